This is an optimization exercise on Yosys and OpenROAD, whose aim is small area, not a production implementation.
At most, simulation tests tie the RTL to the original design; equivalence was not proved.
Runs are listed by start time; runs that overlapped did not see each other's results, and the first one shown may already differ from the original design.
Not every run is shown, and edits may drop behaviour that the tests do not exercise.
No functional check of the RTL was part of runs 1, 2 and 5.
The clock cells of runs 4 to 10 come from the design's own scripts or RTL, not from TritonCTS.
The flow treats the clock pin as an ideal source. Dropping or thinning the clock tree relies on that and would not hold on a real chip.

[flow/design.v]
module seven_seg_controller (
    input clk,
    input reset,
    input avs_address,
    input avs_write,
    input [15:0] avs_writedata,
    output avs_waitrequest,
    output reg sr_data,
    output reg sr_clk,
    output reg sr_latch
);
    assign avs_waitrequest = 1'b0;
    localparam [5:0] ST_LOAD = 6'd31;
    localparam [5:0] ST_IDLE = 6'd6;
    reg [15:0] display_data;
    reg [1:0]  digit_sel;
    reg [23:0] cnt;
    reg [17:0] refresh_counter;
    reg        load_req;
    reg [3:0]  f_code;      
    reg [1:0]  f_digit;     
    reg [5:0]  st;
    wire wr      = avs_write & ~avs_address;
    wire debug   = &display_data;
    wire tick    = &cnt[11:0];
    wire refresh = ~debug & (load_req | (&refresh_counter));
    wire shifting = st[5];
    wire is_load  = ~st[5] & st[4];
    wire is_idle  = ~st[5] & st[2] & st[1] & ~st[0];
    wire is_hold  = ~st[5] & ~st[4] & ~(st[2] & (st[1] | st[0]));   
    wire [3:0] cur_code = display_data[digit_sel*4 +: 4];
    reg [7:0] seg;
    always @(*) begin
        case (f_code)
            4'd0: seg = 8'hC0;
            4'd1: seg = 8'hF9;
            4'd2: seg = 8'hA4;
            4'd3: seg = 8'hB0;
            4'd4: seg = 8'h99;
            4'd5: seg = 8'h92;
            4'd6: seg = 8'h82;
            4'd7: seg = 8'hF8;
            4'd8: seg = 8'h80;
            4'd9: seg = 8'h90;
            default: seg = 8'hFF;
        endcase
    end
    wire [3:0] bi = st[4:1];
    wire frame_bit = bi[3] ? (bi[2] & (bi[1:0] == f_digit)) : seg[~bi[2:0]];
    always @(posedge clk or posedge reset) begin
        if (reset) begin
            display_data    <= 16'h0000;
            digit_sel       <= 2'd0;
            cnt             <= 24'd0;
            refresh_counter <= 18'd0;
            load_req        <= 1'b0;
            st              <= ST_IDLE;
            sr_data         <= 1'b0;
            sr_clk          <= 1'b0;
            sr_latch        <= 1'b0;
        end else begin
            cnt <= cnt + 1'b1;
            if (wr)
                display_data <= avs_writedata;
            load_req <= ~refresh & (wr | load_req);
            if (debug) begin
                sr_data  <= 1'b0;
                sr_clk   <= 1'b0;
                sr_latch <= cnt[23];
                st       <= ST_IDLE;
            end else begin
                if (load_req)
                    refresh_counter <= 18'd0;
                else
                    refresh_counter <= refresh_counter + 1'b1;
                if (refresh)
                    digit_sel <= digit_sel + 1'b1;
                if (tick && !is_idle)
                    st <= st + 1'b1;
                else if (refresh)
                    st <= ST_LOAD;
                if (tick) begin
                    sr_clk   <= shifting & st[0];
                    sr_latch <= is_hold;
                    if (shifting)
                        sr_data <= frame_bit;
                    else if (is_idle)
                        sr_data <= 1'b0;
                end
            end
        end
    end
    always @(posedge clk) begin
        if (tick && is_load && !debug) begin
            f_code  <= cur_code;
            f_digit <= digit_sel;
        end
    end
endmodule
[flow/run.sh]
#!/bin/bash
# synth_recipe.tcl (not shown) runs the flow's synth.tcl, then flattens the netlist and writes it again
# the make line also repeats each setting of config.mk as NAME=value (left out here)
make -C /OpenROAD-flow-scripts/flow DESIGN_CONFIG=/design/flow/config.mk WORK_HOME=/design/flow/orfs CLKGATE_MAP_FILE= SYNTH_SCRIPT=/design/flow/synth_recipe.tcl finish
[flow/config.mk]
export PLATFORM = sky130hd
export DESIGN_NAME = seven_seg_controller
export DESIGN_NICKNAME = seven_seg_controller
export VERILOG_FILES = /design/flow/design.v
export SDC_FILE = /design/flow/constraint.sdc
export NUM_CORES = 4
export LEC_CHECK = 0
export ABC_AREA = 1
export CAP_MARGIN = 20
export CORE_MARGIN = 2
export CORE_UTILIZATION = 40
export SLEW_MARGIN = 20
[flow/constraint.sdc]
create_clock -name core_clock -period 10.0 [get_ports {clk}]
set_input_delay 2.0000 -clock core_clock [delete_from_list [all_inputs] [get_ports {clk}]]
set_output_delay 2.0000 -clock core_clock [all_outputs]
set_load 0.01 [all_outputs]
==> reports/summary.txt, run 1 <==
antenna violations before repair = 0
sequential fraction of the synthesis area = 46.3%
number of buffers and inverters on the critical path = 1
highest clock rate = 307 MHz
port buffer count = 22
total of warnings raised by yosys = 1
setup repair after global routing missed its margin = no
number of endpoints with negative hold slack in the final report = 0
row cnt = 38
initial standard-cell utilization of the core = 41.1%
type of origin of the critical path = flop
area grow syn2layout = 12.4%
endpoints failing setup = 0
master of the slowest instance on the critical path = sky130_fd_sc_hd__clkdlybuf4s50_1
critical path peak fanout = 2
clock latency at the later pin of the worst-skew pair = 0.36 ns
Crit path max-delay family = buffers and inverters
number of global-route vias before repair = 3352
Die Ht = 110 um
CTS tree = done
number of iterations in the first detailed-routing pass = 4
Iter 0 DRT Violations = 165
core box area = 10900 um2
list of cells traversed by the critical path = clkdlybuf4s50_1
post-detail-place hpwl = 6320 um
category of the worst setup path capture point = output pin
clock slew seen by the registers of the worst setup and hold paths = 0.08 ns
Antenna Nets Post-Route = 0
part of the cycle the worst path needs = 32.6%
crit path kind = reg -> out
post-CTS setup repair buffer count = 0
total I/O pin count = 24
WP data required = 8.00 ns
Filler Cell Count = 1078
status = timing/DRC/antenna clean
H-tree lvl count = 3
max incr delay on CP = 0.54 ns
DRC violation count after routing = 0
fraction of layout instances using a drive strength above 1 = 12.5%
average size of a mapped cell = 8.48 um2
die area = 12100 um2
Total Negative Setup Slacks = 0 ns
total congestion overflow after global routing = 0
maximum capacitance violations = 0
wire length per cell = 12.1 um
die width = 110 um
number of buffers created by CTS = 9
post-synthesis cell count = 528
antenna diode count = 0
number of hold buffers added after CTS = 0
CTS sink count = 83
via count = 3430
largest clock skew in the final design = 0.0144 ns
combined area of all synthesized cells = 4480 um2
transition at the pin with the smallest max-transition slack = 0.874 ns
total detailed-routing wirelength = 8430 um
final critical-path required period = 3.26 ns
global routing usage summed across all routing layers = 16.0%
worst slew margin relative to its limit = 41.7%
number of nets in the layout = 583
worst-case clock buffer depth = 2
Resized cells post-CTS = 0
Tightest Hold Check Type = reg -> reg
number of pins with negative max-slew slack in the final report = 0
routability-driven placement congestion ratio = 0.836
pin count of the biggest net entering global routing = 71
clock root cell = sky130_fd_sc_hd__clkbuf_8
CP Data Arrival Time = 1.26 ns
first-pass GRT wire length = 15200 um
DR vias/cell = 4.91
post-synthesis register bit count = 83
Distinct cells, synth = 49
-- per-stage QoR --
step / instances / instance area (um2) / util, % / hold WS [ns] / setup WS (ns)
floorplan: 528 / 4480 / - / 0.423 / 6.24
global placement: 683 / 4840 / 44.4 / 0.436 / 6.44
detailed placement: 683 / 4840 / 44.4 / 0.451 / 6.41
CTS: 699 / 5030 / 46.2 / 0.464 / 6.70
global route: 699 / 5030 / 46.2 / 0.477 / 6.67
finish: 699 / 5030 / 46.2 / 0.457 / 6.74
-- layer usage --
metal	share of wire, %	vias to the layer above	GRT usage, %
met4	1.3	0	5.97
met1	50	1610	21.6
met5	0	-	0
li1	-	1761	-
met3	2.9	13	3.62
met2	46	46	24.9
-- cell usage after synthesis, drive strengths merged --
cell type / instances / area (um2)
nand2: 132 / 571
dfrtp: 68 / 1700
nor2: 67 / 319
inv: 57 / 214
nand3: 38 / 230
o21ai: 25 / 125
a21oi: 17 / 88.8
nor3: 17 / 101
xor2: 15 / 131
nand4: 12 / 75.1
mux2: 10 / 113
xnor2: 10 / 87.6
ha: 9 / 113
buf: 7 / 43.8
dfxtp: 7 / 140
edfxtp: 6 / 180
nand3b: 4 / 30.0
nor4: 3 / 18.8
or2: 3 / 18.8
and2: 2 / 12.5
clkbuf: 2 / 7.51
clkinv: 2 / 13.8
dfstp: 2 / 52.6
o2111ai: 2 / 17.5
o22ai: 2 / 12.5
o31ai: 2 / 15.0
a211oi: 1 / 7.51
a31oi: 1 / 6.26
and3: 1 / 6.26
conb: 1 / 3.75
nor3b: 1 / 7.51
o211ai: 1 / 7.51
o21a: 1 / 7.51
-- final timing paths --
check | startpoint | cells past startpoint | endpoint | slack (ns)
setup / recovery | sr_clk$_DFFE_PP0P_ | 1 | sr_clk | 6.74
hold / removal | cnt[0]$_DFF_PP0_ | 1 | cnt[0]$_DFF_PP0_ | 0.46
setup reg to reg | display_data[7]$_DFFE_PP0P_ | 12 | seg[3]$_DFF_P_ | 7.88
hold reg to reg | cnt[0]$_DFF_PP0_ | 1 | cnt[0]$_DFF_PP0_ | 0.46
max in group asynchronous | reset | 3 | display_data[13]$_DFFE_PP0P_ | 7.21
min in group asynchronous | reset | 3 | cnt[7]$_DFF_PP0_ | 2.22
-- cell usage in the layout (no fill, tap or decap), types with 5 or more instances in the layout --
cell                              instances
sky130_fd_sc_hd__edfxtp_1                 6
sky130_fd_sc_hd__nor3_1                  15
sky130_fd_sc_hd__nand4_1                 12
sky130_fd_sc_hd__clkbuf_8                10
sky130_fd_sc_hd__dfrtp_1                 68
sky130_fd_sc_hd__nand2_1                118
sky130_fd_sc_hd__mux2_2                  10
sky130_fd_sc_hd__o21ai_0                 21
sky130_fd_sc_hd__inv_2                    6
sky130_fd_sc_hd__a21oi_1                 16
sky130_fd_sc_hd__nand2_4                  8
sky130_fd_sc_hd__inv_1                   51
sky130_fd_sc_hd__ha_1                     9
sky130_fd_sc_hd__nor2_2                   5
sky130_fd_sc_hd__nor2_1                  57
sky130_fd_sc_hd__dfxtp_1                  7
sky130_fd_sc_hd__nand3_1                 33
sky130_fd_sc_hd__xor2_1                  15
sky130_fd_sc_hd__nand2_2                  6
sky130_fd_sc_hd__clkdlybuf4s50_1         22
sky130_fd_sc_hd__xnor2_1                 10
-- flip-flops by register name (all words and copies together), names as in the netlist --
register         flops
sr_data              1
f_code               4
sr_clk               1
display_data        16
f_digit              2
refresh_counter     18
st                   6
digit_sel            2
seg                  7
cnt                 24
load_req             1
sr_latch             1
-- kinds of logic (layout without fill, tap and decap cells) --
logic type               after synthesis  in the layout  synth area share (%)
other                                  1              1                0.0837
flip-flops                            83             83                  46.3
AO/OA/AOI/OAI                         52             52                  6.42
buffers and inverters                 68             99                  6.23
adder cells (fa/ha/maj)                9              9                  2.51
multiplexers                          10             10                  2.51
AND/OR/NAND/NOR                      280            280                  31.0
XOR/XNOR                              25             25                  4.89
-- final cells by class --
class                           instances  area (um2)  area share, %
Clock buffer                           12         145           2.88
Clock inverter                          4        51.3           1.02
Inverter                               59         228           4.52
Multi-Input combinational cell        377        2130           42.2
Sequential cell                        83        2070           41.2
Tap cell                              140         175           3.48
Timing Repair Buffer                   24         235           4.67
Power of run 1 is not shown: the default activity estimate is doubtful for this run.
==> run 2: changes to the inputs <==
--- a/flow/config.mk
+++ b/flow/config.mk
@@ -5,7 +5,6 @@
 export SDC_FILE = /design/flow/constraint.sdc
 export NUM_CORES = 4
 export LEC_CHECK = 0
-export ABC_AREA = 1
 export CAP_MARGIN = 20
 export CORE_MARGIN = 2
 export CORE_UTILIZATION = 40
==> run 2 against run 1 <==
Effect of this change:
- register-to-register slack got worse by 0.97 ns
- sequential share of layout area rose by 3.0 points
- die area decreased by 7.2%
- non-clock buffer count up 2
- hold slack improved by 0.0051 ns
- critical path depth stayed put
- count of clock-buffer cells in the layout is 2 lower
- worst setup slack better by 0.013 ns
- critical path type unchanged
- critical endpoint is now sr_latch
==> reports/summary.txt, run 2 <==
Post-synth EDFFs = 6 (unchanged)
least setup slack across all paths after layout = 6.76 ns (+0.0133 ns)
first-pass GRT wire length = 13700 um (-9.7%)
total of warnings raised by yosys = 1 (unchanged)
Iter 0 DRT Violations = 136 (-18%)
number of global-route vias before repair = 2822 (-16%)
post-detail-place hpwl = 5390 um (-15%)
antenna diode count = 0 (unchanged)
worst slew margin relative to its limit = 41.3% (-0.45 points)
number of iterations in the first detailed-routing pass = 4 (unchanged)
antenna violations before repair = 0 (unchanged)
H-tree lvl count = 3 (unchanged)
largest reg by FF count = cnt
part of the cycle the worst path needs = 32.4% (-0.13 points)
combined area of all synthesized cells = 4140 um2 (-7.5%)
core box area = 10200 um2 (-6.5%)
highest clock rate = 308 MHz (+0.41%)
fraction of layout instances using a drive strength above 1 = 11.8% (-0.67 points)
most frequent cells in the layout = 68 x sky130_fd_sc_hd__dfrtp_1, 34 x sky130_fd_sc_hd__o21ai_0, 30 x sky130_fd_sc_hd__nor2_1
WP data required = 8.00 ns (about the same)
final critical-path required period = 3.24 ns (-0.0133 ns)
clock root cell = sky130_fd_sc_hd__clkbuf_8
DR vias/cell = 5.32 (+8.4%)
number of hold buffers added after CTS = 0 (unchanged)
sequential fraction of the synthesis area = 50.1% (+3.8 points)
Die Ht = 106 um (-3.7%)
CTS sink count = 83 (unchanged)
number of endpoints with negative hold slack in the final report = 0 (unchanged)
list of cells traversed by the critical path = clkdlybuf4s50_1
category of the worst setup path capture point = output pin
die width = 106 um (-3.7%)
status = timing/DRC/antenna clean
crit path kind = reg -> out
Antenna Nets Post-Route = 0 (unchanged)
dominant cell by count in the synthesized netlist = sky130_fd_sc_hd__dfrtp_1
proportion of netlist area held by the largest area contributor = 41.1% (+3.1 points)
Resized cells post-CTS = 0 (unchanged)
area grow syn2layout = 13.2%
setup repair after global routing missed its margin = no
post-synthesis cell count = 397 (-25%)
total I/O pin count = 24 (unchanged)
transition at the pin with the smallest max-transition slack = 0.880 ns (+0.00669 ns)
global routing usage summed across all routing layers = 15.1% (-0.91 points)
Post-Place Cell Area = 4490 um2 (-7.2%)
cells taking the most area after synthesis = sky130_fd_sc_hd__dfrtp_1 41%, sky130_fd_sc_hd__edfxtp_1 4.3%, sky130_fd_sc_hd__mux2_2 4.3%, sky130_fd_sc_hd__o21ai_0 4.1%, sky130_fd_sc_hd__dfxtp_1 3.4%
wire length per cell = 14.0 um (+16%)
Filler Cell Count = 990 (-8.2%)
maximum capacitance violations = 0 (unchanged)
fraction of registers with async set or reset after synthesis = 84.3% (unchanged)
Final Instance Count excl. Fillers = 558 (-20%)
endpoints failing setup = 0 (unchanged)
DRC violation count after routing = 0 (unchanged)
post-CTS setup repair buffer count = 0 (unchanged)
most frequently used flop master after synthesis = sky130_fd_sc_hd__dfrtp_1
row cnt = 37 (-2.6%)
CP Data Arrival Time = 1.24 ns (-0.02 ns)
most used standard cells in the synthesized netlist = 68 x sky130_fd_sc_hd__dfrtp_1, 34 x sky130_fd_sc_hd__o21ai_0, 30 x sky130_fd_sc_hd__nor2_1, 28 x sky130_fd_sc_hd__nand2_1, 18 x sky130_fd_sc_hd__nand3_1
via count = 2968 (-13%)
type of origin of the critical path = flop
total congestion overflow after global routing = 0 (unchanged)
pin count of the biggest net entering global routing = 71 (unchanged)
largest clock skew in the final design = 0.0166 ns (+0.00217 ns)
leading cell type in the layout, fill and taps excluded = sky130_fd_sc_hd__dfrtp_1
port buffer count = 22 (unchanged)
Yosys top cell by area = sky130_fd_sc_hd__dfrtp_1
post-placement setup slack = 6.68 ns (+0.268 ns)
number of pins with negative max-slew slack in the final report = 0 (unchanged)
number of placed instances, taps included = 542 (-21%)
Crit path max-delay family = buffers and inverters
registers with the most flip-flops = cnt (24), refresh_counter (18), display_data (16)
Distinct cells, synth = 54 (+10%)
worst-case clock buffer depth = 2 (unchanged)
area of all placed cells without fillers = 4690 um2 (-6.8%)
critical path peak fanout = 2 (unchanged)
clock latency at the later pin of the worst-skew pair = 0.35 ns (about the same)
master of the slowest instance on the critical path = sky130_fd_sc_hd__clkdlybuf4s50_1
max incr delay on CP = 0.54 ns (about the same)
clock slew seen by the registers of the worst setup and hold paths = 0.08 ns (about the same)
number of nets in the layout = 446 (-23%)
number of buffers created by CTS = 9 (unchanged)
routability-driven placement congestion ratio = 0.793 (-5.1%)
average size of a mapped cell = 10.4 um2 (+23%)
Total Negative Setup Slacks = 0 ns (unchanged)
Tightest Hold Check Type = reg -> reg
initial standard-cell utilization of the core = 40.7% (-0.46 points)
number of buffers and inverters on the critical path = 1 (unchanged)
total detailed-routing wirelength = 7790 um (-7.6%)
Largest register FFs = 24 (unchanged)
post-synthesis register bit count = 83 (unchanged)
die area = 11200 um2 (-7.2%)
CTS tree = done
==> run 2: per-layer routing <==
layer / track usage (%) / part of all wire, % / up-vias
met4: 5.17 / 1.1 / 0
li1: - / - / 1463
met1: 20.3 / 48 / 1458
met5: 0 / 0 / -
met2: 24.3 / 48 / 40
met3: 3.03 / 3.0 / 7
==> run 2: path summary, 6_finish.rpt <==
kind	from	end	slack (ns)	cells after the start
worst min register to register	cnt[0]$_DFF_PP0_	cnt[0]$_DFF_PP0_	0.46	1
worst max register to register	cnt[0]$_DFF_PP0_	seg[4]$_DFF_P_	6.91	13
worst max-delay path	sr_latch$_DFFE_PP0P_	sr_latch	6.76	1
max in group asynchronous	reset	display_data[9]$_DFFE_PP0P_	7.20	3
worst min-delay path	cnt[0]$_DFF_PP0_	cnt[0]$_DFF_PP0_	0.46	1
min in group asynchronous	reset	sr_clk$_DFFE_PP0P_	2.21	3
==> run 2: layout make-up <==
cell class                 instances  area (um2)  share of cell area, %
clock buffer                      10         128                   2.72
inverter                          17        63.8                   1.36
sequential                        83        2070                   44.2
multi-input combinational        280        1930                   41.2
tap                              136         170                   3.63
timing repair buffer              26         250                   5.33
clock inverter                     6        73.8                   1.57
==> run 2: kinds of logic after synthesis <==
kind of cell | count (synthesis) | synth area share [%]
buffers and inverters | 34 | 3.47
other | 1 | 0.0905
flip-flops | 83 | 50.1
multiplexers | 29 | 9.33
adder cells (fa/ha/maj) | 9 | 2.72
AO/OA/AOI/OAI | 73 | 10.7
AND/OR/NAND/NOR | 138 | 17.3
XOR/XNOR | 30 | 6.34
==> run 2: metrics by stage <==
stage	utilization, %	hold slack [ns]
global placement	44.1	0.439
floorplan	-	0.420
finish	46.1	0.463
global route	46.1	0.488
detailed placement	44.1	0.454
CTS	46.1	0.466
Power of run 2 is not shown: the default activity estimate is doubtful for this run.
==> run 3: changes to the inputs <==
==> flow/design.v (replaced) <==
module seven_seg_controller (
    input clk,
    input reset,
    input avs_address,
    input avs_write,
    input [15:0] avs_writedata,
    output avs_waitrequest,
    output reg sr_data,
    output reg sr_clk,
    output reg sr_latch
);
    assign avs_waitrequest = 1'b0;
    localparam [5:0] ST_LOAD = 6'd31;
    localparam [5:0] ST_IDLE = 6'd6;
    reg [15:0] display_data;
    reg [1:0]  digit_sel;
    reg [11:0] div;         
    reg [11:0] ticks;       
    reg [17:0] rfr;         
    reg        load_req;
    reg [3:0]  f_code;      
    reg [1:0]  f_digit;     
    reg [5:0]  st;
    wire div_z  = ~|div[10:0];
    wire div_fb = div[11] ^ div[0] ^ div[1] ^ div[7] ^ div_z;
    wire rfr_z  = ~|rfr[16:0];
    wire rfr_fb = rfr[17] ^ rfr[6] ^ rfr_z;
    wire wr      = avs_write & ~avs_address;
    wire debug   = &display_data;
    wire tick    = div[11] & div_z;             
    wire refresh = ~debug & (load_req | (rfr[17] & rfr_z));
    wire shifting = st[5];
    wire is_load  = ~st[5] & st[4];
    wire is_idle  = ~st[5] & st[2] & st[1] & ~st[0];
    wire is_hold  = ~st[5] & ~st[4] & ~(st[2] & (st[1] | st[0]));   
    wire [3:0] cur_code = display_data[digit_sel*4 +: 4];
    localparam [15:0] SEG0 = 16'b1111110000010010;
    localparam [15:0] SEG1 = 16'b1111110001100000;
    localparam [15:0] SEG2 = 16'b1111110000000100;
    localparam [15:0] SEG3 = 16'b1111110010010010;
    localparam [15:0] SEG4 = 16'b1111111010111010;
    localparam [15:0] SEG5 = 16'b1111110010001110;
    localparam [15:0] SEG6 = 16'b1111110010000011;
    wire [7:0] seg = {1'b1, SEG6[f_code], SEG5[f_code], SEG4[f_code], SEG3[f_code],
                      SEG2[f_code], SEG1[f_code], SEG0[f_code]};
    wire [3:0] bi = st[4:1];
    wire frame_bit = bi[3] ? (bi[2] & (bi[1:0] == f_digit)) : seg[~bi[2:0]];
    always @(posedge clk or posedge reset) begin
        if (reset) begin
            display_data <= 16'h0000;
            digit_sel    <= 2'd0;
            div          <= 12'd0;
            ticks        <= 12'd0;
            rfr          <= 18'd0;
            load_req     <= 1'b0;
            st           <= ST_IDLE;
            sr_data      <= 1'b0;
            sr_clk       <= 1'b0;
            sr_latch     <= 1'b0;
        end else begin
            div <= {div[10:0], div_fb};
            if (tick)
                ticks <= ticks + 1'b1;
            if (load_req)
                rfr <= 18'd0;
            else
                rfr <= {rfr[16:0], rfr_fb};
            if (wr)
                display_data <= avs_writedata;
            load_req <= ~refresh & (wr | load_req);
            if (debug) begin
                sr_data  <= 1'b0;
                sr_clk   <= 1'b0;
                sr_latch <= ticks[11];
                st       <= ST_IDLE;
            end else begin
                if (refresh)
                    digit_sel <= digit_sel + 1'b1;
                if (tick && !is_idle)
                    st <= st + 1'b1;
                else if (refresh)
                    st <= ST_LOAD;
                if (tick) begin
                    sr_clk   <= shifting & st[0];
                    sr_latch <= is_hold;
                    if (shifting)
                        sr_data <= frame_bit;
                    else if (is_idle)
                        sr_data <= 1'b0;
                end
            end
        end
    end
    always @(posedge clk) begin
        if (tick && is_load && !debug) begin
            f_code  <= cur_code;
            f_digit <= digit_sel;
        end
    end
endmodule
==> run 3 against run 2 <==
Effect of this change:
- first-iteration DRC count shrank 51%
- non-clock buffer count decreased by 1
- critical path type unchanged
- die area decreased by 18%
- fmax down 0.32%
- hold slack worse by 0.085 ns
- global-route usage down 1.6 points
- register-to-register slack better by 0.95 ns
- utilization increased by 1.5 points
- worst setup slack got worse by 0.010 ns
- final area is 17% lower
- critical path depth stayed put
==> reports/summary.txt, run 3 <==
status = timing/DRC/antenna clean
Antenna Nets Post-Route = 0 (unchanged)
Final Core Density = 47.6% (+1.5 points)
core box area = 8220 um2 (-19%)
total congestion overflow after global routing = 0 (unchanged)
list of cells traversed by the critical path = clkdlybuf4s50_1
antenna diode count = 0 (unchanged)
cells taking the most area after synthesis = sky130_fd_sc_hd__dfrtp_1 50%, sky130_fd_sc_hd__mux2_2 5.7%, sky130_fd_sc_hd__edfxtp_1 5.3%, sky130_fd_sc_hd__xnor2_1 4.1%, sky130_fd_sc_hd__nor2b_1 3.5%
registers with the most flip-flops = rfr (18), display_data (16)
H-tree lvl count = 3 (unchanged)
clock root cell = sky130_fd_sc_hd__clkbuf_8
sequential fraction of the synthesis area = 57.2% (+7.1 points)
part of the cycle the worst path needs = 32.5% (+0.10 points)
transition at the pin with the smallest max-transition slack = 0.853 ns (-0.0276 ns)
crit path kind = reg -> out
post-placement setup slack = 6.70 ns (+0.0186 ns)
worst-case clock buffer depth = 2 (unchanged)
DRC violation count after routing = 0 (unchanged)
Total Negative Setup Slacks = 0 ns (unchanged)
category of the worst setup path capture point = output pin
post-CTS setup repair buffer count = 0 (unchanged)
clock latency at the later pin of the worst-skew pair = 0.34 ns (about the same)
total I/O pin count = 24 (unchanged)
leading cell type in the layout, fill and taps excluded = sky130_fd_sc_hd__dfrtp_1
most used standard cells in the synthesized netlist = 68 x sky130_fd_sc_hd__dfrtp_1, 19 x sky130_fd_sc_hd__nor2b_1, 17 x sky130_fd_sc_hd__mux2_2, 16 x sky130_fd_sc_hd__xnor2_1, 13 x sky130_fd_sc_hd__nand2_1
Yosys top cell by area = sky130_fd_sc_hd__dfrtp_1
number of pins with negative max-slew slack in the final report = 0 (unchanged)
port buffer count = 22 (unchanged)
sequential cell area = 1930 um2 (-6.8%)
CTS sink count = 76 (-8.4%)
dominant cell by count in the synthesized netlist = sky130_fd_sc_hd__dfrtp_1
Largest register FFs = 18 (-25%)
worst slew margin relative to its limit = 43.1% (+1.8 points)
Die Ht = 96.0 um (-9.3%)
DR vias/cell = 5.11 (-3.9%)
post-synthesis cell count = 271 (-32%)
area grow syn2layout = 15.6%
largest clock skew in the final design = 0.00840 ns (-0.00818 ns)
most frequently used flop master after synthesis = sky130_fd_sc_hd__dfrtp_1
number of hold buffers added after CTS = 0 (unchanged)
number of buffers and inverters on the critical path = 1 (unchanged)
total detailed-routing wirelength = 5710 um (-27%)
post-detail-place hpwl = 3870 um (-28%)
die width = 96.0 um (-9.3%)
maximum capacitance violations = 0 (unchanged)
routability-driven placement congestion ratio = 0.759 (-4.3%)
number of global-route vias before repair = 2004 (-29%)
via count = 2076 (-30%)
master of the slowest instance on the critical path = sky130_fd_sc_hd__clkdlybuf4s50_1
Filler Cell Count = 726 (-27%)
first-pass GRT wire length = 9520 um (-30%)
post-synthesis register bit count = 76 (-8.4%)
row cnt = 33 (-11%)
WP data required = 8.00 ns (about the same)
reg2reg start = div[6]$_DFF_PP0_
Final Instance Count excl. Fillers = 406 (-27%)
type of origin of the critical path = flop
setup repair after global routing missed its margin = no
die area = 9210 um2 (-18%)
number of endpoints with negative hold slack in the final report = 0 (unchanged)
area of the multi-input gates = 1360 um2 (-30%)
combined area of all synthesized cells = 3380 um2 (-18%)
critical path peak fanout = 2 (unchanged)
pin count of the biggest net entering global routing = 71 (unchanged)
largest reg by FF count = rfr
wire length per cell = 14.1 um (+0.73%)
start point of the critical path = sr_clk$_DFFE_PP0P_
Crit path max-delay family = buffers and inverters
fraction of layout instances using a drive strength above 1 = 17.6% (+5.8 points)
Post-synth EDFFs = 6 (unchanged)
number of nets in the layout = 325 (-27%)
clock slew seen by the registers of the worst setup and hold paths = 0.08 ns (about the same)
number of placed instances, taps included = 390 (-28%)
antenna violations before repair = 0 (unchanged)
Resized cells post-CTS = 0 (unchanged)
global routing usage summed across all routing layers = 13.5% (-1.6 points)
most frequent cells in the layout = 68 x sky130_fd_sc_hd__dfrtp_1, 22 x sky130_fd_sc_hd__clkdlybuf4s50_1, 19 x sky130_fd_sc_hd__nor2b_1
final critical-path required period = 3.25 ns (+0.0104 ns)
endpoints failing setup = 0 (unchanged)
highest clock rate = 307 MHz (-0.32%)
CP Data Arrival Time = 1.25 ns (about the same)
Distinct cells, synth = 52 (-3.7%)
fraction of registers with async set or reset after synthesis = 92.1% (+7.8 points)
average size of a mapped cell = 12.5 um2 (+20%)
initial standard-cell utilization of the core = 41.2% (+0.50 points)
number of iterations in the first detailed-routing pass = 4 (unchanged)
CTS tree = done
Tightest Hold Check Type = reg -> reg
total of warnings raised by yosys = 1 (unchanged)
least setup slack across all paths after layout = 6.75 ns (-0.0104 ns)
proportion of netlist area held by the largest area contributor = 50.3% (+9.2 points)
hold_sp = div[9]$_DFF_PP0_
max incr delay on CP = 0.54 ns (about the same)
Iter 0 DRT Violations = 66 (-51%)
number of buffers created by CTS = 9 (unchanged)
## run 3: cell count changes after synthesis, moves of 5 or more
cell	previous run	this run
sky130_fd_sc_hd__nand4_1	16	7
sky130_fd_sc_hd__inv_1	17	11
sky130_fd_sc_hd__nand3_1	18	8
sky130_fd_sc_hd__nor2b_1	4	19
sky130_fd_sc_hd__xor2_1	14	5
sky130_fd_sc_hd__mux2i_1	6	1
sky130_fd_sc_hd__o21ai_0	34	7
sky130_fd_sc_hd__nor2_1	30	11
sky130_fd_sc_hd__a21oi_1	14	7
sky130_fd_sc_hd__and3_1	9	4
sky130_fd_sc_hd__nor3_1	11	4
sky130_fd_sc_hd__nand2_1	28	13
sky130_fd_sc_hd__dfxtp_1	7	0
## run 3: per-layer routing
layer  vias to the layer above  share of wire (%)  track usage, %
met5                         -                  0               0
met4                         0                1.1            4.52
met3                         6                3.6            4.23
met2                        32                 47            20.7
met1                      1029                 49            18.2
li1                       1009                  -               -
## run 3: final timing paths
kind	to	slack [ns]	cells past startpoint
worst max-delay path	sr_clk	6.75	1
worst min-delay path	div[10]$_DFF_PP0_	0.38	0
worst max register to register	f_code[0]$_DFFE_PP_	7.86	3
worst min register to register	div[10]$_DFF_PP0_	0.38	0
max in group asynchronous	display_data[2]$_DFFE_PP0P_	7.21	3
min in group asynchronous	rfr[13]$_DFF_PP0_	2.24	3
## run 3: cells by family (layout without fill, tap and decap cells)
| kind of cell | count (synthesis) | after routing | synth area share (%) |
|---|---|---|---|
| flops | 76 | 76 | 57.2 |
| fa+ha+maj | 9 | 9 | 3.33 |
| simple gates | 85 | 85 | 15.3 |
| buf+inv | 22 | 52 | 2.81 |
| mux | 22 | 22 | 8.62 |
| compound gates | 35 | 35 | 7.17 |
| other cells | 1 | 1 | 0.111 |
| xor+xnor | 21 | 21 | 5.44 |
## run 3: stage by stage
| step | hold WS [ns] | area, um2 |
|---|---|---|
| floorplan | 0.355 | 3380 |
| global placement | 0.361 | 3700 |
| detailed placement | 0.363 | 3710 |
| CTS | 0.383 | 3910 |
| global route | 0.389 | 3910 |
| finish | 0.378 | 3910 |
## run 3: cell type report
| type | instances | share of cell area (%) |
|---|---|---|
| inverters | 11 | 1.06 |
| clock inverters | 5 | 1.54 |
| repair buffers | 25 | 6.21 |
| well taps | 105 | 3.36 |
| clock buffers | 11 | 3.61 |
| multi-input cells | 173 | 34.8 |
| flip-flops and latches | 76 | 49.5 |
Power of run 3 is not shown: the default activity estimate is doubtful for this run.
==> run 4: changes to the inputs <==
==> flow/design.v (replaced) <==
module seven_seg_controller (
    input clk,
    input reset,
    input avs_address,
    input avs_write,
    input [15:0] avs_writedata,
    output avs_waitrequest,
    output reg sr_data,
    output reg sr_clk,
    output reg sr_latch
);
    assign avs_waitrequest = 1'b0;
    localparam [5:0] ST_LOAD = 6'd31;
    localparam [5:0] ST_IDLE = 6'd6;
    reg        first;          
    reg [15:0] display_raw;    
    reg        display_ok;     
    reg [1:0]  digit_sel;
    reg [11:0] div;            
    reg [11:0] ticks;          
    reg [17:0] rfr;            
    reg        load_req;
    reg [3:0]  f_code;         
    reg [1:0]  f_digit;        
    reg [5:0]  st;
    wire div_z  = ~|div[10:0];
    wire div_fb = div[11] ^ div[0] ^ div[1] ^ div[7] ^ div_z;
    wire rfr_z  = ~|rfr[16:0];
    wire rfr_fb = rfr[17] ^ rfr[6] ^ rfr_z;
    wire wr      = avs_write & ~avs_address;
    wire debug   = display_ok & (&display_raw);
    wire tick    = div[11] & div_z;             
    wire refresh = ~debug & (load_req | (rfr[17] & rfr_z & ~first));
    wire shifting = st[5];
    wire is_load  = ~st[5] & st[4];
    wire is_idle  = ~st[5] & st[2] & st[1] & ~st[0];
    wire is_hold  = ~st[5] & ~st[4] & ~(st[2] & (st[1] | st[0]));   
    wire [3:0] cur_code = display_raw[digit_sel*4 +: 4] & {4{display_ok}};
    localparam [15:0] SEG0 = 16'b1111110000010010;
    localparam [15:0] SEG1 = 16'b1111110001100000;
    localparam [15:0] SEG2 = 16'b1111110000000100;
    localparam [15:0] SEG3 = 16'b1111110010010010;
    localparam [15:0] SEG4 = 16'b1111111010111010;
    localparam [15:0] SEG5 = 16'b1111110010001110;
    localparam [15:0] SEG6 = 16'b1111110010000011;
    wire [7:0] seg = {1'b1, SEG6[f_code], SEG5[f_code], SEG4[f_code], SEG3[f_code],
                      SEG2[f_code], SEG1[f_code], SEG0[f_code]};
    wire [3:0] bi = st[4:1];
    wire frame_bit = bi[3] ? (bi[2] & (bi[1:0] == f_digit)) : seg[~bi[2:0]];
    always @(posedge clk or posedge reset) begin
        if (reset) begin
            first      <= 1'b1;
            display_ok <= 1'b0;
            digit_sel  <= 2'd0;
            div        <= 12'd0;
            ticks      <= 12'd0;
            load_req   <= 1'b0;
            sr_data    <= 1'b0;
            sr_clk     <= 1'b0;
            sr_latch   <= 1'b0;
        end else begin
            first <= 1'b0;
            div <= {div[10:0], div_fb};
            if (tick)
                ticks <= ticks + 1'b1;
            if (wr)
                display_ok <= 1'b1;
            load_req <= ~refresh & (wr | load_req);
            if (debug) begin
                sr_data  <= 1'b0;
                sr_clk   <= 1'b0;
                sr_latch <= ticks[11];
            end else begin
                if (refresh)
                    digit_sel <= digit_sel + 1'b1;
                if (tick) begin
                    sr_clk   <= shifting & st[0];
                    sr_latch <= is_hold;
                    if (shifting)
                        sr_data <= frame_bit;
                    else if (is_idle)
                        sr_data <= 1'b0;
                end
            end
        end
    end
    always @(posedge clk) begin
        if (wr)
            display_raw <= avs_writedata;
        if (first)
            rfr <= 18'd1;
        else if (load_req)
            rfr <= 18'd0;
        else
            rfr <= {rfr[16:0], rfr_fb};
        if (first || debug)
            st <= ST_IDLE;
        else if (tick && !is_idle)
            st <= st + 1'b1;
        else if (refresh)
            st <= ST_LOAD;
        if (tick && is_load && !debug) begin
            f_code  <= cur_code;
            f_digit <= digit_sel;
        end
    end
endmodule
==> flow/flow/run.sh (new file) <==
#!/bin/bash
# Own layout flow: the standard ORFS flow (standard.sh) with three changes
#  - after floorplan, every cell is swapped for the smallest cell of its
#    family (same function, lowest drive); repair_design later upsizes
#    whatever slew or load limits need;
#  - the port buffers are buf_1 rather than the delay-buffer cell;
#  - the clock tree is one clock buffer (flow/pre_cts.tcl).
# Output of the whole make run goes to flow_make.log in the work folder.
set -euo pipefail
W=$PWD
export POST_FLOORPLAN_TCL=$W/flow/downsize.tcl
export BUFFER_PORTS_ARGS="-buffer_cell sky130_fd_sc_hd__buf_1"
export PRE_CTS_TCL=$W/flow/pre_cts.tcl
bash standard.sh > "$W/flow_make.log" 2>&1
==> flow/flow/downsize.tcl (new file) <==
# Swap every cell for the smallest-area cell of the same family
# (sky130_fd_sc_hd__<function>_<drive>), skipping cells on DONT_USE_CELLS.
proc ds_dont_use { name } {
  foreach p $::env(DONT_USE_CELLS) {
    if { [string match $p $name] } { return 1 }
  }
  return 0
}
set ds_db [ord::get_db]
array unset ds_best
foreach lib [$ds_db getLibs] {
  foreach m [$lib getMasters] {
    set n [$m getName]
    if { ![regexp {^(sky130_fd_sc_hd__.+)_([0-9]+)$} $n -> fam drv] } { continue }
    if { [ds_dont_use $n] } { continue }
    if { [$m getType] ne "CORE" } { continue }
    set a [expr { [$m getWidth] * [$m getHeight] }]
    if { ![info exists ds_best($fam)] || $a < [lindex $ds_best($fam) 1] } {
      set ds_best($fam) [list $m $a]
    }
  }
}
set ds_n 0
foreach inst [[ord::get_db_block] getInsts] {
  set m [$inst getMaster]
  set n [$m getName]
  if { ![regexp {^(sky130_fd_sc_hd__.+)_([0-9]+)$} $n -> fam drv] } { continue }
  if { ![info exists ds_best($fam)] } { continue }
  lassign $ds_best($fam) bm ba
  if { $ba < [expr { [$m getWidth] * [$m getHeight] }] } {
    $inst swapMaster $bm
    incr ds_n
  }
}
puts "downsize: swapped $ds_n cells for smaller ones of the same family"
==> flow/flow/pre_cts.tcl (new file) <==
# Clock tree made here instead of by TritonCTS: the clock pins are split into
# CLK_CLUSTERS groups of equal size by position, and each group gets one clock
# buffer (CLKBUF_CELL) at its centre, driven by the clock port.
proc clock_tree_synthesis { args } {
  puts "clock_tree_synthesis skipped: the clock tree comes from flow/pre_cts.tcl"
}
set ct_cell sky130_fd_sc_hd__clkbuf_8
if { [info exists ::env(CLKBUF_CELL)] } { set ct_cell $::env(CLKBUF_CELL) }
set ct_k 4
if { [info exists ::env(CLK_CLUSTERS)] } { set ct_k $::env(CLK_CLUSTERS) }
set ct_block [ord::get_db_block]
set ct_master [[ord::get_db] findMaster $ct_cell]
set ct_clk [$ct_block findNet clk]
set ct_sinks [$ct_clk getITerms]
set ct_pts {}
foreach it $ct_sinks {
  set b [[$it getInst] getBBox]
  lappend ct_pts [list [expr { ([$b xMin] + [$b xMax]) / 2 }] [expr { ([$b yMin] + [$b yMax]) / 2 }]]
}
set ct_n [llength $ct_pts]
# groups of equal size: halve by x, then halve each half by y (ct_k is 2 or 4),
# or by x alone into ct_k slices (ct_k is 3)
proc ct_split { idx pts axis parts } {
  set sorted [lsort -integer -index 1 [lmap i $idx { list $i [lindex [lindex $pts $i] $axis] }]]
  set n [llength $sorted]
  set out {}
  for { set k 0 } { $k < $parts } { incr k } {
    set lo [expr { $k * $n / $parts }]
    set hi [expr { ($k + 1) * $n / $parts - 1 }]
    lappend out [lmap e [lrange $sorted $lo $hi] { lindex $e 0 }]
  }
  return $out
}
set ct_all {}
for { set i 0 } { $i < $ct_n } { incr i } { lappend ct_all $i }
if { $ct_k == 4 } {
  set ct_groups {}
  foreach half [ct_split $ct_all $ct_pts 0 2] {
    lappend ct_groups {*}[ct_split $half $ct_pts 1 2]
  }
} else {
  set ct_groups [ct_split $ct_all $ct_pts 0 $ct_k]
}
set ct_asg [lrepeat $ct_n 0]
set ct_c {}
set k 0
foreach g $ct_groups {
  set sx 0; set sy 0
  foreach i $g {
    lset ct_asg $i $k
    incr sx [lindex [lindex $ct_pts $i] 0]
    incr sy [lindex [lindex $ct_pts $i] 1]
  }
  lappend ct_c [list [expr { $sx / [llength $g] }] [expr { $sy / [llength $g] }]]
  incr k
}
for { set k 0 } { $k < $ct_k } { incr k } {
  set buf [odb::dbInst_create $ct_block $ct_master clkbuf_leaf_$k]
  set net [odb::dbNet_create $ct_block clknet_leaf_$k]
  $net setSigType CLOCK
  set m 0
  foreach it $ct_sinks a $ct_asg {
    if { $a == $k } {
      $it disconnect
      $it connect $net
      incr m
    }
  }
  [$buf findITerm A] connect $ct_clk
  [$buf findITerm X] connect $net
  $buf setLocation [lindex [lindex $ct_c $k] 0] [lindex [lindex $ct_c $k] 1]
  $buf setPlacementStatus PLACED
  puts "clock tree: $ct_cell clkbuf_leaf_$k drives $m clock pins"
}
set_propagated_clock [all_clocks]
==> flow/standard.sh (new file) <==
#!/bin/bash
# synth_recipe.tcl (not shown) runs the flow's synth.tcl, then flattens the netlist and writes it again
# the make line also repeats each setting of config.mk as NAME=value (left out here)
make -C /OpenROAD-flow-scripts/flow DESIGN_CONFIG=/design/flow/config.mk WORK_HOME=/design/flow/orfs CLKGATE_MAP_FILE= SYNTH_SCRIPT=/design/flow/synth_recipe.tcl "${@:-finish}"
removed: flow/run.sh
==> run 4 against run 3 <==
Effect of this change:
- die area decreased by 2.3%
- utilization decreased by 4.4 points
- worst setup slack improved by 0.57 ns
- critical endpoint is now sr_data
- highest routed layer unchanged
==> reports/summary.txt, run 4 <==
Antenna Nets Post-Route = 0 (unchanged)
post-synthesis register bit count = 78 (+2.6%)
number of buffers and inverters on the critical path = 1 (unchanged)
leading cell type in the layout, fill and taps excluded = sky130_fd_sc_hd__dfrtp_1
proportion of netlist area held by the largest area contributor = 23.5% (-27 points)
die area = 9000 um2 (-2.3%)
Critical path destination = sr_data
registers with the most flip-flops = rfr (18), display_raw (16)
setup repair after global routing missed its margin = no
type of origin of the critical path = flop
category of the worst setup path capture point = output pin
Crit path max-delay family = flip-flops
post-synthesis cell count = 276 (+1.8%)
transition at the pin with the smallest max-transition slack = 0.737 ns (-0.116 ns)
reg-to-reg critical path endpoint = ticks[11]$_DFFE_PP0P_
number of hold buffers added after CTS = 0 (unchanged)
crit path kind = reg -> out
DR vias/cell = 5.04 (-1.4%)
total of warnings raised by yosys = 1 (unchanged)
routability-driven placement congestion ratio = 0.869 (+14%)
worst slew margin relative to its limit = 50.7% (+7.5 points)
cells taking the most area after synthesis = sky130_fd_sc_hd__dfrtp_1 23%, sky130_fd_sc_hd__edfxtp_1 20%, sky130_fd_sc_hd__dfxtp_1 15%, sky130_fd_sc_hd__and2_1 4.0%, sky130_fd_sc_hd__xnor2_1 3.4%
fraction of layout instances using a drive strength above 1 = 5.78% (-12 points)
total congestion overflow after global routing = 0 (unchanged)
start point of the critical path = sr_data$_DFFE_PP0P_
Total Negative Setup Slacks = 0 ns (unchanged)
die width = 94.9 um (-1.1%)
largest clock skew in the final design = 0.00908 ns (+0.000686 ns)
port buffer count = 22 (unchanged)
setup slack on the worst flop-to-flop path = 7.72 ns (-0.14 ns)
CP Data Arrival Time = 0.69 ns (-0.56 ns)
core box area = 8090 um2 (-1.5%)
critical path peak fanout = 2 (unchanged)
antenna violations before repair = 0 (unchanged)
total number of cells along the worst setup path = 1 (unchanged)
number of pins with negative max-slew slack in the final report = 0 (unchanged)
endpoints failing setup = 0 (unchanged)
fraction of registers with async set or reset after synthesis = 41.0% (-51 points)
WP data required = 8.00 ns (about the same)
Die Ht = 94.9 um (-1.1%)
Iter 0 DRT Violations = 62 (-6.1%)
global routing usage summed across all routing layers = 11.5% (-2.0 points)
final-layout worst hold slack = 0.417 ns (+0.0389 ns)
part of the cycle the worst path needs = 26.9% (-5.7 points)
Tightest Hold Check Type = reg -> reg
final critical-path required period = 2.69 ns (-0.569 ns)
largest reg by FF count = rfr
Resized cells post-CTS = 0 (unchanged)
DRC violation count after routing = 0 (unchanged)
number of iterations in the first detailed-routing pass = 4 (unchanged)
initial standard-cell utilization of the core = 40.8% (-0.36 points)
number of nets in the layout = 325 (unchanged)
highest clock rate = 372 MHz (+21%)
status = timing/DRC/antenna clean
maximum capacitance violations = 0 (unchanged)
sequential fraction of the synthesis area = 58.8% (+1.7 points)
first-pass GRT wire length = 8760 um (-8.0%)
reg2reg start = div[1]$_DFF_PP0_
list of cells traversed by the critical path = buf_1
Final Instance Count excl. Fillers = 399 (-1.7%)
number of placed instances, taps included = 395 (+1.3%)
pin count of the biggest net entering global routing = 33 (-54%)
antenna diode count = 0 (unchanged)
number of endpoints with negative hold slack in the final report = 0 (unchanged)
total detailed-routing wirelength = 5100 um (-11%)
Largest register FFs = 18 (unchanged)
Distinct cells, synth = 51 (-1.9%)
number of global-route vias before repair = 1962 (-2.1%)
worst reg2reg path depth = 5 (+2)
via count = 2012 (-3.1%)
wire length per cell = 12.8 um (-9.1%)
clock latency at the later pin of the worst-skew pair = 0.17 ns (-0.17 ns)
most frequent cells in the layout = 31 x sky130_fd_sc_hd__dfrtp_1, 24 x sky130_fd_sc_hd__dfxtp_1, 22 x sky130_fd_sc_hd__nand2_1, 22 x sky130_fd_sc_hd__edfxtp_1, 22 x sky130_fd_sc_hd__buf_1
row cnt = 33 (unchanged)
clock slew seen by the registers of the worst setup and hold paths = 0.11 ns (+0.03 ns)
post-CTS setup repair buffer count = 0 (unchanged)
dominant cell by count in the synthesized netlist = sky130_fd_sc_hd__dfrtp_1
most frequently used flop master after synthesis = sky130_fd_sc_hd__dfrtp_1
post-detail-place hpwl = 3630 um (-6.1%)
master of the slowest instance on the critical path = sky130_fd_sc_hd__dfrtp_1
Post-synth EDFFs = 22 (+16)
total I/O pin count = 24 (unchanged)
max incr delay on CP = 0.39 ns (-0.15 ns)
average size of a mapped cell = 12.0 um2 (-4.1%)
area grow syn2layout = 5.91%
Yosys top cell by area = sky130_fd_sc_hd__dfrtp_1
most used standard cells in the synthesized netlist = 31 x sky130_fd_sc_hd__dfrtp_1, 24 x sky130_fd_sc_hd__dfxtp_1, 22 x sky130_fd_sc_hd__edfxtp_1, 21 x sky130_fd_sc_hd__and2_1, 21 x sky130_fd_sc_hd__nand2_1
combined area of all synthesized cells = 3300 um2 (-2.4%)
## run 4: cell families after synthesis
group / count (synthesis) / share of synthesized area, %
other: 1 / 0.114
and+or+nand+nor: 101 / 18.1
muxes: 6 / 3.37
AOI/OAI and AO/OA: 39 / 7.95
DFF: 78 / 58.8
adders and majority gates: 9 / 3.41
buffers and inverters: 22 / 2.92
xor gates and xnor gates: 20 / 5.30
## run 4: worst register-to-register path, cell delays in order, from the launching register on
cell and delay (ns):
sky130_fd_sc_hd__dfrtp_1 0.45, sky130_fd_sc_hd__nor4b_1 0.41, sky130_fd_sc_hd__and3_1 0.44, sky130_fd_sc_hd__nand4_1 0.30, sky130_fd_sc_hd__nor4_1 0.42, sky130_fd_sc_hd__xor2_1 0.19
## run 4: through the flow
stage	instance area [um2]	util (%)	worst slack (ns)
after floorplan	3310	-	6.79
after global placement	3440	42.5	7.21
after detailed placement	3440	42.5	7.20
after CTS	3490	43.2	7.30
after global routing	3500	43.2	7.26
final	3500	43.2	7.31
## run 4: how the worst min path moves through the flow
stage                           startpoint          endpoint  slack, ns  depth (start not counted)
after floorplan           div[2]$_DFF_PP0_  div[3]$_DFF_PP0_       0.37                          0
after global placement    div[6]$_DFF_PP0_  div[7]$_DFF_PP0_       0.39                          0
after detailed placement  div[6]$_DFF_PP0_  div[7]$_DFF_PP0_       0.39                          0
after CTS                 div[2]$_DFF_PP0_  div[3]$_DFF_PP0_       0.42                          0
after global routing      div[2]$_DFF_PP0_  div[3]$_DFF_PP0_       0.44                          0
final                     div[2]$_DFF_PP0_  div[3]$_DFF_PP0_       0.42                          0
## run 4: final cells by class
class                      instances  area (um2)
buffer                             4        55.1
fill                             796        4590
inverter                          11        41.3
multi-input combinational        177        1230
sequential                        78        1940
tap                              105         131
timing repair buffer              24        97.6
## run 4: layer usage
layer / vias to the layer above / part of all wire, % / GRT usage [%]
met2: 39 / 46 / 18.9
met5: - / 0 / 0
met1: 948 / 49 / 17.3
li1: 1019 / - / -
met4: 0 / 1.3 / 1.45
met3: 6 / 3.7 / 0.638
Power of run 4 is not shown: the default activity estimate is doubtful for this run.
==> run 5: changes to the inputs <==
--- a/flow/design.v
+++ b/flow/design.v
@@ -18,7 +18,9 @@
     reg [1:0]  digit_sel;
     reg [11:0] div;            
     reg [11:0] ticks;          
-    reg [17:0] rfr;            
+    reg [17:0] rfq;            
+    localparam [17:0] RFR_INV = 18'b10_1010_1010_1010_1010;
+    wire [17:0] rfr = rfq ^ RFR_INV;    
     reg        load_req;
     reg [3:0]  f_code;         
     reg [1:0]  f_digit;        
@@ -35,6 +37,18 @@
     wire is_load  = ~st[5] & st[4];
     wire is_idle  = ~st[5] & st[2] & st[1] & ~st[0];
     wire is_hold  = ~st[5] & ~st[4] & ~(st[2] & (st[1] | st[0]));   
+    wire        st_en = tick & ~is_idle;
+    reg  [11:0] tk_c;
+    reg  [5:0]  st_c;
+    integer i;
+    always @(*) begin
+        tk_c[0] = tick;
+        for (i = 1; i < 12; i = i + 1)
+            tk_c[i] = tk_c[i-1] & ticks[i-1];
+        st_c[0] = st_en;
+        for (i = 1; i < 6; i = i + 1)
+            st_c[i] = st_c[i-1] & st[i-1];
+    end
     wire [3:0] cur_code = display_raw[digit_sel*4 +: 4] & {4{display_ok}};
     localparam [15:0] SEG0 = 16'b1111110000010010;
     localparam [15:0] SEG1 = 16'b1111110001100000;
@@ -61,8 +75,7 @@
         end else begin
             first <= 1'b0;
             div <= {div[10:0], div_fb};
-            if (tick)
-                ticks <= ticks + 1'b1;
+            ticks <= ticks ^ tk_c;
             if (wr)
                 display_ok <= 1'b1;
             load_req <= ~refresh & (wr | load_req);
@@ -71,8 +84,7 @@
                 sr_clk   <= 1'b0;
                 sr_latch <= ticks[11];
             end else begin
-                if (refresh)
-                    digit_sel <= digit_sel + 1'b1;
+                digit_sel <= digit_sel ^ {refresh & digit_sel[0], refresh};
                 if (tick) begin
                     sr_clk   <= shifting & st[0];
                     sr_latch <= is_hold;
@@ -88,15 +100,15 @@
         if (wr)
             display_raw <= avs_writedata;
         if (first)
-            rfr <= 18'd1;
+            rfq <= 18'd1 ^ RFR_INV;
         else if (load_req)
-            rfr <= 18'd0;
+            rfq <= RFR_INV;
         else
-            rfr <= {rfr[16:0], rfr_fb};
+            rfq <= {rfr[16:0], rfr_fb} ^ RFR_INV;
         if (first || debug)
             st <= ST_IDLE;
-        else if (tick && !is_idle)
-            st <= st + 1'b1;
+        else if (st_en)
+            st <= st ^ st_c;
         else if (refresh)
             st <= ST_LOAD;
         if (tick && is_load && !debug) begin
==> flow/flow/run.sh (replaced) <==
#!/bin/bash
# Own layout flow: the standard ORFS flow (standard.sh) with these changes
#  - synthesis: the standard flow's synthesis script with the logic mapped by an
#    area-oriented ABC script (flow/synth.tcl, flow/area.abc), and without
#    ORFS's half/full-adder extraction (ADDER_MAP_FILE empty), so ABC maps
#    that logic as well; registers are untouched;
#  - after floorplan, every cell is swapped for the smallest cell of its
#    family (same function, lowest drive); repair_design later upsizes
#    whatever slew or load limits need (flow/downsize.tcl);
#  - the port buffers are buf_1 rather than the delay-buffer cell;
#  - the clock tree is four clkbuf_8, each driving a quarter of the
#    flip-flops, all four driven by the clock port (flow/pre_cts.tcl).
# Output of the whole make run goes to flow_make.log in the work folder.
set -euo pipefail
W=$PWD
export FLOW_SYNTH_TCL=$W/synth_recipe.tcl
export FLOW_ABC_SCRIPT=$W/flow/area.abc
export POST_FLOORPLAN_TCL=$W/flow/downsize.tcl
export BUFFER_PORTS_ARGS="-buffer_cell sky130_fd_sc_hd__buf_1"
export PRE_CTS_TCL=$W/flow/pre_cts.tcl
export CLKBUF_CELL=sky130_fd_sc_hd__clkbuf_8
export CLK_CLUSTERS=4
sed -e "s#SYNTH_SCRIPT=[^ ]*#SYNTH_SCRIPT=$W/flow/synth.tcl ADDER_MAP_FILE=#" standard.sh > flow_standard.sh
grep -q "SYNTH_SCRIPT=$W/flow/synth.tcl" flow_standard.sh
bash flow_standard.sh > "$W/flow_make.log" 2>&1
==> flow/flow/area.abc (new file) <==
strash
ifraig
dc2
strash
&get -n
&deepsyn -J 100 -T 120
&put
strash
&get -n
&dch -f
&nf -a -R 1000
&put
topo
==> flow/flow/synth.tcl (new file) <==
# The standard flow's synthesis script (synth_recipe.tcl in the work folder), run unchanged
# except that ABC maps the logic with the area-oriented script in
# FLOW_ABC_SCRIPT instead of ORFS's speed script. The registers are mapped
# before ABC runs, so they are the same as in the standard synthesis.
proc abc { args } {
  set i [lsearch -exact $args -script]
  if { $i >= 0 } { lset args [expr { $i + 1 }] $::env(FLOW_ABC_SCRIPT) }
  yosys abc {*}$args
}
source $::env(FLOW_SYNTH_TCL)
==> run 5 against run 4 <==
Effect of this change:
- flip-flop and latch count stayed put
- first-iteration DRC count is 95% higher
- synthesized area is 14% lower
- largest cell class unchanged
==> reports/summary.txt, run 5 <==
crit path kind = reg -> out
worst slew margin relative to its limit = 60.0% (+9.4 points)
DR vias/cell = 4.78 (-5.2%)
Yosys top cell by area = sky130_fd_sc_hd__dfrtp_1
highest clock rate = 369 MHz (-0.93%)
WP data required = 8.00 ns (about the same)
antenna diode count = 0 (unchanged)
category of the worst setup path capture point = output pin
part of the cycle the worst path needs = 27.1% (+0.25 points)
number of buffers and inverters on the critical path = 1 (unchanged)
reg-to-reg critical path endpoint = ticks[11]$_DFF_PP0_
initial standard-cell utilization of the core = 41.5% (+0.67 points)
maximum capacitance violations = 0 (unchanged)
number of nets in the layout = 288 (-11%)
combined area of all synthesized cells = 2830 um2 (-14%)
antenna violations before repair = 0 (unchanged)
largest reg by FF count = rfq
total number of cells along the worst setup path = 1 (unchanged)
area of the multi-input gates = 871 um2 (-29%)
max incr delay on CP = 0.42 ns (+0.03 ns)
dominant cell by count in the synthesized netlist = sky130_fd_sc_hd__nand2_1
list of cells traversed by the critical path = buf_1
port buffer count = 22 (unchanged)
Antenna Nets Post-Route = 0 (unchanged)
Largest register FFs = 18 (unchanged)
global routing usage summed across all routing layers = 11.9% (+0.43 points)
Critical path destination = sr_data
master of the slowest instance on the critical path = sky130_fd_sc_hd__dfrtp_1
row cnt = 30 (-9.1%)
number of iterations in the first detailed-routing pass = 4 (unchanged)
transition at the pin with the smallest max-transition slack = 0.597 ns (-0.140 ns)
total congestion overflow after global routing = 0 (unchanged)
sequential cell area = 1940 um2 (unchanged)
type of origin of the critical path = flop
largest clock skew in the final design = 0.00856 ns (-0.000526 ns)
routability-driven placement congestion ratio = 0.728 (-16%)
Post-synth EDFFs = 22 (unchanged)
Total Negative Setup Slacks = 0 ns (unchanged)
proportion of netlist area held by the largest area contributor = 27.4% (+3.9 points)
Resized cells post-CTS = 0 (unchanged)
total detailed-routing wirelength = 4230 um (-17%)
post-synthesis cell count = 237 (-14%)
first-pass GRT wire length = 7770 um (-11%)
DRC violation count after routing = 0 (unchanged)
die width = 88.2 um (-7.1%)
total of warnings raised by yosys = 1 (unchanged)
reg2reg start = div[1]$_DFF_PP0_
post-detail-place hpwl = 3110 um (-14%)
registers with the most flip-flops = rfq (18), display_raw (16)
most frequently used flop master after synthesis = sky130_fd_sc_hd__dfrtp_1
CP Data Arrival Time = 0.71 ns (+0.02 ns)
number of endpoints with negative hold slack in the final report = 0 (unchanged)
status = timing/DRC/antenna clean
number of global-route vias before repair = 1748 (-11%)
start point of the critical path = sr_data$_DFFE_PP0P_
setup slack on the worst flop-to-flop path = 7.34 ns (-0.38 ns)
number of pins with negative max-slew slack in the final report = 0 (unchanged)
most frequent cells in the layout = 37 x sky130_fd_sc_hd__nand2_1, 31 x sky130_fd_sc_hd__dfrtp_1, 28 x sky130_fd_sc_hd__nor2_1
worst reg2reg path depth = 12 (+7)
Filler Cell Count = 690 (-13%)
area grow syn2layout = 10.0%
Die Ht = 88.2 um (-7.1%)
fraction of registers with async set or reset after synthesis = 41.0% (unchanged)
critical path peak fanout = 2 (unchanged)
post-CTS setup repair buffer count = 0 (unchanged)
number of hold buffers added after CTS = 0 (unchanged)
sequential fraction of the synthesis area = 68.6% (+9.7 points)
core box area = 6830 um2 (-16%)
Iter 0 DRT Violations = 121 (+95%)
cells taking the most area after synthesis = sky130_fd_sc_hd__dfrtp_1 27%, sky130_fd_sc_hd__edfxtp_1 23%, sky130_fd_sc_hd__dfxtp_1 17%, sky130_fd_sc_hd__nand2_1 4.9%, sky130_fd_sc_hd__xnor2_1 4.3%
pin count of the biggest net entering global routing = 33 (unchanged)
leading cell type in the layout, fill and taps excluded = sky130_fd_sc_hd__nand2_1
final critical-path required period = 2.71 ns (+0.0252 ns)
total I/O pin count = 24 (unchanged)
most used standard cells in the synthesized netlist = 37 x sky130_fd_sc_hd__nand2_1, 31 x sky130_fd_sc_hd__dfrtp_1, 28 x sky130_fd_sc_hd__nor2_1, 24 x sky130_fd_sc_hd__dfxtp_1, 22 x sky130_fd_sc_hd__edfxtp_1
fraction of layout instances using a drive strength above 1 = 3.76% (-2.0 points)
Tightest Hold Check Type = reg -> reg
average size of a mapped cell = 12.0 um2 (about the same)
die area = 7770 um2 (-14%)
post-synthesis register bit count = 78 (unchanged)
clock slew seen by the registers of the worst setup and hold paths = 0.11 ns (about the same)
Crit path max-delay family = flip-flops
wire length per cell = 11.7 um (-8.5%)
Distinct cells, synth = 41 (-20%)
Cells on Worst Hold Path = 1 (+1)
endpoints failing setup = 0 (unchanged)
clock latency at the later pin of the worst-skew pair = 0.16 ns (about the same)
via count = 1731 (-14%)
setup repair after global routing missed its margin = no
==> run 5: cell types whose count changed in the layout (fill, tap and decap cells not counted), moves of 9 or more <==
cell / previous run / this run
sky130_fd_sc_hd__and2_1: 21 / 0
sky130_fd_sc_hd__nor2_1: 8 / 28
sky130_fd_sc_hd__inv_1: 11 / 0
sky130_fd_sc_hd__nand2_1: 22 / 37
sky130_fd_sc_hd__ha_1: 9 / 0
==> run 5: worst min-delay path by stage <==
stage	startpoint	endpoint
2_1_floorplan	rfq[8]$_SDFF_PP0_	rfq[9]$_SDFF_PP1_
3_3_place_gp	div[9]$_DFF_PP0_	div[10]$_DFF_PP0_
3_5_place_dp	rfq[16]$_SDFF_PP0_	rfq[17]$_SDFF_PP1_
4_1_cts	rfq[16]$_SDFF_PP0_	rfq[17]$_SDFF_PP1_
5_1_grt	rfq[16]$_SDFF_PP0_	rfq[17]$_SDFF_PP1_
6_report	rfq[16]$_SDFF_PP0_	rfq[17]$_SDFF_PP1_
==> run 5: final cells by class <==
cell class,instances,share of cell area (%)
Multi-Input combinational cell,153,27.9
Tap cell,96,3.85
Timing Repair Buffer,25,3.37
Sequential cell,78,62.3
Inverter,6,0.762
Buffer,4,1.77
==> run 5: cell families after synthesis <==
family                 Yosys count  synth area share, %
other                            1                0.132
flip-flops                      78                 68.6
AO/OA/AOI/OAI                   29                 7.15
buffers and inverters            7                 1.06
AND/OR/NAND/NOR                101                 16.6
XOR/XNOR                        21                 6.49
==> run 5: layer usage <==
metal / vias to the layer above / share of wire (%) / global-route usage (%)
met5: - / 0 / 0
met4: 0 / 1.3 / 1.24
met1: 806 / 51 / 17.9
met2: 28 / 45 / 19.9
li1: 893 / - / -
met3: 4 / 3.1 / 0.754
==> run 5: stage by stage <==
stage	hold WS (ns)	util (%)	instances	worst slack [ns]	cell area (um2)
after CTS	0.388	45.6	362	7.28	3120
after global placement	0.357	44.8	358	7.26	3060
after floorplan	0.352	-	238	6.65	2840
final	0.385	45.6	362	7.29	3120
after global routing	0.395	45.6	362	6.94	3120
after detailed placement	0.359	44.8	358	7.24	3060
Power of run 5 is not shown: the default activity estimate is doubtful for this run.
==> run 6: changes to the inputs <==
--- a/flow/design.v
+++ b/flow/design.v
@@ -17,7 +17,8 @@
     reg        display_ok;     
     reg [1:0]  digit_sel;
     reg [11:0] div;            
-    reg [11:0] ticks;          
+    reg [10:0] tks;            
+    reg        cyc23;          
     reg [17:0] rfq;            
     localparam [17:0] RFR_INV = 18'b10_1010_1010_1010_1010;
     wire [17:0] rfr = rfq ^ RFR_INV;    
@@ -27,6 +28,8 @@
     reg [5:0]  st;
     wire div_z  = ~|div[10:0];
     wire div_fb = div[11] ^ div[0] ^ div[1] ^ div[7] ^ div_z;
+    wire tks_z  = ~|tks[9:0];
+    wire tks_fb = tks[10] ^ tks[1] ^ tks_z;
     wire rfr_z  = ~|rfr[16:0];
     wire rfr_fb = rfr[17] ^ rfr[6] ^ rfr_z;
     wire wr      = avs_write & ~avs_address;
@@ -38,13 +41,9 @@
     wire is_idle  = ~st[5] & st[2] & st[1] & ~st[0];
     wire is_hold  = ~st[5] & ~st[4] & ~(st[2] & (st[1] | st[0]));   
     wire        st_en = tick & ~is_idle;
-    reg  [11:0] tk_c;
     reg  [5:0]  st_c;
     integer i;
     always @(*) begin
-        tk_c[0] = tick;
-        for (i = 1; i < 12; i = i + 1)
-            tk_c[i] = tk_c[i-1] & ticks[i-1];
         st_c[0] = st_en;
         for (i = 1; i < 6; i = i + 1)
             st_c[i] = st_c[i-1] & st[i-1];
@@ -67,7 +66,7 @@
             display_ok <= 1'b0;
             digit_sel  <= 2'd0;
             div        <= 12'd0;
-            ticks      <= 12'd0;
+            cyc23      <= 1'b0;
             load_req   <= 1'b0;
             sr_data    <= 1'b0;
             sr_clk     <= 1'b0;
@@ -75,14 +74,14 @@
         end else begin
             first <= 1'b0;
             div <= {div[10:0], div_fb};
-            ticks <= ticks ^ tk_c;
+            cyc23 <= cyc23 ^ (tick & tks[10] & tks_z);
             if (wr)
                 display_ok <= 1'b1;
             load_req <= ~refresh & (wr | load_req);
             if (debug) begin
                 sr_data  <= 1'b0;
                 sr_clk   <= 1'b0;
-                sr_latch <= ticks[11];
+                sr_latch <= cyc23;
             end else begin
                 digit_sel <= digit_sel ^ {refresh & digit_sel[0], refresh};
                 if (tick) begin
@@ -99,6 +98,14 @@
     always @(posedge clk) begin
         if (wr)
             display_raw <= avs_writedata;
+        if (first)
+            tks <= 11'd0;
+        else if (tick)
+            tks <= {tks[9:0], tks_fb};
+        if (first)
+            tks <= 11'd0;
+        else if (tick)
+            tks <= {tks[9:0], tks_fb};
         if (first)
             rfq <= 18'd1 ^ RFR_INV;
         else if (load_req)
==> run 6 against run 5 <==
Effect of this change:
- still clean on timing, DRC and antenna
- synthesized area down 2.4%
- sequential share of layout area up 0.17 points
- final cell count is 5.2% lower
- global-route usage grew 0.063 points
- first-iteration DRC count down 47%
- register-to-register slack better by 0.31 ns
- worst setup slack improved by 0.0073 ns
- synthesized cell count is 1.3% lower
- clock skew grew 0.00082 ns
- utilization fell by 0.92 points
- wire length rose by 4.7%
- final area decreased by 3.1%
==> reports/summary.txt, run 6 <==
status = timing/DRC/antenna clean
number of placed instances, taps included = 339 (-5.3%)
Tightest Hold Check Type = reg -> reg
initial standard-cell utilization of the core = 40.9% (-0.56 points)
cells taking the most area after synthesis = sky130_fd_sc_hd__dfxtp_1 25%, sky130_fd_sc_hd__edfxtp_1 24%, sky130_fd_sc_hd__dfrtp_1 18%, sky130_fd_sc_hd__nand2_1 4.3%, sky130_fd_sc_hd__nor2_1 3.5%
dominant cell by count in the synthesized netlist = sky130_fd_sc_hd__dfxtp_1
highest clock rate = 370 MHz (+0.27%)
total I/O pin count = 24 (unchanged)
post-synthesis register bit count = 78 (unchanged)
sequential fraction of the synthesis area = 68.3% (-0.28 points)
wire length per cell = 12.9 um (+11%)
Final Instance Count excl. Fillers = 343 (-5.2%)
type of origin of the critical path = flop
post-CTS setup repair buffer count = 0 (unchanged)
antenna diode count = 0 (unchanged)
Distinct cells, synth = 41 (unchanged)
port buffer count = 22 (unchanged)
final critical-path required period = 2.70 ns (-0.00729 ns)
number of iterations in the first detailed-routing pass = 4 (unchanged)
most frequent cells in the layout = 35 x sky130_fd_sc_hd__dfxtp_1, 32 x sky130_fd_sc_hd__nand2_1, 26 x sky130_fd_sc_hd__nor2_1
Resized cells post-CTS = 0 (unchanged)
clock latency at the later pin of the worst-skew pair = 0.17 ns (about the same)
Post-synth EDFFs = 22 (unchanged)
routability-driven placement congestion ratio = 0.764 (+4.9%)
Yosys top cell by area = sky130_fd_sc_hd__dfxtp_1
combined area of all synthesized cells = 2770 um2 (-2.4%)
DR vias/cell = 5.19 (+8.5%)
crit path kind = reg -> out
hold_sp = rfq[16]$_SDFF_PP0_
start point of the critical path = sr_latch$_DFFE_PP0P_
number of global-route vias before repair = 1746 (-0.11%)
total of warnings raised by yosys = 1 (unchanged)
number of nets in the layout = 285 (-1.0%)
Filler Cell Count = 637 (-7.7%)
area grow syn2layout = 9.28%
largest clock skew in the final design = 0.00937 ns (+0.000815 ns)
leading cell type in the layout, fill and taps excluded = sky130_fd_sc_hd__dfxtp_1
via count = 1779 (+2.8%)
maximum capacitance violations = 0 (unchanged)
total met2 wirelength after detailed routing = 1990 um (+4.7%)
first-pass GRT wire length = 7690 um (-1.1%)
critical path peak fanout = 2 (unchanged)
endpoints failing setup = 0 (unchanged)
antenna violations before repair = 0 (unchanged)
post-synthesis cell count = 234 (-1.3%)
list of cells traversed by the critical path = buf_1
setup repair after global routing missed its margin = no
routed length on met3 = 132 um (-0.75%)
largest reg by FF count = rfq
proportion of netlist area held by the largest area contributor = 25.3% (-2.0 points)
Antenna Nets Post-Route = 0 (unchanged)
Die Ht = 87.1 um (-1.2%)
most used standard cells in the synthesized netlist = 35 x sky130_fd_sc_hd__dfxtp_1, 32 x sky130_fd_sc_hd__nand2_1, 26 x sky130_fd_sc_hd__nor2_1, 22 x sky130_fd_sc_hd__edfxtp_1, 20 x sky130_fd_sc_hd__dfrtp_1
CP Data Arrival Time = 0.70 ns (about the same)
category of the worst setup path capture point = output pin
detailed-route wire length on metal 1 = 2220 um (+3.8%)
WP data required = 8.00 ns (about the same)
average size of a mapped cell = 11.8 um2 (-1.2%)
number of endpoints with negative hold slack in the final report = 0 (unchanged)
total detailed-routing wirelength = 4430 um (+4.7%)
fraction of registers with async set or reset after synthesis = 26.9% (-14 points)
pin count of the biggest net entering global routing = 22 (-33%)
fraction of layout instances using a drive strength above 1 = 3.04% (-0.72 points)
number of pins with negative max-slew slack in the final report = 0 (unchanged)
die width = 87.1 um (-1.2%)
registers with the most flip-flops = rfq (18), display_raw (16), div (12)
post-detail-place hpwl = 3180 um (+2.4%)
clock slew seen by the registers of the worst setup and hold paths = 0.11 ns (about the same)
number of hold buffers added after CTS = 0 (unchanged)
highest metal layer used by the detailed router = met4
Largest register FFs = 18 (unchanged)
DRC violation count after routing = 0 (unchanged)
die area = 7590 um2 (-2.3%)
number of buffers and inverters on the critical path = 1 (unchanged)
master of the slowest instance on the critical path = sky130_fd_sc_hd__dfrtp_1
Crit path max-delay family = flip-flops
global routing usage summed across all routing layers = 12.0% (+0.063 points)
max incr delay on CP = 0.41 ns (about the same)
most frequently used flop master after synthesis = sky130_fd_sc_hd__dfxtp_1
part of the cycle the worst path needs = 27.0% (-0.073 points)
total congestion overflow after global routing = 0 (unchanged)
Iter 0 DRT Violations = 64 (-47%)
reg2reg start = div[9]$_DFF_PP0_
core box area = 6760 um2 (-1.1%)
worst slew margin relative to its limit = 45.0% (-15 points)
Total Negative Setup Slacks = 0 ns (unchanged)
row cnt = 30 (unchanged)
transition at the pin with the smallest max-transition slack = 0.819 ns (+0.222 ns)
[run 6: kinds of logic after synthesis]
group           Yosys count  share of synthesized area, %
simple gates             96                          16.5
flops                    78                          68.3
compound gates           45                          11.4
xor+xnor                  9                          2.85
buf+inv                   5                         0.814
other cells               1                         0.136
[run 6: cell type report]
type,count,area (um2),area share [%]
flip-flops and latches,78,1890,62.5
multi-input cells,152,858,28.4
repair buffers,25,105,3.48
well taps,80,100,3.31
plain buffers,4,55.1,1.82
inverters,4,15.0,0.497
[run 6: per-stage QoR]
stage / setup slack, ns / utilization [%] / hold slack [ns] / instance area, um2
after CTS: 7.28 / 44.7 / 0.386 / 3020
after floorplan: 6.79 / - / 0.352 / 2770
after global placement: 7.26 / 43.9 / 0.361 / 2970
after global routing: 7.24 / 44.7 / 0.409 / 3020
after detailed placement: 7.25 / 43.9 / 0.365 / 2970
final: 7.30 / 44.7 / 0.385 / 3020
[run 6: path summary, 6_finish.rpt]
kind / slack [ns] / cells after the start / end
worst min register to register: 0.39 / 1 / rfq[17]$_SDFF_PP1_
max in group asynchronous: 7.82 / 2 / first$_DFF_PP1_
worst max register to register: 7.65 / 6 / f_code[3]$_DFFE_PP_
worst max-delay path: 7.30 / 1 / sr_latch
min in group asynchronous: 1.82 / 2 / div[4]$_DFF_PP0_
worst min-delay path: 0.39 / 1 / rfq[17]$_SDFF_PP1_
[run 6: per-layer routing]
metal  vias up  GRT usage [%]
met2        33           20.3
met1       838           17.3
met5         -              0
met3         6          0.758
li1        902              -
met4         0           2.10
Power of run 6 is not shown: the default activity estimate is doubtful for this run.
==> run 7: changes to the inputs <==
--- a/flow/design.v
+++ b/flow/design.v
@@ -16,13 +16,14 @@
     reg [15:0] display_raw;    
     reg        display_ok;     
     reg [1:0]  digit_sel;
-    reg [11:0] div;            
+    reg [11:0] divq;           
+    localparam [11:0] DIV_INV = 12'b1010_1010_1010;
+    wire [11:0] div = divq ^ DIV_INV;   
     reg [10:0] tks;            
     reg        cyc23;          
     reg [17:0] rfq;            
     localparam [17:0] RFR_INV = 18'b10_1010_1010_1010_1010;
     wire [17:0] rfr = rfq ^ RFR_INV;    
-    reg        load_req;
     reg [3:0]  f_code;         
     reg [1:0]  f_digit;        
     reg [5:0]  st;
@@ -34,8 +35,8 @@
     wire rfr_fb = rfr[17] ^ rfr[6] ^ rfr_z;
     wire wr      = avs_write & ~avs_address;
     wire debug   = display_ok & (&display_raw);
-    wire tick    = div[11] & div_z;             
-    wire refresh = ~debug & (load_req | (rfr[17] & rfr_z & ~first));
+    wire tick    = div[11] & div_z & ~first;    
+    wire refresh = ~debug & rfr[17] & rfr_z & ~first;
     wire shifting = st[5];
     wire is_load  = ~st[5] & st[4];
     wire is_idle  = ~st[5] & st[2] & st[1] & ~st[0];
@@ -64,26 +65,18 @@
         if (reset) begin
             first      <= 1'b1;
             display_ok <= 1'b0;
-            digit_sel  <= 2'd0;
-            div        <= 12'd0;
-            cyc23      <= 1'b0;
-            load_req   <= 1'b0;
             sr_data    <= 1'b0;
             sr_clk     <= 1'b0;
             sr_latch   <= 1'b0;
         end else begin
             first <= 1'b0;
-            div <= {div[10:0], div_fb};
-            cyc23 <= cyc23 ^ (tick & tks[10] & tks_z);
             if (wr)
                 display_ok <= 1'b1;
-            load_req <= ~refresh & (wr | load_req);
             if (debug) begin
                 sr_data  <= 1'b0;
                 sr_clk   <= 1'b0;
                 sr_latch <= cyc23;
             end else begin
-                digit_sel <= digit_sel ^ {refresh & digit_sel[0], refresh};
                 if (tick) begin
                     sr_clk   <= shifting & st[0];
                     sr_latch <= is_hold;
@@ -99,17 +92,39 @@
         if (wr)
             display_raw <= avs_writedata;
         if (first)
-            tks <= 11'd0;
-        else if (tick)
-            tks <= {tks[9:0], tks_fb};
+            divq <= 12'd1 ^ DIV_INV;
+        else
+            divq <= {div[10:0], div_fb} ^ DIV_INV;
+        if (first) begin
+            digit_sel <= 2'd0;
+            cyc23     <= 1'b0;
+        end else begin
+            digit_sel <= digit_sel ^ {refresh & digit_sel[0], refresh};
+            cyc23     <= cyc23 ^ (tick & tks[10] & tks_z);
+        end
         if (first)
             tks <= 11'd0;
         else if (tick)
             tks <= {tks[9:0], tks_fb};
         if (first)
+            divq <= 12'd1 ^ DIV_INV;
+        else
+            divq <= {div[10:0], div_fb} ^ DIV_INV;
+        if (first) begin
+            digit_sel <= 2'd0;
+            cyc23     <= 1'b0;
+        end else begin
+            digit_sel <= digit_sel ^ {refresh & digit_sel[0], refresh};
+            cyc23     <= cyc23 ^ (tick & tks[10] & tks_z);
+        end
+        if (first)
+            tks <= 11'd0;
+        else if (tick)
+            tks <= {tks[9:0], tks_fb};
+        if (wr && !refresh)
+            rfq <= 18'h20000 ^ RFR_INV;
+        else if (first)
             rfq <= 18'd1 ^ RFR_INV;
-        else if (load_req)
-            rfq <= RFR_INV;
         else
             rfq <= {rfr[16:0], rfr_fb} ^ RFR_INV;
         if (first || debug)
==> run 7 against run 6 <==
Effect of this change:
- first-iteration DRC count up 16%
- global-route usage up 1.1 points
- register-to-register slack better by 0.03 ns
- worst setup slack worse by 0.15 ns
- sequential share of layout area down 2.9 points
- wire length up 7.9%
- critical path depth up 4
- largest cell class unchanged
- highest routed layer unchanged
==> reports/summary.txt, run 7 <==
status = timing/DRC/antenna clean
setup slack on the worst flop-to-flop path = 7.68 ns (+0.03 ns)
most frequent cells in the layout = 50 x sky130_fd_sc_hd__dfxtp_1, 28 x sky130_fd_sc_hd__nand2_1, 27 x sky130_fd_sc_hd__nor2_1
type of origin of the critical path = input pin
combined area of all synthesized cells = 2740 um2 (-0.90%)
global routing usage summed across all routing layers = 13.1% (+1.1 points)
Filler Cell Count = 629 (-1.3%)
WP data required = 10.04 ns (+2.04 ns)
total number of cells along the worst setup path = 5 (+4)
Iter 0 DRT Violations = 74 (+16%)
Final Core Density = 44.7% (about the same)
core box area = 6720 um2 (-0.56%)
CP Data Arrival Time = 2.89 ns (+2.19 ns)
crit path kind = in -> reg
master of the slowest instance on the critical path = sky130_fd_sc_hd__or2_0
routability-driven placement congestion ratio = 0.889 (+16%)
reg-to-reg critical path endpoint = f_code[1]$_DFFE_PP_
critical path peak fanout = 21 (+19)
wire length per cell = 13.5 um (+4.2%)
Antenna Nets Post-Route = 0 (unchanged)
sequential fraction of the synthesis area = 65.3% (-3.0 points)
clock latency at the later pin of the worst-skew pair = 0.17 ns (about the same)
post-detail-place hpwl = 3390 um (+6.7%)
list of cells traversed by the critical path = buf_1 > nor2b_1 > buf_4 > or2_0 > nor2_1
DR vias/cell = 5.29 (+2.1%)
pin count of the biggest net entering global routing = 22 (unchanged)
number of nets in the layout = 297 (+4.2%)
number of buffers and inverters on the critical path = 2 (+1)
fraction of layout instances using a drive strength above 1 = 3.27% (+0.23 points)
antenna violations before repair = 0 (unchanged)
number of pins with negative max-slew slack in the final report = 0 (unchanged)
antenna diode count = 0 (unchanged)
first-pass GRT wire length = 8400 um (+9.3%)
Total Negative Setup Slacks = 0 ns (unchanged)
post-synthesis cell count = 246 (+5.1%)
die area = 7530 um2 (-0.87%)
Critical path destination = rfq[12]$_SDFF_PP0_
Resized cells post-CTS = 0 (unchanged)
port buffer count = 22 (unchanged)
Largest register FFs = 18 (unchanged)
reg2reg start = divq[1]$_SDFF_PP1_
area of all placed cells without fillers = 3000 um2 (-0.62%)
cells taking the most area after synthesis = sky130_fd_sc_hd__dfxtp_1 37%, sky130_fd_sc_hd__edfxtp_1 24%, sky130_fd_sc_hd__nand2_1 3.8%, sky130_fd_sc_hd__nor2_1 3.7%, sky130_fd_sc_hd__dfrtp_1 3.7%
area grow syn2layout = 9.59%
total I/O pin count = 24 (unchanged)
setup repair after global routing missed its margin = no
leading cell type in the layout, fill and taps excluded = sky130_fd_sc_hd__dfxtp_1
maximum capacitance violations = 0 (unchanged)
number of endpoints with negative hold slack in the final report = 0 (unchanged)
total detailed-routing wirelength = 4780 um (+7.9%)
Die Ht = 86.8 um (-0.44%)
Yosys top cell by area = sky130_fd_sc_hd__dfxtp_1
registers with the most flip-flops = rfq (18), display_raw (16), divq (12)
worst reg2reg path depth = 6 (unchanged)
start point of the critical path = avs_write
initial standard-cell utilization of the core = 40.8% (-0.14 points)
Distinct cells, synth = 40 (-2.4%)
post-CTS setup repair buffer count = 0 (unchanged)
dominant cell by count in the synthesized netlist = sky130_fd_sc_hd__dfxtp_1
transition at the pin with the smallest max-transition slack = 0.700 ns (-0.119 ns)
part of the cycle the worst path needs = 28.5% (+1.5 points)
final critical-path required period = 2.85 ns (+0.146 ns)
post-synthesis register bit count = 77 (-1.3%)
Tightest Hold Check Type = reg -> reg
number of iterations in the first detailed-routing pass = 4 (unchanged)
most used standard cells in the synthesized netlist = 50 x sky130_fd_sc_hd__dfxtp_1, 28 x sky130_fd_sc_hd__nand2_1, 27 x sky130_fd_sc_hd__nor2_1, 22 x sky130_fd_sc_hd__edfxtp_1, 13 x sky130_fd_sc_hd__a21oi_1
most frequently used flop master after synthesis = sky130_fd_sc_hd__dfxtp_1
highest clock rate = 351 MHz (-5.1%)
largest reg by FF count = rfq
endpoints failing setup = 0 (unchanged)
Crit path max-delay family = simple AND/OR/NAND/NOR gates
max incr delay on CP = 0.38 ns (-0.03 ns)
Post-synth EDFFs = 22 (unchanged)
fraction of registers with async set or reset after synthesis = 6.49% (-20 points)
number of hold buffers added after CTS = 0 (unchanged)
via count = 1879 (+5.6%)
worst slew margin relative to its limit = 53.2% (+8.2 points)
row cnt = 30 (unchanged)
largest clock skew in the final design = 0.0166 ns (+0.00726 ns)
Post-Place Cell Area = 2950 um2 (-0.63%)
clock slew seen by the registers of the worst setup and hold paths = 0.10 ns (about the same)
number of global-route vias before repair = 1731 (-0.86%)
total congestion overflow after global routing = 0 (unchanged)
proportion of netlist area held by the largest area contributor = 36.5% (+11 points)
average size of a mapped cell = 11.1 um2 (-5.7%)
Cells on Worst Hold Path = 1 (unchanged)
category of the worst setup path capture point = flop
total of warnings raised by yosys = 1 (unchanged)
die width = 86.8 um (-0.44%)
DRC violation count after routing = 0 (unchanged)
run 7: cell families (layout without fill, tap and decap cells):
group,Yosys count,after routing,synth area share [%]
AO/OA/AOI/OAI,57,57,13.9
flip-flops,77,77,65.3
multiplexers,1,1,0.365
buffers and inverters,4,32,0.685
XOR/XNOR,6,6,1.92
AND/OR/NAND/NOR,100,100,17.7
other,1,2,0.137
run 7: worst min path at each step:
stage,start,slack (ns),to
final,rfq[10]$_SDFF_PP0_,0.40,rfq[11]$_SDFF_PP1_
after CTS,divq[2]$_SDFF_PP0_,0.40,divq[3]$_SDFF_PP1_
after detailed placement,rfq[8]$_SDFF_PP0_,0.38,rfq[9]$_SDFF_PP1_
after floorplan,rfq[8]$_SDFF_PP0_,0.35,rfq[9]$_SDFF_PP1_
after global routing,rfq[8]$_SDFF_PP0_,0.41,rfq[9]$_SDFF_PP1_
after global placement,divq[6]$_SDFF_PP0_,0.37,divq[7]$_SDFF_PP1_
run 7: cell type report:
type                            count  area [um2]  area share [%]
Buffer                              4        55.1            1.83
Inverter                            3        11.3           0.375
Multi-Input combinational cell    166         943            31.4
Sequential cell                    77        1790            59.5
Tap cell                           80         100            3.33
Timing Repair Buffer               25         105            3.50
run 7: layer usage:
layer	track usage (%)	wire, um	up-vias
met5	0	0	-
met4	1.70	73	0
met3	0.857	144	6
met2	19.7	2040	32
met1	21.0	2520	879
li1	-	-	962
run 7: metrics by stage:
step | hold slack, ns | cells | setup slack [ns]
CTS | 0.396 | 355 | 7.15
detailed placement | 0.379 | 351 | 6.97
global placement | 0.370 | 351 | 6.98
floorplan | 0.353 | 247 | 6.56
global route | 0.413 | 355 | 7.03
finish | 0.396 | 355 | 7.15
Power of run 7 is not shown: the default activity estimate is doubtful for this run.
==> run 8: changes to the inputs <==
--- a/flow/design.v
+++ b/flow/design.v
@@ -10,8 +10,8 @@
     output reg sr_latch
 );
     assign avs_waitrequest = 1'b0;
-    localparam [5:0] ST_LOAD = 6'd31;
-    localparam [5:0] ST_IDLE = 6'd6;
+    localparam [5:0] ST_LOAD = 6'd0;
+    localparam [5:0] ST_IDLE = 6'd25;
     reg        first;          
     reg [15:0] display_raw;    
     reg        display_ok;     
@@ -38,16 +38,16 @@
     wire tick    = div[11] & div_z & ~first;    
     wire refresh = ~debug & rfr[17] & rfr_z & ~first;
     wire shifting = st[5];
-    wire is_load  = ~st[5] & st[4];
-    wire is_idle  = ~st[5] & st[2] & st[1] & ~st[0];
-    wire is_hold  = ~st[5] & ~st[4] & ~(st[2] & (st[1] | st[0]));   
+    wire is_load  = ~st[5] & ~st[4];
+    wire is_idle  = ~st[5] & ~st[2] & ~st[1] & st[0];
+    wire is_hold  = ~st[5] & st[4] & (st[2] | (st[1] & st[0]));   
     wire        st_en = tick & ~is_idle;
     reg  [5:0]  st_c;
     integer i;
     always @(*) begin
         st_c[0] = st_en;
         for (i = 1; i < 6; i = i + 1)
-            st_c[i] = st_c[i-1] & st[i-1];
+            st_c[i] = st_c[i-1] & ~st[i-1];
     end
     wire [3:0] cur_code = display_raw[digit_sel*4 +: 4] & {4{display_ok}};
     localparam [15:0] SEG0 = 16'b1111110000010010;
@@ -59,7 +59,7 @@
     localparam [15:0] SEG6 = 16'b1111110010000011;
     wire [7:0] seg = {1'b1, SEG6[f_code], SEG5[f_code], SEG4[f_code], SEG3[f_code],
                       SEG2[f_code], SEG1[f_code], SEG0[f_code]};
-    wire [3:0] bi = st[4:1];
+    wire [3:0] bi = ~st[4:1];
     wire frame_bit = bi[3] ? (bi[2] & (bi[1:0] == f_digit)) : seg[~bi[2:0]];
     always @(posedge clk or posedge reset) begin
         if (reset) begin
@@ -78,7 +78,7 @@
                 sr_latch <= cyc23;
             end else begin
                 if (tick) begin
-                    sr_clk   <= shifting & st[0];
+                    sr_clk   <= shifting & ~st[0];
                     sr_latch <= is_hold;
                     if (shifting)
                         sr_data <= frame_bit;
@@ -91,21 +91,6 @@
     always @(posedge clk) begin
         if (wr)
             display_raw <= avs_writedata;
-        if (first)
-            divq <= 12'd1 ^ DIV_INV;
-        else
-            divq <= {div[10:0], div_fb} ^ DIV_INV;
-        if (first) begin
-            digit_sel <= 2'd0;
-            cyc23     <= 1'b0;
-        end else begin
-            digit_sel <= digit_sel ^ {refresh & digit_sel[0], refresh};
-            cyc23     <= cyc23 ^ (tick & tks[10] & tks_z);
-        end
-        if (first)
-            tks <= 11'd0;
-        else if (tick)
-            tks <= {tks[9:0], tks_fb};
         if (first)
             divq <= 12'd1 ^ DIV_INV;
         else
==> run 8 against run 7 <==
Effect of this change:
- utilization decreased by 0.20 points
- synthesized area shrank 0.64%
- flip-flop and latch count is the same
- register-to-register slack worse by 0.33 ns
- synthesized cell count up 0.41%
- highest routed layer unchanged
- still clean on timing, DRC and antenna
- fmax is 1.6% lower
- via count shrank 1.5%
- clock skew decreased by 0.0043 ns
- worst setup slack worse by 0.048 ns
- global-route usage decreased by 0.15 points
==> reports/summary.txt, run 8 <==
clock slew seen by the registers of the worst setup and hold paths = 0.10 ns (about the same)
Total Negative Setup Slacks = 0 ns (unchanged)
most frequent cells in the layout = 50 x sky130_fd_sc_hd__dfxtp_1, 28 x sky130_fd_sc_hd__nor2_1, 25 x sky130_fd_sc_hd__nand2_1
maximum capacitance violations = 0 (unchanged)
number of placed instances, taps included = 350 (-0.28%)
total I/O pin count = 24 (unchanged)
setup repair after global routing missed its margin = no
port buffer count = 22 (unchanged)
die width = 86.5 um (-0.31%)
leading cell type in the layout, fill and taps excluded = sky130_fd_sc_hd__dfxtp_1
wire length per cell = 13.4 um (-0.20%)
start point of the critical path = avs_write
post-synthesis register bit count = 77 (unchanged)
endpoints failing setup = 0 (unchanged)
number of hold buffers added after CTS = 0 (unchanged)
DRC violation count after routing = 0 (unchanged)
status = timing/DRC/antenna clean
row cnt = 30 (unchanged)
global routing usage summed across all routing layers = 12.9% (-0.15 points)
registers with the most flip-flops = rfq (18), display_raw (16), divq (12)
number of pins with negative max-slew slack in the final report = 0 (unchanged)
worst slew margin relative to its limit = 53.4% (+0.23 points)
post-CTS setup repair buffer count = 0 (unchanged)
Resized cells post-CTS = 0 (unchanged)
largest clock skew in the final design = 0.0123 ns (-0.00431 ns)
DR vias/cell = 5.23 (-1.2%)
Post-synth EDFFs = 22 (unchanged)
total congestion overflow after global routing = 0 (unchanged)
via count = 1851 (-1.5%)
number of iterations in the first detailed-routing pass = 4 (unchanged)
total of warnings raised by yosys = 1 (unchanged)
fraction of registers with async set or reset after synthesis = 6.49% (unchanged)
dominant cell by count in the synthesized netlist = sky130_fd_sc_hd__dfxtp_1
number of nets in the layout = 296 (-0.34%)
Iter 0 DRT Violations = 70 (-5.4%)
Filler Cell Count = 641 (+1.9%)
core box area = 6680 um2 (-0.56%)
Antenna Nets Post-Route = 0 (unchanged)
highest clock rate = 345 MHz (-1.6%)
sequential fraction of the synthesis area = 65.7% (+0.42 points)
proportion of netlist area held by the largest area contributor = 36.8% (+0.24 points)
Final Instance Count excl. Fillers = 354 (-0.28%)
part of the cycle the worst path needs = 29.0% (+0.48 points)
average size of a mapped cell = 11.0 um2 (-1.0%)
fraction of layout instances using a drive strength above 1 = 2.92% (-0.35 points)
initial standard-cell utilization of the core = 40.7% (about the same)
pin count of the biggest net entering global routing = 22 (unchanged)
final-layout worst hold slack = 0.394 ns (-0.00173 ns)
largest reg by FF count = rfq
Largest register FFs = 18 (unchanged)
Distinct cells, synth = 40 (unchanged)
antenna diode count = 0 (unchanged)
most frequently used flop master after synthesis = sky130_fd_sc_hd__dfxtp_1
cells taking the most area after synthesis = sky130_fd_sc_hd__dfxtp_1 37%, sky130_fd_sc_hd__edfxtp_1 24%, sky130_fd_sc_hd__nor2_1 4.0%, sky130_fd_sc_hd__dfrtp_1 3.7%, sky130_fd_sc_hd__a22o_1 3.5%
final critical-path required period = 2.90 ns (+0.0477 ns)
type of origin of the critical path = input pin
clock latency at the later pin of the worst-skew pair = 0.17 ns (about the same)
most used standard cells in the synthesized netlist = 50 x sky130_fd_sc_hd__dfxtp_1, 29 x sky130_fd_sc_hd__nor2_1, 25 x sky130_fd_sc_hd__nand2_1, 22 x sky130_fd_sc_hd__edfxtp_1, 16 x sky130_fd_sc_hd__o21ai_0
number of global-route vias before repair = 1703 (-1.6%)
reg2reg start = divq[0]$_SDFF_PP1_
combined area of all synthesized cells = 2720 um2 (-0.64%)
CP Data Arrival Time = 2.94 ns (+0.05 ns)
Yosys top cell by area = sky130_fd_sc_hd__dfxtp_1
Tightest Hold Check Type = reg -> reg
first-pass GRT wire length = 8100 um (-3.5%)
area grow syn2layout = 9.19%
Die Ht = 86.5 um (-0.31%)
category of the worst setup path capture point = flop
routability-driven placement congestion ratio = 0.770 (-13%)
post-synthesis cell count = 247 (+0.41%)
antenna violations before repair = 0 (unchanged)
total detailed-routing wirelength = 4760 um (-0.48%)
hold_sp = rfq[12]$_SDFF_PP0_
critical path peak fanout = 21 (unchanged)
die area = 7480 um2 (-0.61%)
number of endpoints with negative hold slack in the final report = 0 (unchanged)
WP data required = 10.04 ns (about the same)
post-detail-place hpwl = 3370 um (-0.60%)
crit path kind = in -> reg
transition at the pin with the smallest max-transition slack = 0.693 ns (-0.00669 ns)
run 8: final timing paths:
check | end | slack (ns) | depth (start not counted)
max | rfq[8]$_SDFF_PP0_ | 7.10 | 5
min | rfq[13]$_SDFF_PP1_ | 0.39 | 1
max reg2reg | st[5]$_SDFFE_PP0P_ | 7.35 | 9
min reg2reg | rfq[13]$_SDFF_PP1_ | 0.39 | 1
max in group asynchronous | first$_DFF_PP1_ | 8.10 | 2
min in group asynchronous | sr_clk$_DFFE_PP0P_ | 1.67 | 2
run 8: kinds of logic (layout without fill, tap and decap cells):
group / count (synthesis) / after routing / share of synthesized area (%)
XOR/XNOR: 4 / 4 / 1.29
multiplexers: 1 / 1 / 0.414
flip-flops: 77 / 77 / 65.7
AO/OA/AOI/OAI: 53 / 53 / 12.5
AND/OR/NAND/NOR: 107 / 107 / 19.3
other: 1 / 2 / 0.138
buffers and inverters: 4 / 30 / 0.689
run 8: critical path, cell delays in order:
cell                      delay [ns]
sky130_fd_sc_hd__buf_1          0.06
sky130_fd_sc_hd__nor2b_1        0.12
sky130_fd_sc_hd__buf_4          0.26
sky130_fd_sc_hd__or2_0          0.42
sky130_fd_sc_hd__nor2_1         0.08
run 8: through the flow:
step	instance area [um2]	setup WS [ns]	util, %
finish	2970	7.10	44.5
global placement	2910	6.94	43.5
global route	2970	6.98	44.5
CTS	2960	7.09	44.4
detailed placement	2910	6.91	43.5
floorplan	2730	6.56	-
run 8: per-layer routing:
layer | part of all wire [%] | global-route usage [%] | vias to the layer above
li1 | - | - | 953
met1 | 50 | 20.4 | 854
met2 | 44 | 19.9 | 34
met3 | 4.1 | 0.952 | 10
met4 | 1.8 | 1.99 | 0
met5 | 0 | 0 | -
run 8: cell type report:
class / count / area, um2 / share of cell area [%]
Sequential cell: 77 / 1790 / 60.1
Inverter: 3 / 11.3 / 0.379
Timing Repair Buffer: 23 / 90.1 / 3.03
Buffer: 4 / 55.1 / 1.85
Tap cell: 80 / 100 / 3.37
Multi-Input combinational cell: 167 / 928 / 31.2
Power of run 8 is not shown: the default activity estimate is doubtful for this run.
==> run 9: changes to the inputs <==
--- a/flow/design.v
+++ b/flow/design.v
@@ -16,9 +16,10 @@
     reg [15:0] display_raw;    
     reg        display_ok;     
     reg [1:0]  digit_sel;
-    reg [11:0] divq;           
-    localparam [11:0] DIV_INV = 12'b1010_1010_1010;
-    wire [11:0] div = divq ^ DIV_INV;   
+    reg [10:0] divq;           
+    localparam [10:0] DIV_INV = 11'b010_1010_1010;
+    wire [10:0] div = divq ^ DIV_INV;   
+    reg        cyc11;          
     reg [10:0] tks;            
     reg        cyc23;          
     reg [17:0] rfq;            
@@ -27,15 +28,16 @@
     reg [3:0]  f_code;         
     reg [1:0]  f_digit;        
     reg [5:0]  st;
-    wire div_z  = ~|div[10:0];
-    wire div_fb = div[11] ^ div[0] ^ div[1] ^ div[7] ^ div_z;
+    wire div_z  = ~|div[9:0];
+    wire div_fb = div[10] ^ div[1] ^ div_z;
+    wire div_end = div[10] & div_z;              
     wire tks_z  = ~|tks[9:0];
     wire tks_fb = tks[10] ^ tks[1] ^ tks_z;
     wire rfr_z  = ~|rfr[16:0];
     wire rfr_fb = rfr[17] ^ rfr[6] ^ rfr_z;
     wire wr      = avs_write & ~avs_address;
     wire debug   = display_ok & (&display_raw);
-    wire tick    = div[11] & div_z & ~first;    
+    wire tick    = cyc11 & div_end & ~first;    
     wire refresh = ~debug & rfr[17] & rfr_z & ~first;
     wire shifting = st[5];
     wire is_load  = ~st[5] & ~st[4];
@@ -59,8 +61,7 @@
     localparam [15:0] SEG6 = 16'b1111110010000011;
     wire [7:0] seg = {1'b1, SEG6[f_code], SEG5[f_code], SEG4[f_code], SEG3[f_code],
                       SEG2[f_code], SEG1[f_code], SEG0[f_code]};
-    wire [3:0] bi = ~st[4:1];
-    wire frame_bit = bi[3] ? (bi[2] & (bi[1:0] == f_digit)) : seg[~bi[2:0]];
+    wire frame_bit = ~st[4] ? (~st[3] & (~st[2:1] == f_digit)) : seg[st[3:1]];
     always @(posedge clk or posedge reset) begin
         if (reset) begin
             first      <= 1'b1;
@@ -91,10 +92,13 @@
     always @(posedge clk) begin
         if (wr)
             display_raw <= avs_writedata;
-        if (first)
-            divq <= 12'd1 ^ DIV_INV;
-        else
-            divq <= {div[10:0], div_fb} ^ DIV_INV;
+        if (first) begin
+            divq  <= 11'd1 ^ DIV_INV;
+            cyc11 <= 1'b0;
+        end else begin
+            divq  <= {div[9:0], div_fb} ^ DIV_INV;
+            cyc11 <= cyc11 ^ div_end;
+        end
         if (first) begin
             digit_sel <= 2'd0;
             cyc23     <= 1'b0;
--- a/flow/flow/run.sh
+++ b/flow/flow/run.sh
@@ -1,7 +1,8 @@
 #!/bin/bash
 # Own layout flow: the standard ORFS flow (standard.sh) with these changes
 #  - synthesis: the standard flow's synthesis script with the logic mapped by an
-#    area-oriented ABC script (flow/synth.tcl, flow/area.abc), and without
+#    area-oriented ABC script, run with six random seeds keeping the
+#    smallest result (flow/synth.tcl, flow/area.abc), and without
 #    ORFS's half/full-adder extraction (ADDER_MAP_FILE empty), so ABC maps
 #    that logic as well; registers are untouched;
 #  - after floorplan, every cell is swapped for the smallest cell of its
@@ -15,6 +16,7 @@
 W=$PWD
 export FLOW_SYNTH_TCL=$W/synth_recipe.tcl
 export FLOW_ABC_SCRIPT=$W/flow/area.abc
+export FLOW_ABC_SEEDS="0 1 2 3 4 5"
 export POST_FLOORPLAN_TCL=$W/flow/downsize.tcl
 export BUFFER_PORTS_ARGS="-buffer_cell sky130_fd_sc_hd__buf_1"
 export PRE_CTS_TCL=$W/flow/pre_cts.tcl
==> flow/flow/synth.tcl (replaced) <==
# The standard flow's synthesis script (synth_recipe.tcl in the work folder), run unchanged
# except for how ABC maps the logic: with the area-oriented script in
# FLOW_ABC_SCRIPT instead of ORFS's speed script, once for each random seed
# of its &deepsyn step in FLOW_ABC_SEEDS, keeping the smallest result. The
# registers are mapped before ABC runs, so they are the same as in the
# standard synthesis.
proc abc { args } {
  set i [lsearch -exact $args -script]
  set lib [lindex $args [expr { [lsearch -exact $args -liberty] + 1 }]]
  yosys design -save flow_pre_abc
  set best_area -1
  set best_seed -1
  foreach seed $::env(FLOW_ABC_SEEDS) {
    yosys design -load flow_pre_abc
    set f [open $::env(FLOW_ABC_SCRIPT) r]
    set script [read $f]
    close $f
    set tmp [file join $::env(OBJECTS_DIR) abc_seed_$seed.script]
    set g [open $tmp w]
    puts -nonewline $g [string map [list "&deepsyn " "&deepsyn -S $seed "] $script]
    close $g
    set a $args
    lset a [expr { $i + 1 }] $tmp
    yosys abc {*}$a
    set st [tee -q -s result.string stat -liberty $lib]
    set area 1e9
    regexp {Chip area for module[^:]*:\s*([0-9.]+)} $st -> area
    puts "flow abc: seed $seed, area $area"
    if { $best_area < 0 || $area < $best_area } {
      set best_area $area
      set best_seed $seed
      yosys design -save flow_best_abc
    }
  }
  puts "flow abc: keeping seed $best_seed, area $best_area"
  yosys design -load flow_best_abc
}
source $::env(FLOW_SYNTH_TCL)
==> run 9 against run 8 <==
Effect of this change:
- still clean
- worst setup slack gained 0.043 ns
- sequential share of layout area grew 0.25 points
- critical path depth is the same
- final cell count shrank 1.4%
- via count shrank 1.7%
- register-to-register slack gained 0.20 ns
- critical path type unchanged
- critical endpoint is now rfq[14]$_SDFF_PP0_
- highest routed layer unchanged
==> reports/summary.txt, run 9 <==
type of origin of the critical path = input pin
post-detail-place hpwl = 3310 um (-1.8%)
Total Negative Setup Slacks = 0 ns (unchanged)
worst slew margin relative to its limit = 46.5% (-6.9 points)
Yosys top cell by area = sky130_fd_sc_hd__dfxtp_1
Antenna Nets Post-Route = 0 (unchanged)
initial standard-cell utilization of the core = 41.9% (+1.2 points)
post-synthesis register bit count = 77 (unchanged)
endpoints failing setup = 0 (unchanged)
number of pins with negative max-slew slack in the final report = 0 (unchanged)
CP Data Arrival Time = 2.91 ns (-0.03 ns)
proportion of netlist area held by the largest area contributor = 37.0% (+0.19 points)
pin count of the biggest net entering global routing = 22 (unchanged)
Resized cells post-CTS = 0 (unchanged)
total congestion overflow after global routing = 0 (unchanged)
crit path kind = in -> reg
most frequently used flop master after synthesis = sky130_fd_sc_hd__dfxtp_1
master of the slowest instance on the critical path = sky130_fd_sc_hd__or2_0
setup repair after global routing missed its margin = no
max incr delay on CP = 0.39 ns (-0.03 ns)
setup slack on the worst flop-to-flop path = 7.55 ns (+0.20 ns)
Crit path max-delay family = simple AND/OR/NAND/NOR gates
first-pass GRT wire length = 7870 um (-2.9%)
post-synthesis cell count = 244 (-1.2%)
Post-Place Cell Area = 2900 um2 (-0.34%)
Iter 0 DRT Violations = 72 (+2.9%)
status = timing/DRC/antenna clean
number of buffers and inverters on the critical path = 2 (unchanged)
global routing usage summed across all routing layers = 12.5% (-0.44 points)
final critical-path required period = 2.86 ns (-0.0431 ns)
critical path peak fanout = 21 (unchanged)
Tightest Hold Check Type = reg -> reg
registers with the most flip-flops = rfq (18), display_raw (16)
number of hold buffers added after CTS = 0 (unchanged)
list of cells traversed by the critical path = buf_1 > nor2b_1 > buf_4 > or2_0 > nor2_1
most used standard cells in the synthesized netlist = 50 x sky130_fd_sc_hd__dfxtp_1, 35 x sky130_fd_sc_hd__nor2_1, 26 x sky130_fd_sc_hd__nand2_1, 22 x sky130_fd_sc_hd__edfxtp_1, 15 x sky130_fd_sc_hd__a21oi_1
total I/O pin count = 24 (unchanged)
dominant cell by count in the synthesized netlist = sky130_fd_sc_hd__dfxtp_1
Distinct cells, synth = 36 (-10%)
DRC violation count after routing = 0 (unchanged)
antenna diode count = 0 (unchanged)
WP data required = 10.05 ns (about the same)
Die Ht = 86.3 um (-0.24%)
die width = 86.3 um (-0.24%)
transition at the pin with the smallest max-transition slack = 0.800 ns (+0.107 ns)
largest clock skew in the final design = 0.00956 ns (-0.00276 ns)
maximum capacitance violations = 0 (unchanged)
category of the worst setup path capture point = flop
port buffer count = 22 (unchanged)
sequential fraction of the synthesis area = 66.0% (+0.33 points)
leading cell type in the layout, fill and taps excluded = sky130_fd_sc_hd__dfxtp_1
most frequent cells in the layout = 50 x sky130_fd_sc_hd__dfxtp_1, 35 x sky130_fd_sc_hd__nor2_1, 26 x sky130_fd_sc_hd__nand2_1
area of all placed cells without fillers = 2960 um2 (-0.42%)
fraction of registers with async set or reset after synthesis = 6.49% (unchanged)
via count = 1820 (-1.7%)
number of endpoints with negative hold slack in the final report = 0 (unchanged)
row cnt = 29 (-3.3%)
total detailed-routing wirelength = 4640 um (-2.5%)
number of iterations in the first detailed-routing pass = 4 (unchanged)
fraction of layout instances using a drive strength above 1 = 2.94% (+0.021 points)
routability-driven placement congestion ratio = 0.845 (+9.8%)
core box area = 6460 um2 (-3.3%)
area grow syn2layout = 9.28% (about the same)
highest clock rate = 350 MHz (+1.5%)
part of the cycle the worst path needs = 28.6% (-0.43 points)
Post-synth EDFFs = 22 (unchanged)
Largest register FFs = 18 (unchanged)
cells taking the most area after synthesis = sky130_fd_sc_hd__dfxtp_1 37%, sky130_fd_sc_hd__edfxtp_1 24%, sky130_fd_sc_hd__nor2_1 4.8%, sky130_fd_sc_hd__dfrtp_1 3.7%, sky130_fd_sc_hd__nand2_1 3.6%
post-CTS setup repair buffer count = 0 (unchanged)
average size of a mapped cell = 11.1 um2 (+0.72%)
clock slew seen by the registers of the worst setup and hold paths = 0.11 ns (about the same)
clock latency at the later pin of the worst-skew pair = 0.17 ns (about the same)
antenna violations before repair = 0 (unchanged)
number of nets in the layout = 294 (-0.68%)
wire length per cell = 13.3 um (-1.1%)
number of global-route vias before repair = 1680 (-1.4%)
largest reg by FF count = rfq
die area = 7450 um2 (-0.49%)
total of warnings raised by yosys = 1 (unchanged)
DR vias/cell = 5.21 (-0.27%)
combined area of all synthesized cells = 2710 um2 (-0.51%)
-- run 9: cell families after synthesis --
group,count (synthesis),synth area share (%)
XOR/XNOR,7,2.26
buffers and inverters,4,0.693
AND/OR/NAND/NOR,106,18.9
AO/OA/AOI/OAI,49,12.0
other,1,0.138
flip-flops,77,66.0
-- run 9: worst reg2reg max path: stages (launching register included) --
cell,delay [ns]
sky130_fd_sc_hd__dfxtp_1,0.33
sky130_fd_sc_hd__nor2_1,0.10
sky130_fd_sc_hd__nand3_1,0.09
sky130_fd_sc_hd__nor4_1,0.44
sky130_fd_sc_hd__nand3_1,0.23
sky130_fd_sc_hd__clkinv_1,0.15
sky130_fd_sc_hd__nand2_1,0.15
sky130_fd_sc_hd__nor4_2,0.61
-- run 9: through the flow --
| step | setup WS [ns] | hold slack [ns] | util [%] | instances |
|---|---|---|---|---|
| final | 7.14 | 0.400 | 45.8 | 349 |
| after global routing | 6.99 | 0.414 | 45.8 | 349 |
| after CTS | 7.15 | 0.398 | 45.7 | 349 |
| after detailed placement | 6.96 | 0.371 | 44.9 | 345 |
| after global placement | 7.00 | 0.375 | 44.9 | 345 |
| after floorplan | 6.56 | 0.352 | - | 245 |
-- run 9: layout make-up --
| type | count | area [um2] |
|---|---|---|
| Fill cell | 619 | 3500 |
| Sequential cell | 77 | 1790 |
| Multi-Input combinational cell | 164 | 912 |
| Timing Repair Buffer | 24 | 97.6 |
| Tap cell | 77 | 96.3 |
| Buffer | 4 | 55.1 |
| Inverter | 3 | 11.3 |
-- run 9: worst paths after layout --
kind,depth (start not counted),end,startpoint
setup / recovery,5,rfq[14]$_SDFF_PP0_,avs_write
hold / removal,1,rfq[15]$_SDFF_PP1_,rfq[14]$_SDFF_PP0_
setup reg to reg,7,f_code[0]$_DFFE_PP_,divq[6]$_SDFF_PP0_
hold reg to reg,1,rfq[15]$_SDFF_PP1_,rfq[14]$_SDFF_PP0_
max in group asynchronous,2,first$_DFF_PP1_,reset
min in group asynchronous,2,sr_clk$_DFFE_PP0P_,reset
-- run 9: layer usage --
layer / global-route usage, % / up-vias / share of wire, %
li1: - / 937 / -
met1: 20.0 / 828 / 52
met2: 18.5 / 44 / 40
met3: 1.43 / 11 / 5.0
met4: 1.70 / 0 / 2.3
met5: 0 / - / 0
Power of run 9 is not shown: the default activity estimate is doubtful for this run.
==> run 10: changes to the inputs <==
--- a/flow/design.v
+++ b/flow/design.v
@@ -122,7 +122,7 @@
             st <= st ^ st_c;
         else if (refresh)
             st <= ST_LOAD;
-        if (tick && is_load && !debug) begin
+        if (tick && is_load) begin
             f_code  <= cur_code;
             f_digit <= digit_sel;
         end
--- a/flow/flow/run.sh
+++ b/flow/flow/run.sh
@@ -1,7 +1,7 @@
 #!/bin/bash
 # Own layout flow: the standard ORFS flow (standard.sh) with these changes
 #  - synthesis: the standard flow's synthesis script with the logic mapped by an
-#    area-oriented ABC script, run with six random seeds keeping the
+#    area-oriented ABC script, run with twelve random seeds keeping the
 #    smallest result (flow/synth.tcl, flow/area.abc), and without
 #    ORFS's half/full-adder extraction (ADDER_MAP_FILE empty), so ABC maps
 #    that logic as well; registers are untouched;
@@ -16,7 +16,7 @@
 W=$PWD
 export FLOW_SYNTH_TCL=$W/synth_recipe.tcl
 export FLOW_ABC_SCRIPT=$W/flow/area.abc
-export FLOW_ABC_SEEDS="0 1 2 3 4 5"
+export FLOW_ABC_SEEDS="0 1 2 3 4 5 6 7 8 9 10 11"
 export POST_FLOORPLAN_TCL=$W/flow/downsize.tcl
 export BUFFER_PORTS_ARGS="-buffer_cell sky130_fd_sc_hd__buf_1"
 export PRE_CTS_TCL=$W/flow/pre_cts.tcl
==> run 10 against run 9 <==
Effect of this change:
- final area shrank 0.34%
- global-route usage grew 0.39 points
- register-to-register slack lost 0.25 ns
- utilization grew 0.10 points
- via count grew 0.71%
- wire length shrank 0.54%
- still clean on timing, DRC and antenna
- die area shrank 0.30%
==> reports/summary.txt, run 10 <==
endpoints failing setup = 0 (unchanged)
number of hold buffers added after CTS = 0 (unchanged)
number of iterations in the first detailed-routing pass = 5 (+1)
post-detail-place hpwl = 3350 um (+1.1%)
post-synthesis cell count = 247 (+1.2%)
highest clock rate = 348 MHz (-0.62%)
status = timing/DRC/antenna clean
setup repair after global routing missed its margin = no
Critical path destination = rfq[8]$_SDFF_PP0_
reg-to-reg critical path endpoint = sr_data$_DFFE_PP0P_
Total Negative Setup Slacks = 0 ns (unchanged)
most frequently used flop master after synthesis = sky130_fd_sc_hd__dfxtp_1
WP data required = 10.05 ns (about the same)
total number of cells along the worst setup path = 5 (unchanged)
number of nets in the layout = 296 (+0.68%)
post-CTS setup repair buffer count = 0 (unchanged)
list of cells traversed by the critical path = buf_1 > nor2b_1 > buf_4 > or2_0 > nor2_1
crit path kind = in -> reg
row cnt = 29 (unchanged)
Largest register FFs = 18 (unchanged)
Final Core Density = 45.9% (+0.10 points)
Antenna Nets Post-Route = 0 (unchanged)
Post-synth EDFFs = 22 (unchanged)
sequential cell area = 1790 um2 (unchanged)
antenna violations before repair = 0 (unchanged)
fraction of registers with async set or reset after synthesis = 6.49% (unchanged)
total I/O pin count = 24 (unchanged)
max incr delay on CP = 0.40 ns (about the same)
leading cell type in the layout, fill and taps excluded = sky130_fd_sc_hd__dfxtp_1
die width = 86.2 um (-0.15%)
number of buffers and inverters on the critical path = 2 (unchanged)
CP Data Arrival Time = 2.92 ns (about the same)
worst slew margin relative to its limit = 44.8% (-1.7 points)
master of the slowest instance on the critical path = sky130_fd_sc_hd__or2_0
wire length per cell = 13.2 um (-1.1%)
routability-driven placement congestion ratio = 0.787 (-6.9%)
worst reg2reg path depth = 9 (+2)
start point of the critical path = avs_write
average size of a mapped cell = 10.9 um2 (-1.5%)
Iter 0 DRT Violations = 107 (+49%)
Filler Cell Count = 613 (-0.97%)
combined area of all synthesized cells = 2700 um2 (-0.32%)
part of the cycle the worst path needs = 28.7% (+0.18 points)
pin count of the biggest net entering global routing = 22 (unchanged)
total of warnings raised by yosys = 1 (unchanged)
Resized cells post-CTS = 0 (unchanged)
sequential fraction of the synthesis area = 66.2% (+0.21 points)
total congestion overflow after global routing = 0 (unchanged)
Yosys top cell by area = sky130_fd_sc_hd__dfxtp_1
clock slew seen by the registers of the worst setup and hold paths = 0.10 ns (about the same)
Tightest Hold Check Type = reg -> reg
dominant cell by count in the synthesized netlist = sky130_fd_sc_hd__dfxtp_1
type of origin of the critical path = input pin
die area = 7420 um2 (-0.30%)
largest clock skew in the final design = 0.00916 ns (-0.000406 ns)
Distinct cells, synth = 33 (-8.3%)
most used standard cells in the synthesized netlist = 50 x sky130_fd_sc_hd__dfxtp_1, 39 x sky130_fd_sc_hd__nand2_1, 32 x sky130_fd_sc_hd__nor2_1, 22 x sky130_fd_sc_hd__edfxtp_1, 13 x sky130_fd_sc_hd__a21oi_1
proportion of netlist area held by the largest area contributor = 37.1% (+0.12 points)
post-placement setup slack = 6.96 ns (-0.00554 ns)
area of the multi-input gates = 910 um2 (-0.27%)
area grow syn2layout = 9.27% (about the same)
global routing usage summed across all routing layers = 12.9% (+0.39 points)
maximum capacitance violations = 0 (unchanged)
registers with the most flip-flops = rfq (18), display_raw (16)
least setup slack across all paths after layout = 7.13 ns (-0.0178 ns)
port buffer count = 22 (unchanged)
critical path peak fanout = 21 (unchanged)
initial standard-cell utilization of the core = 42.0% (+0.10 points)
number of global-route vias before repair = 1801 (+7.2%)
core box area = 6420 um2 (-0.56%)
DRC violation count after routing = 0 (unchanged)
via count = 1833 (+0.71%)
category of the worst setup path capture point = flop
number of endpoints with negative hold slack in the final report = 0 (unchanged)
reg2reg start = divq[7]$_SDFF_PP1_
first-pass GRT wire length = 8090 um (+2.8%)
setup slack on the worst flop-to-flop path = 7.30 ns (-0.25 ns)
post-synthesis register bit count = 77 (unchanged)
DR vias/cell = 5.22 (+0.14%)
antenna diode count = 0 (unchanged)
largest reg by FF count = rfq
final critical-path required period = 2.87 ns (+0.0178 ns)
Cells on Worst Hold Path = 1 (unchanged)
cells taking the most area after synthesis = sky130_fd_sc_hd__dfxtp_1 37%, sky130_fd_sc_hd__edfxtp_1 24%, sky130_fd_sc_hd__nand2_1 5.4%, sky130_fd_sc_hd__nor2_1 4.4%, sky130_fd_sc_hd__dfrtp_1 3.7%
clock latency at the later pin of the worst-skew pair = 0.17 ns (about the same)
Die Ht = 86.2 um (-0.15%)
number of pins with negative max-slew slack in the final report = 0 (unchanged)
Crit path max-delay family = simple AND/OR/NAND/NOR gates
transition at the pin with the smallest max-transition slack = 0.826 ns (+0.0254 ns)
total detailed-routing wirelength = 4620 um (-0.54%)
most frequent cells in the layout = 50 x sky130_fd_sc_hd__dfxtp_1, 39 x sky130_fd_sc_hd__nand2_1, 32 x sky130_fd_sc_hd__nor2_1
final-layout worst hold slack = 0.394 ns (-0.00566 ns)
fraction of layout instances using a drive strength above 1 = 2.92% (-0.021 points)
==> run 10: cell count changes after synthesis, moves of 3 or more <==
cell                       before  now
sky130_fd_sc_hd__a222oi_1       0    4
sky130_fd_sc_hd__and3_1         1    4
sky130_fd_sc_hd__nand2_1       26   39
sky130_fd_sc_hd__nand2b_1       6    2
sky130_fd_sc_hd__nor2_1        35   32
sky130_fd_sc_hd__nor3_1         4    7
sky130_fd_sc_hd__o221ai_1       4    0
sky130_fd_sc_hd__o22ai_1        4    0
==> run 10: routing by layer <==
metal	up-vias	routed length, um	GRT usage (%)
met2	42	2060	21.6
met3	6	183	0.770
li1	951	-	-
met4	0	73	1.59
met1	834	2300	18.9
met5	-	0	0
==> run 10: cells by family (layout without fill, tap and decap cells) <==
kind of cell | after synthesis | in the layout | share of synthesized area (%)
AND/OR/NAND/NOR | 115 | 115 | 19.9
flip-flops | 77 | 77 | 66.2
buffers and inverters | 4 | 30 | 0.695
other | 1 | 2 | 0.139
AO/OA/AOI/OAI | 45 | 45 | 11.4
XOR/XNOR | 5 | 5 | 1.62
==> run 10: worst min-delay path by stage <==
stage | start | to | slack [ns]
after global placement | divq[8]$_SDFF_PP0_ | divq[9]$_SDFF_PP1_ | 0.37
after detailed placement | rfq[12]$_SDFF_PP0_ | rfq[13]$_SDFF_PP1_ | 0.37
after floorplan | rfq[8]$_SDFF_PP0_ | rfq[9]$_SDFF_PP1_ | 0.35
after CTS | rfq[12]$_SDFF_PP0_ | rfq[13]$_SDFF_PP1_ | 0.40
final | rfq[8]$_SDFF_PP0_ | rfq[9]$_SDFF_PP1_ | 0.39
after global routing | rfq[12]$_SDFF_PP0_ | rfq[13]$_SDFF_PP1_ | 0.41
==> run 10: area by class of cell <==
type / instances / area share [%]
buffer: 4 / 1.87
inverter: 3 / 0.382
multi-input combinational: 167 / 30.8
sequential: 77 / 60.6
tap: 77 / 3.27
timing repair buffer: 23 / 3.05
==> run 10: stage by stage <==
| stage | area, um2 | instances |
|---|---|---|
| floorplan | 2700 | 248 |
| finish | 2950 | 351 |
| global route | 2950 | 351 |
| CTS | 2940 | 351 |
| detailed placement | 2880 | 347 |
| global placement | 2880 | 347 |
Power of run 10 is not shown: the default activity estimate is doubtful for this run.

## port drivers added, routing unchanged
How much do the figures lean on ideal ports? The routed layouts below were timed once more, with nothing changed but the port constraints.
Step 1: set_driving_cell puts a clkbuf_16 on clk and a buf_2 on each other input, an assumption about the parent block.
Step 2 also shifts input and output timing later by t, the mid clock arrival at the registers, as if the neighbouring blocks saw the same clock.
Slacks: no drivers / after step 1 / after step 2; pairs: no drivers / after step 1.
run | shift t [ns] | setup slack, ns | worst hold slack (ns)
run 1 | 0.388 | 6.742 / 6.710 / 6.435 | 0.457 / 0.457 / 0.457
run 2 | 0.378 | 6.755 / 6.724 / 6.698 | 0.463 / 0.463 / 0.463
run 3 | 0.365 | 6.745 / 6.713 / 6.700 | 0.378 / 0.378 / 0.378
run 4 | 0.218 | 7.314 / 7.259 / 7.215 | 0.417 / 0.417 / 0.417
run 5 | 0.216 | 7.289 / 7.233 / 7.259 | 0.385 / 0.385 / 0.385
run 6 | 0.223 | 7.296 / 7.236 / 7.258 | 0.385 / 0.385 / 0.385
run 7 | 0.221 | 7.150 / 7.186 / 6.965 | 0.396 / 0.396 / 0.396
run 8 | 0.220 | 7.102 / 7.133 / 6.914 | 0.394 / 0.394 / 0.394
run 9 | 0.222 | 7.145 / 7.180 / 6.958 | 0.400 / 0.400 / 0.400
run 10 | 0.217 | 7.127 / 7.156 / 6.938 | 0.394 / 0.394 / 0.394
After both steps every run listed still meets setup and hold. The setup slack of run 1, which loses most, moves by -0.032 ns with the drivers and by -0.307 ns with both steps.
